Source: an optimization exercise on an open RTL-to-GDS flow (aim: a short achievable clock period and few clock cycles). Production flows keep margins and buffers that such runs may drop.
Function was checked by simulation only, so behaviour that the tests miss may differ from the original.
Runs are listed by start time; runs that overlapped did not see each other's results, and the first one shown may already differ from the original design.
Not every run is shown, and edits may drop behaviour that the tests do not exercise.
Power figures rest on the tool's default switching activity, not on a simulated workload.

<file path="flow/design.v">
module alu_control
  (
   input [5:0] opcode,
   input [5:0] funct,
   output [3:0] op
   );
    reg [3:0]   opreg;
    assign op = opreg;
    always @ (opcode or funct)
    begin
        case(opcode)
          6'b000000:
            begin
                case(funct)
                6'b100000:
                  opreg = 4'b0001;
                6'b100010:
                  opreg = 4'b0010 ;
                6'b011000:
                  opreg = 4'b0011 ;
                6'b011010:
                  opreg = 4'b0100;
                default:
                  opreg = 4'b0000;
                endcase  
            end
        6'b001000:
          opreg = 4'b0001;
        default:
          opreg = 4'b0000;
        endcase  
    end  
endmodule  
module alu
  (
   input [5:0] opcode,
   input [5:0] funct,
   input [31:0]  busA,
   input [31:0]  busB,
   output [31:0] result,
   output        zero,
   input         clk,
   input         rst
   );
    wire [3:0]   op;
    alu_control alu_control(
                            .opcode(opcode),
                            .funct(funct),
                            .op(op));
    reg [31:0]   result_reg;
    assign result = result_reg;
    assign zero = result == 32'd0;
    always @ (op or busA or busB or rst)
    begin
        if(rst)
        begin
            result_reg <= 32'd0;
        end
        else
        begin
            case(op)
            4'b0001:
              result_reg <= busA + busB;
            4'b0010:
              result_reg <= busA - busB;
            4'b0011:
              result_reg <= busA * busB;
            4'b0100:
              result_reg <= (busB == 32'd0) ? 32'hffffffff : busA / busB;
            default:
              result_reg <= busB;
            endcase  
        end
    end  
endmodule  
module register_file
  (
   input         write_enable,
   input [4:0]   write_register,
   input [31:0]  busW,
   input [4:0]   RS,
   input [4:0]   RT,
   output [31:0] busA,
   output [31:0] busB,
   input         rst,
   input         clk
   );
    integer      i;
    reg [31:0]   registers[31:0];
    reg [31:0]   busA_reg;
    reg [31:0]   busB_reg;
    assign busA = busA_reg;
    assign busB = busB_reg;
    always @ (*)
    begin
        if(rst)
        begin
            busA_reg <= 32'b0;
            busB_reg <= 32'b0;
        end
        else
        begin
            busA_reg <= registers[RS];
            busB_reg <= registers[RT];
        end
    end  
    always@(posedge clk)
    begin
        if(rst)
        begin
            for(i = 0; i < 32; i = i + 1)
              registers[i] <= 32'b0;
        end
        else
        begin
            if(write_enable)
            begin
                if (write_register != 0)
                  registers[write_register] <= busW;
            end
        end
    end  
endmodule  
module mips
  (
   input         clk,
   input         rst,
   output [31:0] imem_addr,
   input [31:0]  imem_data,
   output        wb_en,
   output [4:0]  wb_reg,
   output [31:0] wb_data
   );
    reg [31:0] pc;
    wire        jmp;
    wire [31:0] jmp_adr;
    wire [31:0] busA;
    wire [31:0] busB;
    wire [31:0] instruction = rst ? 32'b0 : imem_data;
    wire [5:0]  opcode = instruction[31:26];
    wire [4:0]  RS = instruction[25:21];
    wire [4:0]  RT = instruction[20:16];
    wire [4:0]  RD = instruction[15:11];
    wire [31:0]  immediate = { {16{instruction[15]}}, instruction[15:0]};
    wire [5:0]  funct = instruction[5:0];
    wire [25:0]  jump_target = instruction[25:0];
    assign jmp_adr = (opcode == 6'b000010) ? {6'b0, jump_target} : 32'b0;
    assign jmp = (opcode == 6'b000010) ? 1'b1 : 1'b0;
    wire        alu_zero;
    wire [31:0] alu_out;
    always@(posedge clk)
    begin
        if(rst)
        begin
            pc <= 32'd0;
        end
        else
        begin
            case(opcode)
            6'b000010:
              pc <= jmp_adr;
            6'b000100:
                if(alu_zero)
                  pc <= pc + 32'd4 + (32'd4 * immediate);
                else
                  pc <= pc + 32'd4;
            default:
              pc <= pc + 32'd4;
            endcase
        end
    end  
    assign imem_addr = pc;
    wire [31:0] alu_busB = (
        ((opcode == 6'b001000 ) ? 1 : 
         (opcode == 6'b001111 ) ? 1 : 
         0)) ? immediate : busB;
    wire [5:0]  alu_opcode = (opcode == 6'b000100) ? 6'b000000 : opcode;
    wire [5:0]  alu_funct = (opcode == 6'b000100) ? 6'b100010 : funct;
    alu alu(
            .opcode(alu_opcode),
            .funct(alu_funct),
            .busA(busA),
            .busB(alu_busB),
            .result(alu_out),
            .zero(alu_zero),
            .clk(clk),
            .rst(rst));
    wire r_type_write = (
        ((opcode == 6'b000000 ) ? 1 : 
         0)) &&
                        (funct == 6'b100000 || funct == 6'b100010 ||
                         funct == 6'b011000 || funct == 6'b011010);
    wire reg_write_enable = ((opcode == 6'b001111) ? 1'b1 :
                             (opcode == 6'b001000) ? 1'b1 :
                             r_type_write);
    wire [4:0] reg_write_register = (
        ((opcode == 6'b001000 ) ? 1 : 
         (opcode == 6'b001111 ) ? 1 : 
         (opcode == 6'b000100 ) ? 1 : 
         0)) ? RT : RD;
    wire [31:0] reg_write_data = alu_out;
    register_file reg_file(
                           .write_enable(reg_write_enable),
                           .write_register(reg_write_register),
                           .busW(reg_write_data),
                           .RS(RS),
                           .RT(RT),
                           .busA(busA),
                           .busB(busB),
                           .rst(rst),
                           .clk(clk));
    assign wb_en = reg_write_enable && (reg_write_register != 5'd0) && !rst;
    assign wb_reg = reg_write_register;
    assign wb_data = reg_write_data;
endmodule  
</file>
<file path="flow/run.sh">
#!/bin/bash
# synth_recipe.tcl (not shown) runs the flow's synth.tcl, then flattens the netlist and writes it again
# the make line also repeats each setting of config.mk as NAME=value (left out here)
make -C /OpenROAD-flow-scripts/flow DESIGN_CONFIG=/design/flow/config.mk WORK_HOME=/design/flow/orfs CLKGATE_MAP_FILE= SYNTH_SCRIPT=/design/flow/synth_recipe.tcl finish
</file>
<file path="flow/config.mk">
export PLATFORM = sky130hd
export DESIGN_NAME = mips
export DESIGN_NICKNAME = mips
export VERILOG_FILES = /design/flow/design.v
export SDC_FILE = /design/flow/constraint.sdc
export NUM_CORES = 4
export LEC_CHECK = 0
export CAP_MARGIN = 20
export CORE_MARGIN = 2
export CORE_UTILIZATION = 40
export SETUP_SLACK_MARGIN = 3
export SLEW_MARGIN = 20
</file>
<file path="flow/constraint.sdc">
create_clock -name core_clock -period 160.0 [get_ports {clk}]
set_input_delay 32.0000 -clock core_clock [delete_from_list [all_inputs] [get_ports {clk}]]
set_output_delay 32.0000 -clock core_clock [all_outputs]
set_load 0.01 [all_outputs]
</file>
==> metrics.yaml, run 1 <==
setup_path:
  rrSetupSlack_ns: 70.52
  slowest_delay_ns: 0.62
  cp_data_arrival_time_ns: 119.74
  crit_buf_inv: 32
  path_common_cell: "o21a_1"
  crit_path_max_fanout: 85
  worstSetupEndpointType: "output pin"
  critPathSlowestCell: "or4_4"
  crit_path_start_kind: "primary input"
  cp_top_family: "compound AO/OA/AOI/OAI gates"
  worstSetupPathType: "in2out"
  required_ns: 128.00
floorplanning:
  die_area_um2: 261000
  initial_utilization_pct: 40.1
  boundaryPins: 104
  die_x_um: 511
  core_um2: 256000
  die_y_um: 511
  rows: 186
cts:
  clkLatencyLatePin_ns: 0.78
  root_buffer: "clkbuf_16"
  clockBufferDepth: 3
  clk_pin_slew_ns: 0.06
  clock_sinks: 1056
  htreeDepth: 3
  numCtsBuffers: 110
  cts_tree: "built"
final_layout:
  reg_top3: "reg_file.registers: 1024 flops, pc: 32 flops"
  largest_reg_flops: 1024
  synthToLayoutAreaGrowth_pct: 10.1
  nFillCells: 24700
  final_core_util_pct: 44.2
  final_nets: 12200
  regMostFlops: "reg_file.registers"
  post_route_cells_drive_above_1_share_pct: 11.7
drt:
  vias: 97500
  wl_mm: 492
  drcViolationCount: 0
  post_drt_wl_per_cell_um: 33.8
  vias_per_cell: 6.69
  drt_iter0_markers: 14100
  dr.pass1.iters: 6
  ant_nets: 0
logic_synthesis:
  syn_area_per_cell_um2: 9.19
  syn-instance-count: 11200
  synth_warnings: 4
  ys_dominant_reg_cell: "edfxtp_1"
  ys_seq_area_share_pct: 30.5
  async_flop_share_pct: 0
  synth_edf_count: 1024
  synth_cell_types: 107
  netlist_area_um2: 103000
  ys_ff_latch: 1056
global_route:
  grt_pass1_vias: 95300
  antenna_found_initial: 31
  grt_max_degree: 87
  grt_pass1_wl_mm: 688
  grt_usage_pct: 36.3
  grt_overflow_total: 0
run_status:
  status: "finished clean"
flow_run:
  maxCapViolCount: 0
min_path:
  hp-class: "reg2reg"
place:
  dp_hpwl_mm: 328
  io_buffers: 103
  gp_congestion: 0.991
sta:
  fin_tns_setup_ns: 0
  worst_pin_slew_ns: 1.31
  slew_viol_final: 0
  setup_viol: 0
  final-hold-violation-count: 0
  post-route-period-util_pct: 94.8
  period_minus_slack_ns: 151.74
  slew-limit-headroom_pct: 12.0
  fmax_ghz: 0.00659
  rsz0062_at_grt: "no"
  clock_skew_ns: 0.0499
[through the flow]
step | hold WS (ns) | cells | worst slack (ns) | area [um2]
finish | 0.474 | 14600 | 8.26 | 113000
global route | 0.489 | 14600 | 2.85 | 113000
CTS | 0.478 | 14500 | 3.07 | 112000
detailed placement | 0.467 | 14300 | 1.56 | 109000
global placement | 0.461 | 14300 | 2.73 | 109000
floorplan | 0.481 | 11200 | 15.38 | 103000
[area by class of cell]
class,count,area (um2),share of cell area (%)
clock buffers,125,2850,2.52
inverters,570,2150,1.90
multi-input cells,8856,67600,59.7
well taps,3384,4230,3.74
repair buffers,492,4170,3.69
diodes,19,47.5,0.0420
flip-flops and latches,1056,31400,27.7
repair inverters,1,5.00,0.00442
clock inverters,80,712,0.629
[tightest hold or removal path: cells and delay by family, from the launching register on]
family	cells	cell delay, ns
compound gates	1	0.05
simple gates	1	0.06
flops	1	0.32
[placed cells by master, fill, tap and decap left out, drive strengths merged, types with 237 or more instances in the layout]
master	netlist	routed
buf	207	393
nand3	237	237
fa	410	410
nor2	1690	1690
mux4	281	281
inv	562	566
nand2	1225	1225
nor3	255	255
edfxtp	1024	1024
mux2i	261	261
xnor2	317	317
a21oi	566	566
ha	718	718
o21ai	422	422
[repair_timing]
action,in CTS,in global routing
hold buffers,0,0
cloned,1,5
setup buffers,14,27
pin swaps,2,13
gates resized for setup,13,128
endpoints found under the setup margin,1,3
hold endpoints to repair,0,0
[cells by family (layout without fill, tap and decap cells)]
kind of cell	count (synthesis)	count (layout)	share of synthesized area (%)
AO/OA/AOI/OAI	2359	2360	15.4
XOR/XNOR	482	482	4.14
adder cells (fa/ha/maj)	1128	1128	16.7
buffers and inverters	1304	1268	5.12
flip-flops	1056	1056	30.5
multiplexers	651	651	9.89
other	1	51	0.00365
AND/OR/NAND/NOR	4201	4203	18.2
[cells in the mapped netlist, types with 70 or more instances]
master / instances / area [um2]
buf_1: 70 / 263
nand3_1: 237 / 1190
o21ai_0: 396 / 1980
a21o_1: 201 / 1510
a211oi_1: 95 / 713
nand2b_1: 108 / 676
or3_1: 80 / 500
edfxtp_1: 1024 / 30700
nor2_1: 1690 / 6340
ha_1: 718 / 8980
nand4_1: 92 / 576
inv_1: 559 / 2100
mux2i_1: 261 / 2610
o22ai_1: 95 / 594
o21a_1: 187 / 1400
clkbuf_1: 527 / 1980
mux4_2: 281 / 6330
buf_2: 88 / 440
xor2_1: 163 / 1430
xnor2_1: 316 / 2770
nand2_1: 1225 / 4600
nor2b_1: 133 / 832
mux2_2: 108 / 1220
a21oi_1: 564 / 2820
a31oi_1: 101 / 632
nor3_1: 252 / 1260
fa_1: 410 / 8210
[layer usage]
| metal | global-route usage (%) | share of wire, % | vias up |
|---|---|---|---|
| li1 | - | - | 40100 |
| met2 | 56.6 | 44 | 7417 |
| met4 | 23.1 | 7.7 | 22 |
| met3 | 10.8 | 13 | 1946 |
| met1 | 43.8 | 35 | 48000 |
| met5 | 0.110 | 0.053 | - |
[worst paths after layout]
| check | from | endpoint | cells after the start |
|---|---|---|---|
| worst max-delay path | rst | wb_data[0] | 379 |
| worst min-delay path | pc[1] | pc[1] | 2 |
| worst max register to register | reg_file.registers[29][21] | pc[5] | 382 |
| worst min register to register | pc[1] | pc[1] | 2 |
Testbench counts, summed over its fixed seeds: cycles 35,634.
Power of run 1 is left out: the tool's default activity adds up to more than one toggle a clock period on the data nets, which glitch-free logic cannot reach.
==> inputs of run 2 (changes only) <==
==> flow/design.v (replaced) <==
module alu
  (
   input [31:0]  busA,
   input [31:0]  busB,
   input [31:0]  imm,
   input         is_lui,
   input         is_addi,
   input [5:0]   funct,
   output [31:0] result
   );
    wire        sub = !is_addi && funct == 6'b100010;
    wire [31:0] opb = is_addi ? imm : busB;
    wire [31:0] sum = busA + (sub ? ~opb : opb) + {31'd0, sub};
    wire [31:0] prod = busA * busB;
    wire        mul = !is_addi && funct == 6'b011000;
    assign result = is_lui ? imm : (mul ? prod : sum);
endmodule  
module div_steps
  #(parameter STEPS = 16)
  (
   input [31:0]  rem_in,
   input [31:0]  quo_in,
   input [31:0]  divisor,
   output [31:0] rem_out,
   output [31:0] quo_out
   );
    reg [31:0] r;
    reg [31:0] q;
    reg [32:0] t;
    integer    i;
    always @(*)
    begin
        r = rem_in;
        q = quo_in;
        for (i = 0; i < STEPS; i = i + 1)
        begin
            t = {r, q[31]} - {1'b0, divisor};
            r = t[32] ? {r[30:0], q[31]} : t[31:0];
            q = {q[30:0], !t[32]};
        end
    end
    assign rem_out = r;
    assign quo_out = q;
endmodule  
module register_file
  (
   input         write_enable,
   input [4:0]   write_register,
   input [31:0]  busW,
   input [4:0]   RS,
   input [4:0]   RT,
   output [31:0] busA,
   output [31:0] busB,
   input         rst,
   input         clk
   );
    integer      i;
    reg [31:0]   registers[31:1];
    assign busA = (RS == 5'd0) ? 32'd0 : registers[RS];
    assign busB = (RT == 5'd0) ? 32'd0 : registers[RT];
    always@(posedge clk)
    begin
        if(rst)
        begin
            for(i = 1; i < 32; i = i + 1)
              registers[i] <= 32'b0;
        end
        else if(write_enable && write_register != 5'd0)
          registers[write_register] <= busW;
    end  
endmodule  
module mips
  (
   input         clk,
   input         rst,
   output [31:0] imem_addr,
   input [31:0]  imem_data,
   output        wb_en,
   output [4:0]  wb_reg,
   output [31:0] wb_data
   );
    reg [31:0]  pc;           
    reg [31:0]  ir;           
    reg         ir_valid;
    assign imem_addr = pc;
    wire        fetch_j = imem_data[31:26] == 6'b000010;
    wire [31:0] pc_plus4 = pc + 32'd4;
    wire [5:0]  opcode = ir[31:26];
    wire [4:0]  RS = ir[25:21];
    wire [4:0]  RT = ir[20:16];
    wire [4:0]  RD = ir[15:11];
    wire [5:0]  funct = ir[5:0];
    wire [31:0] immediate = { {16{ir[15]}}, ir[15:0] };
    wire        is_r    = opcode == 6'b000000;
    wire        is_lui  = opcode == 6'b001111;
    wire        is_addi = opcode == 6'b001000;
    wire        is_beq  = opcode == 6'b000100;
    wire        is_div  = is_r && funct == 6'b011010;
    wire        r_write = is_r && (funct == 6'b100000 || funct == 6'b100010 ||
                                   funct == 6'b011000 || funct == 6'b011010);
    wire        writes  = ir_valid && (is_lui || is_addi || r_write);
    wire [4:0]  dest    = is_r ? RD : RT;
    wire [31:0] busA;
    wire [31:0] busB;
    reg         div_busy;
    reg         div_last;
    reg [31:0]  div_rem;
    reg [31:0]  div_quo;
    reg [31:0]  div_divisor;
    wire        div_start = ir_valid && is_div && !div_busy;
    wire [31:0] d0_rem, d0_quo, d1_rem, d1_quo;
    div_steps #(.STEPS(16)) div_first(
                                      .rem_in(32'd0),
                                      .quo_in(busA),
                                      .divisor(busB),
                                      .rem_out(d0_rem),
                                      .quo_out(d0_quo));
    div_steps #(.STEPS(16)) div_next(
                                     .rem_in(div_rem),
                                     .quo_in(div_quo),
                                     .divisor(div_divisor),
                                     .rem_out(d1_rem),
                                     .quo_out(d1_quo));
    wire        stall = div_start || (div_busy && !div_last);
    wire [31:0] alu_out;
    alu alu(
            .busA(busA),
            .busB(busB),
            .imm(immediate),
            .is_lui(is_lui),
            .is_addi(is_addi),
            .funct(funct),
            .result(alu_out));
    wire [31:0] result = is_div ? d1_quo : alu_out;
    wire        do_write = writes && !stall;
    wire        beq_taken = ir_valid && is_beq && busA == busB;
    wire [31:0] beq_target = pc + {immediate[29:0], 2'b00};
    register_file reg_file(
                           .write_enable(do_write),
                           .write_register(dest),
                           .busW(result),
                           .RS(RS),
                           .RT(RT),
                           .busA(busA),
                           .busB(busB),
                           .rst(rst),
                           .clk(clk));
    always @(posedge clk)
    begin
        if (rst)
        begin
            div_busy <= 1'b0;
            div_last <= 1'b0;
        end
        else if (div_start)
        begin
            div_busy <= 1'b1;
            div_last <= 1'b1;
        end
        else if (div_busy && div_last)
        begin
            div_busy <= 1'b0;
            div_last <= 1'b0;
        end
    end
    always @(posedge clk)
    begin
        if (div_start)
        begin
            div_rem <= d0_rem;
            div_quo <= d0_quo;
            div_divisor <= busB;
        end
    end
    always @(posedge clk)
    begin
        if (rst)
        begin
            pc <= 32'd0;
            ir_valid <= 1'b0;
        end
        else if (beq_taken)
        begin
            pc <= beq_target;
            ir_valid <= 1'b0;
        end
        else if (!stall)
        begin
            pc <= fetch_j ? {6'b0, imem_data[25:0]} : pc_plus4;
            ir_valid <= 1'b1;
        end
    end
    always @(posedge clk)
    begin
        if (!stall)
          ir <= imem_data;
    end
    reg         wb_en_r;
    reg [4:0]   wb_reg_r;
    reg [31:0]  wb_data_r;
    always @(posedge clk)
    begin
        if (rst)
          wb_en_r <= 1'b0;
        else
          wb_en_r <= do_write && dest != 5'd0;
        wb_reg_r <= dest;
        wb_data_r <= result;
    end
    assign wb_en = wb_en_r;
    assign wb_reg = wb_reg_r;
    assign wb_data = wb_data_r;
endmodule  
==> run 2 against run 1 <==
Fmax up 68%. Area after synthesis up 28%. Highest routed layer unchanged. Cell area up 27%. Still clean on timing, DRC and antenna. Largest cell class unchanged. Clock-buffer cell count up 64. Critical path depth up 22. Core utilization down 0.34 points. Wire length down 8.7%. Flip-flop and latch count up 178. Die area up 28%. Sequential share of layout area down 2.5 points. First-iteration DRC count down 16%.
==> metrics.yaml, run 2 <==
logic_synthesis:
  synth.top_cells.by_count: "nor2_1 (2,113), nand2_1 (1,366), inv_1 (1,279)"
  yosysTopAreaCell: "edfxtp_1"
  async_flop_share_pct: 0
  synth_xor_area_share_pct: 5.45
  netlist_area_um2: 132000
  yosys.area.top_type_share_pct: 26.2
  synth.most_common_cell: "nor2_1"
  synth_compound_area_share_pct: 13.8
  synth_top_family_by_area: "adder cells"
  ys_ff_latch: 1234
  synth_cell_types: 106
  synth-adder-area-share_pct: 18.2
  synth_edf_count: 1152
  synth_mux_area_share_pct: 14.3
  ys_dominant_reg_cell: "edfxtp_1"
  synth_area_leaders: "edfxtp_1 (26%), ha_1 (11%), mux4_2 (10%)"
  syn-instance-count: 14300
  syn_area_per_cell_um2: 9.24
  synth_warnings: 3
  ys_seq_area_share_pct: 27.5
  yosys.area_share.simple_pct: 15.1
setup_path:
  crit_path_start_kind: "register"
  path_common_cell: "o21ai_0"
  rr_startpoint: "div_divisor[0]"
  crit_path_end: "reg_file.registers[0][0]"
  worstSetupEndpointType: "register"
  required_ns: 160.49
  rrSetupSlack_ns: 69.48
  r2r-end: "reg_file.registers[0][0]"
  slowest_delay_ns: 0.82
  cp_data_arrival_time_ns: 91.01
  ff2ff_path_depth: 401
  crit_path_max_fanout: 55
  critPathSlowestCell: "edfxtp_1"
  worstSetupStartpoint: "div_divisor[0]"
  worstSetupPathType: "reg2reg"
global_route:
  grt_pass1_wl_mm: 668
  grt_max_degree: 108
  grt_overflow_total: 0
  grt_usage_pct: 26.4
  grt_pass1_vias: 104000
  antenna_found_initial: 16
sta:
  final-hold-violation-count: 0
  fin_ws_ns: 69.48
  slew_viol_final: 0
  clock_skew_ns: 0.111
  fmax_ghz: 0.0110
  worst_pin_slew_ns: 1.16
  post-route-period-util_pct: 56.6
  setup_viol: 0
  rsz0062_at_grt: "no"
  fin_tns_setup_ns: 0
  slew-limit-headroom_pct: 20.7
  period_minus_slack_ns: 90.52
cts:
  numCtsBuffers: 142
  clockBufferDepth: 4
  root_buffer: "clkbuf_16"
  hold_buffers: 0
  htreeDepth: 4
  cts_tree: "built"
  cts_setup_buffers: 0
  clock_sinks: 1234
  post_cts_resize_count: 0
  clkLatencyLatePin_ns: 0.84
  clk_pin_slew_ns: 0.06
min_path:
  hp-class: "reg2reg"
final_layout:
  design_area_um2: 144000
  mostFrequentLayoutCells: "nor2_1 (2,092), nand2_1 (1,349), inv_1 (1,270), ha_1 (1,208), edfxtp_1 (1,152)"
  regMostFlops: "reg_file.registers"
  synthToLayoutAreaGrowth_pct: 8.85
  largest_reg_flops: 1024
  post_route_cells_drive_above_1_share_pct: 11.9
  final_common_cell: "nor2_1"
  final_nets: 15900
drt:
  ant_nets: 0
  drcViolationCount: 0
  vias: 110000
  vias_per_cell: 5.88
  wl_mm: 450
  dr.pass1.iters: 6
  drt_iter0_markers: 11800
  post_drt_wl_per_cell_um: 24.1
place:
  placedInstanceArea_um2: 139000
  place_ws_ns: 70.61
  gp_congestion: 0.938
  dp_hpwl_mm: 313
  io_buffers: 103
floorplanning:
  boundaryPins: 104
  die_y_um: 578
  die_x_um: 578
  initial_utilization_pct: 40.2
  core_um2: 328000
  rows: 210
  die_area_um2: 334000
run_status:
  status: "finished clean"
flow_run:
  maxCapViolCount: 0
## run 2: cell count changes after synthesis, sizes merged, moves of 83 or more
cell and change:
o21ai +404, xnor2 +275, mux4 +329, nand2 +143
a21boi +218, nor2 +426, inv +726, edfxtp +128
o21a -83, mux2i -170, ha +490, a21oi +265
mux2 +268
## run 2: critical path, delay by kind of cell, from the launching register on
| kind | cells | cell delay [ns] |
|---|---|---|
| XOR/XNOR | 5 | 0.82 |
| buffers and inverters | 17 | 6.31 |
| multiplexers | 4 | 1.28 |
| flip-flops | 1 | 0.82 |
| AND/OR/NAND/NOR | 57 | 8.47 |
| adder cells (fa/ha/maj) | 17 | 6.11 |
| AO/OA/AOI/OAI | 301 | 65.84 |
## run 2: how the worst min path moves through the flow
stage | start | end | slack, ns | cells past startpoint
after detailed placement | pc[1] | pc[1] | 0.49 | 2
final | ir[25] | register | 0.49 | 2
after global routing | ir[21] | register | 0.53 | 2
after floorplan | ir[25] | register | 0.43 | 2
after global placement | ir[21] | register | 0.48 | 2
after CTS | pc[0] | pc[0] | 0.50 | 2
## run 2: area by class of cell
| type | instances | area (um2) |
|---|---|---|
| antenna | 1 | 2.50 |
| clock buffer | 189 | 3890 |
| clock inverter | 56 | 445 |
| fill | 31500 | 184000 |
| inverter | 1290 | 4840 |
| multi-input combinational | 11200 | 89200 |
| sequential | 1234 | 36300 |
| tap | 4346 | 5440 |
| timing repair buffer | 414 | 3420 |
## run 2: logic make-up (layout without fill, tap and decap cells)
logic type / after synthesis / count (layout)
and+or+nand+nor: 4646 / 4646
DFF: 1234 / 1234
AOI/OAI and AO/OA: 2917 / 2917
buffers and inverters: 1934 / 1949
other: 1 / 48
adders and majority gates: 1649 / 1649
muxes: 1078 / 1078
xor gates and xnor gates: 818 / 818
## run 2: metrics by stage
stage / utilization (%) / cells / hold WS (ns)
CTS: 43.8 / 18700 / 0.498
global route: 43.8 / 18700 / 0.529
floorplan: - / 14300 / 0.432
finish: 43.8 / 18700 / 0.490
global placement: 42.5 / 18400 / 0.477
detailed placement: 42.5 / 18400 / 0.489
## run 2: per-layer routing
layer	global-route usage, %	routed length (um)	vias up	part of all wire, %
met1	35.7	185000	53100	41
li1	-	-	50700	-
met3	5.68	46700	973	10
met4	11.3	22500	6	5.0
met5	0.156	109	-	0.024
met2	40.9	195000	5159	43
Testbench counts for the RTL of run 2, summed over its fixed seeds: cycles 38,344.
Power of run 2 is left out for the same reason.
==> inputs of run 3 (changes only) <==
--- a/flow/design.v
+++ b/flow/design.v
@@ -16,30 +16,148 @@
     assign result = is_lui ? imm : (mul ? prod : sum);
 endmodule  
-module div_steps
-  #(parameter STEPS = 16)
+module ks_sub
+  #(parameter W = 32)
+  (
+   input [W-1:0]  a,
+   input [W-1:0]  b,
+   output [W-1:0] diff,
+   output         ge
+   );
+    reg [W-1:0]  g, p, gk, pk;
+    integer      i, k;
+    always @(*)
+    begin
+        g = a & ~b;
+        p = a ^ ~b;
+        gk = g;
+        pk = p;
+        gk[0] = g[0] | p[0];
+        for (k = 1; k < W; k = k * 2)
+          for (i = W - 1; i >= k; i = i - 1)
+          begin
+              gk[i] = gk[i] | (pk[i] & gk[i - k]);
+              pk[i] = pk[i] & pk[i - k];
+          end
+    end
+    assign diff = p ^ {gk[W-2:0], 1'b1};
+    assign ge = gk[W-1];
+endmodule  
+module div_step4
+  #(parameter W = 34)
+  (
+   input [W-1:0]  x,
+   input [W-1:0]  d1,
+   input [W-1:0]  d2,
+   input [W-1:0]  d3,
+   input          z1,
+   input          z2,
+   input          z3,
+   output [W-1:0] r,
+   output [1:0]   q
+   );
+    wire [W-1:0] s1, s2, s3;
+    wire         g1, g2, g3;
+    ks_sub #(.W(W)) k1(.a(x), .b(d1), .diff(s1), .ge(g1));
+    ks_sub #(.W(W)) k2(.a(x), .b(d2), .diff(s2), .ge(g2));
+    ks_sub #(.W(W)) k3(.a(x), .b(d3), .diff(s3), .ge(g3));
+    wire         f1 = z1 & g1;
+    wire         f2 = z2 & g2;
+    wire         f3 = z3 & g3;
+    assign q = {f2, f3 | (f1 & !f2)};
+    assign r = f3 ? s3 : f2 ? s2 : f1 ? s1 : x;
+endmodule  
+module div_first
+  #(parameter N = 9)
+  (
+   input [31:0]    dividend,
+   input [31:0]    divisor,
+   input [33:0]    divisor3,    
+   output [31:0]   rem_out,     
+   output [2*N-1:0] quo_out     
+   );
+    wire [33:0] d1 = {2'b0, divisor};
+    wire [33:0] d2 = {1'b0, divisor, 1'b0};
+    wire [31:0] r [0:N];
+    assign r[0] = 32'd0;
+    genvar      j;
+    generate
+        for (j = 0; j < N; j = j + 1)
+        begin : step
+            localparam W = 2 * j + 2;
+            wire [W-1:0] ro;
+            wire [W-1:0] x;
+            wire         z1, z2, z3;
+            if (j == 0)
+              assign x = dividend[31:30];
+            else
+              assign x = {r[j][W-3:0], dividend[31-2*j:30-2*j]};
+            if (W < 34)
+            begin
+                assign z1 = d1[33:W] == 0;
+                assign z2 = d2[33:W] == 0;
+                assign z3 = divisor3[33:W] == 0;
+            end
+            else
+            begin
+                assign z1 = 1'b1;
+                assign z2 = 1'b1;
+                assign z3 = 1'b1;
+            end
+            div_step4 #(.W(W)) s(
+                                 .x(x),
+                                 .d1(d1[W-1:0]),
+                                 .d2(d2[W-1:0]),
+                                 .d3(divisor3[W-1:0]),
+                                 .z1(z1),
+                                 .z2(z2),
+                                 .z3(z3),
+                                 .r(ro),
+                                 .q(quo_out[2*N-1-2*j:2*N-2-2*j]));
+            if (W < 32)
+              assign r[j+1] = {{(32-W){1'b0}}, ro};
+            else
+              assign r[j+1] = ro[31:0];
+        end
+    endgenerate
+    assign rem_out = r[N];
+endmodule  
+module div_next
+  #(parameter N = 7)
   (
    input [31:0]  rem_in,
    input [31:0]  quo_in,
    input [31:0]  divisor,
+   input [33:0]  divisor3,
    output [31:0] rem_out,
    output [31:0] quo_out
    );
-    reg [31:0] r;
-    reg [31:0] q;
-    reg [32:0] t;
-    integer    i;
-    always @(*)
-    begin
-        r = rem_in;
-        q = quo_in;
-        for (i = 0; i < STEPS; i = i + 1)
-        begin
-            t = {r, q[31]} - {1'b0, divisor};
-            r = t[32] ? {r[30:0], q[31]} : t[31:0];
-            q = {q[30:0], !t[32]};
-        end
-    end
-    assign rem_out = r;
-    assign quo_out = q;
+    wire [33:0] d1 = {2'b0, divisor};
+    wire [33:0] d2 = {1'b0, divisor, 1'b0};
+    wire [31:0] r [0:N];
+    wire [31:0] q [0:N];
+    assign r[0] = rem_in;
+    assign q[0] = quo_in;
+    genvar      j;
+    generate
+        for (j = 0; j < N; j = j + 1)
+        begin : step
+            wire [1:0]  qd;
+            wire [33:0] ro;
+            div_step4 #(.W(34)) s(
+                                  .x({r[j], q[j][31:30]}),
+                                  .d1(d1),
+                                  .d2(d2),
+                                  .d3(divisor3),
+                                  .z1(1'b1),
+                                  .z2(1'b1),
+                                  .z3(1'b1),
+                                  .r(ro),
+                                  .q(qd));
+            assign r[j+1] = ro[31:0];
+            assign q[j+1] = {q[j][29:0], qd};
+        end
+    endgenerate
+    assign rem_out = r[N];
+    assign quo_out = q[N];
 endmodule  
 module register_file
@@ -55,16 +173,18 @@
    input         clk
    );
-    integer      i;
     reg [31:0]   registers[31:1];
-    assign busA = (RS == 5'd0) ? 32'd0 : registers[RS];
-    assign busB = (RT == 5'd0) ? 32'd0 : registers[RT];
+    reg [31:1]   written;
+    assign busA = (RS == 5'd0 || !written[RS]) ? 32'd0 : registers[RS];
+    assign busB = (RT == 5'd0 || !written[RT]) ? 32'd0 : registers[RT];
     always@(posedge clk)
     begin
         if(rst)
-        begin
-            for(i = 1; i < 32; i = i + 1)
-              registers[i] <= 32'b0;
-        end
+          written <= 31'd0;
         else if(write_enable && write_register != 5'd0)
+          written[write_register] <= 1'b1;
+    end
+    always@(posedge clk)
+    begin
+        if(write_enable && write_register != 5'd0)
           registers[write_register] <= busW;
     end  
@@ -108,18 +228,24 @@
     reg [31:0]  div_quo;
     reg [31:0]  div_divisor;
+    reg [33:0]  div_divisor3;
     wire        div_start = ir_valid && is_div && !div_busy;
     wire [31:0] d0_rem, d0_quo, d1_rem, d1_quo;
-    div_steps #(.STEPS(16)) div_first(
-                                      .rem_in(32'd0),
-                                      .quo_in(busA),
-                                      .divisor(busB),
-                                      .rem_out(d0_rem),
-                                      .quo_out(d0_quo));
-    div_steps #(.STEPS(16)) div_next(
-                                     .rem_in(div_rem),
-                                     .quo_in(div_quo),
-                                     .divisor(div_divisor),
-                                     .rem_out(d1_rem),
-                                     .quo_out(d1_quo));
+    localparam DIV_FIRST = 9;
+    wire [2*DIV_FIRST-1:0] d0_q;
+    wire [33:0] divisor3 = {2'b0, busB} + {1'b0, busB, 1'b0};
+    div_first #(.N(DIV_FIRST)) div_first(
+                                         .dividend(busA),
+                                         .divisor(busB),
+                                         .divisor3(divisor3),
+                                         .rem_out(d0_rem),
+                                         .quo_out(d0_q));
+    assign d0_quo = {busA[31-2*DIV_FIRST:0], d0_q};
+    div_next #(.N(16-DIV_FIRST)) div_next(
+                                          .rem_in(div_rem),
+                                          .quo_in(div_quo),
+                                          .divisor(div_divisor),
+                                          .divisor3(div_divisor3),
+                                          .rem_out(d1_rem),
+                                          .quo_out(d1_quo));
     wire        stall = div_start || (div_busy && !div_last);
     wire [31:0] alu_out;
@@ -171,4 +297,5 @@
             div_quo <= d0_quo;
             div_divisor <= busB;
+            div_divisor3 <= divisor3;
         end
     end
==> flow/flow/run.sh (new file) <==
#!/bin/bash
# The standard layout, with repair_timing aiming for a setup slack of
# REPAIR_MARGIN ns instead of the flow's few ns, so that the resizer works on
# the paths the achieved period depends on. The SDC is the design's.
set -euo pipefail
REPAIR_MARGIN=126
bash standard.sh SETUP_SLACK_MARGIN=$REPAIR_MARGIN finish > standard_make.log 2>&1
==> flow/standard.sh (new file) <==
#!/bin/bash
# synth_recipe.tcl (not shown) runs the flow's synth.tcl, then flattens the netlist and writes it again
# the make line also repeats each setting of config.mk as NAME=value (left out here)
make -C /OpenROAD-flow-scripts/flow DESIGN_CONFIG=/design/flow/config.mk WORK_HOME=/design/flow/orfs CLKGATE_MAP_FILE= SYNTH_SCRIPT=/design/flow/synth_recipe.tcl "${@:-finish}"
--- a/flow/config.mk
+++ b/flow/config.mk
@@ -9,4 +9,3 @@
 export CORE_MARGIN = 2
 export CORE_UTILIZATION = 40
-export SETUP_SLACK_MARGIN = 3
 export SLEW_MARGIN = 20
removed: flow/run.sh
==> run 3 against run 2 <==
Still clean. Area after synthesis shrank 7.3%. Non-clock buffer count grew 33. Cell count shrank 12%. Clock-buffer cell count shrank 42. Setup slack gained 57 ns. Register-to-register slack gained 59 ns. Cell area shrank 6.2%. Sequential share of layout area grew 1.8 points. Hold slack gained 0.011 ns.
==> metrics.yaml, run 3 <==
run_status:
  status: "finished clean"
logic_synthesis:
  synth.most_common_cell: "ha_1"
  synth_xor_area_share_pct: 5.30
  synth.top_cells.by_count: "ha_1 (1,194), edfxtp_1 (1,139), nand2_1 (1,132)"
  synth_warnings: 14
  synth_area_leaders: "edfxtp_1 (28%), ha_1 (12%), mux4_2 (10%)"
  ys_seq_area_share_pct: 29.8
  yosys.area_share.simple_pct: 11.8
  synth_top_family_by_area: "adder cells"
  synth_edf_count: 1139
  async_flop_share_pct: 0
  netlist_area_um2: 122000
  yosys.area.top_type_share_pct: 28.0
  ys_dominant_reg_cell: "edfxtp_1"
  synth-adder-area-share_pct: 19.5
  ys_ff_latch: 1252
  yosysTopAreaCell: "edfxtp_1"
  syn-instance-count: 12100
  synth_compound_area_share_pct: 16.6
  synth_cell_types: 127
  syn_area_per_cell_um2: 10.1
  synth_mux_area_share_pct: 12.3
sta:
  fmax_ghz: 0.0295
  slew-limit-headroom_pct: 25.9
  fin_ws_ns: 126.09
  rsz0062_at_grt: "no"
  final-hold-violation-count: 0
  worst_pin_slew_ns: 1.10
  clock_skew_ns: 0.133
  period_minus_slack_ns: 33.91
  fin_tns_setup_ns: 0
  slew_viol_final: 0
  post-route-period-util_pct: 21.2
  setup_viol: 0
cts:
  clkLatencyLatePin_ns: 0.82
  cts_tree: "built"
  clockBufferDepth: 3
  clock_sinks: 1252
  clk_pin_slew_ns: 0.06
  numCtsBuffers: 118
  htreeDepth: 3
  hold_buffers: 0
  root_buffer: "clkbuf_16"
place:
  placedInstanceArea_um2: 130000
  io_buffers: 103
  place_ws_ns: 124.98
  dp_hpwl_mm: 307
  gp_congestion: 0.961
flow_run:
  maxCapViolCount: 0
setup_path:
  rrSetupSlack_ns: 128.22
  worstSetupPathType: "reg2out"
  worstSetupStartpoint: "pc[16]"
  worstSetupEndpointType: "output pin"
  cp_top_family: "buffers and inverters"
  required_ns: 128.00
  cp_data_arrival_time_ns: 1.91
  crit_path_max_fanout: 8
  rr_startpoint: "div_divisor[0]"
  crit_path_start_kind: "register"
  critPathSlowestCell: "clkdlybuf4s50_1"
  r2r-end: "reg_file.registers[23][0]"
  worstPathCellList: "clkdlybuf4s50_1"
  crit_buf_inv: 1
  slowest_delay_ns: 0.64
  cp_num_cells: 1
  crit_path_end: "imem_addr[16]"
  ff2ff_path_depth: 126
global_route:
  grt_pass1_wl_mm: 632
  grt_overflow_total: 0
  grt_pass1_vias: 96200
  antenna_found_initial: 10
  grt_usage_pct: 27.2
  grt_max_degree: 103
final_layout:
  design_area_um2: 135000
  final_common_cell: "ha_1"
  largest_reg_flops: 992
  post_route_cells_drive_above_1_share_pct: 11.7
  reg_top3: "reg_file.registers: 992 flops, div_divisor3: 33 flops"
  final_nets: 14000
  synthToLayoutAreaGrowth_pct: 10.2
  mostFrequentLayoutCells: "ha_1 (1,193), edfxtp_1 (1,139), nand2_1 (1,129), inv_1 (995), nor2_1 (773)"
  regMostFlops: "reg_file.registers"
floorplanning:
  core_um2: 304000
  die_x_um: 557
  die_area_um2: 310000
  rows: 202
  die_y_um: 557
  initial_utilization_pct: 40.3
  boundaryPins: 104
drt:
  dr.pass1.iters: 6
  drcViolationCount: 0
  wl_mm: 430
  vias_per_cell: 6.05
  drt_iter0_markers: 10900
  post_drt_wl_per_cell_um: 26.1
  vias: 99600
  ant_nets: 0
min_path:
  min_from: "pc[0]"
  hp-class: "reg2reg"
-- run 3: worst min path at each step --
stage	depth (start not counted)	slack, ns	endpoint
after floorplan	2	0.45	reg_file.written[10]
after global placement	2	0.48	reg_file.written[16]
after detailed placement	2	0.48	reg_file.written[14]
after CTS	2	0.50	reg_file.written[5]
after global routing	2	0.52	reg_file.written[14]
final	2	0.50	pc[0]
-- run 3: cells by family after synthesis --
kind of cell               Yosys count
DFF                               1252
adders and majority gates         1637
other                                1
and+or+nand+nor                   3123
xor gates and xnor gates           740
buffers and inverters             1455
muxes                              810
AOI/OAI and AO/OA                 3129
-- run 3: final cells by class --
type,count,area [um2]
sequential,1252,36500
clock inverter,79,1130
inverter,1008,3810
multi-input combinational,9457,81200
fill,28900,169000
antenna,2,5.00
tap,4080,5100
clock buffer,147,3180
timing repair buffer,447,3780
-- run 3: tightest hold or removal path, stage by stage (launching register included) --
cell,delay (ns)
dfxtp_1,0.32
mux2i_1,0.06
nor2_1,0.08
-- run 3: stage by stage --
stage               instances  hold WS, ns  util (%)
floorplan               12200        0.448         -
global placement        16200        0.479      42.8
detailed placement      16200        0.483      42.8
CTS                     16400        0.500      44.2
global route            16500        0.521      44.4
finish                  16500        0.501      44.4
-- run 3: timing repair --
action,CTS,global route
pin swaps,1,4
resized for setup,7,88
buffers inserted,4,20
endpoints found under the setup margin,20,84
cloned,0,1
-- run 3: routing by layer --
layer	vias up	part of all wire, %	track usage (%)
li1	45100	-	-
met1	49200	41	36.5
met2	4452	46	44.2
met3	830	8.3	4.03
met4	4	4.6	10.3
met5	-	0.0054	0
Testbench counts for the RTL of run 3, summed over its fixed seeds: cycles 38,344.
Power of run 3 is left out for the same reason.
==> inputs of run 4 (changes only) <==
--- a/flow/design.v
+++ b/flow/design.v
@@ -166,8 +166,15 @@
    input [4:0]   write_register,
    input [31:0]  busW,
+   input         write_enable2,
+   input [4:0]   write_register2,
+   input [31:0]  busW2,
    input [4:0]   RS,
    input [4:0]   RT,
+   input [4:0]   RC,
+   input [4:0]   RD,
    output [31:0] busA,
    output [31:0] busB,
+   output [31:0] busC,
+   output [31:0] busD,
    input         rst,
    input         clk
@@ -177,17 +184,56 @@
     assign busA = (RS == 5'd0 || !written[RS]) ? 32'd0 : registers[RS];
     assign busB = (RT == 5'd0 || !written[RT]) ? 32'd0 : registers[RT];
+    assign busC = (RC == 5'd0 || !written[RC]) ? 32'd0 : registers[RC];
+    assign busD = (RD == 5'd0 || !written[RD]) ? 32'd0 : registers[RD];
     always@(posedge clk)
     begin
         if(rst)
           written <= 31'd0;
-        else if(write_enable && write_register != 5'd0)
-          written[write_register] <= 1'b1;
+        else
+        begin
+            if(write_enable2 && write_register2 != 5'd0)
+              written[write_register2] <= 1'b1;
+            if(write_enable && write_register != 5'd0)
+              written[write_register] <= 1'b1;
+        end
     end
     always@(posedge clk)
     begin
+        if(write_enable2 && write_register2 != 5'd0)
+          registers[write_register2] <= busW2;
         if(write_enable && write_register != 5'd0)
           registers[write_register] <= busW;
     end  
 endmodule  
+module fetch_next
+  (
+   input [31:0]  word,
+   input         early_taken,    
+   input [31:0]  early_target,
+   input [31:0]  pc_plus4,
+   input [31:0]  pc_plus8,
+   input [31:0]  pc_plus12,
+   input [31:0]  pc_plus16,
+   output [31:0] next_pc,
+   output        taken           
+   );
+    wire        is_j = word[31:26] == 6'b000010;
+    wire        ubeq = word[31:26] == 6'b000100 && word[15:2] == 14'd0 &&
+                       word[25:21] == word[20:16];
+    reg [31:0]  ubeq_target;
+    always @(*)
+    begin
+        case (word[1:0])
+          2'd0: ubeq_target = pc_plus4;
+          2'd1: ubeq_target = pc_plus8;
+          2'd2: ubeq_target = pc_plus12;
+          default: ubeq_target = pc_plus16;
+        endcase
+    end
+    assign next_pc = early_taken ? early_target :
+                     is_j ? {6'b0, word[25:0]} :
+                     ubeq ? ubeq_target : pc_plus4;
+    assign taken = early_taken || ubeq;
+endmodule  
 module mips
   (
@@ -204,6 +250,10 @@
     reg         ir_valid;
     assign imem_addr = pc;
-    wire        fetch_j = imem_data[31:26] == 6'b000010;
     wire [31:0] pc_plus4 = pc + 32'd4;
+    wire [31:0] pc_plus8 = pc + 32'd8;
+    wire [31:0] pc_plus12 = pc + 32'd12;
+    wire [31:0] pc_plus16 = pc + 32'd16;
+    wire [31:0] fetch_next_pc;
+    wire        fetch_taken;
     wire [5:0]  opcode = ir[31:26];
     wire [4:0]  RS = ir[25:21];
@@ -223,11 +273,44 @@
     wire [31:0] busA;
     wire [31:0] busB;
-    reg         div_busy;
-    reg         div_last;
+    wire [31:0] busC;
+    wire [31:0] busD;
+    localparam BT_N = 4;
+    reg [BT_N-1:0] bt_valid;
+    reg [31:0]     bt_tag [0:BT_N-1];
+    reg [4:0]      bt_rs [0:BT_N-1];
+    reg [4:0]      bt_rt [0:BT_N-1];
+    reg [31:0]     bt_target [0:BT_N-1];
+    reg [1:0]      bt_next;
+    reg            bt_hit;
+    reg [4:0]      bt_hit_rs;
+    reg [4:0]      bt_hit_rt;
+    reg [31:0]     bt_hit_target;
+    integer        n;
+    always @(*)
+    begin
+        bt_hit = 1'b0;
+        bt_hit_rs = 5'd0;
+        bt_hit_rt = 5'd0;
+        bt_hit_target = 32'd0;
+        for (n = 0; n < BT_N; n = n + 1)
+          if (bt_valid[n] && bt_tag[n] == pc)
+          begin
+              bt_hit = 1'b1;
+              bt_hit_rs = bt_hit_rs | bt_rs[n];
+              bt_hit_rt = bt_hit_rt | bt_rt[n];
+              bt_hit_target = bt_hit_target | bt_target[n];
+          end
+    end
+    reg         ir_hit;       
+    reg         ir_taken;     
+    reg         div_busy;     
+    reg [4:0]   div_dest;
     reg [31:0]  div_rem;
     reg [31:0]  div_quo;
     reg [31:0]  div_divisor;
     reg [33:0]  div_divisor3;
-    wire        div_start = ir_valid && is_div && !div_busy;
+    reg         pend_valid;
+    reg [4:0]   pend_reg;
+    reg [31:0]  pend_data;
     wire [31:0] d0_rem, d0_quo, d1_rem, d1_quo;
     localparam DIV_FIRST = 9;
@@ -248,5 +331,7 @@
                                           .rem_out(d1_rem),
                                           .quo_out(d1_quo));
-    wire        stall = div_start || (div_busy && !div_last);
+    wire        stall = ir_valid && div_busy &&
+                        (pend_valid || is_div || RS == div_dest || RT == div_dest);
+    wire        div_start = ir_valid && is_div && !stall;
     wire [31:0] alu_out;
     alu alu(
@@ -258,16 +343,41 @@
             .funct(funct),
             .result(alu_out));
-    wire [31:0] result = is_div ? d1_quo : alu_out;
-    wire        do_write = writes && !stall;
-    wire        beq_taken = ir_valid && is_beq && busA == busB;
+    wire [31:0] result = alu_out;
+    wire        do_write = writes && !is_div && !stall;
+    wire        div_write = div_busy && div_dest != 5'd0;
+    wire        beq_taken = ir_valid && is_beq && !ir_taken && !stall &&
+                            ir[15:0] != 16'd0 && busA == busB;
     wire [31:0] beq_target = pc + {immediate[29:0], 2'b00};
+    wire        e_fwd = do_write && dest != 5'd0;
+    wire [31:0] early_a = (e_fwd && dest == bt_hit_rs) ? alu_out : busC;
+    wire [31:0] early_b = (e_fwd && dest == bt_hit_rt) ? alu_out : busD;
+    wire        early_taken = bt_hit && !(ir_valid && is_div) &&
+                              !(div_busy && (bt_hit_rs == div_dest || bt_hit_rt == div_dest)) &&
+                              early_a == early_b;
+    fetch_next fetch_next(
+                          .word(imem_data),
+                          .early_taken(early_taken),
+                          .early_target(bt_hit_target),
+                          .pc_plus4(pc_plus4),
+                          .pc_plus8(pc_plus8),
+                          .pc_plus12(pc_plus12),
+                          .pc_plus16(pc_plus16),
+                          .next_pc(fetch_next_pc),
+                          .taken(fetch_taken));
     register_file reg_file(
                            .write_enable(do_write),
                            .write_register(dest),
                            .busW(result),
+                           .write_enable2(div_busy),
+                           .write_register2(div_dest),
+                           .busW2(d1_quo),
                            .RS(RS),
                            .RT(RT),
+                           .RC(bt_hit_rs),
+                           .RD(bt_hit_rt),
                            .busA(busA),
                            .busB(busB),
+                           .busC(busC),
+                           .busD(busD),
                            .rst(rst),
                            .clk(clk));
@@ -275,18 +385,7 @@
     begin
         if (rst)
-        begin
-            div_busy <= 1'b0;
-            div_last <= 1'b0;
-        end
-        else if (div_start)
-        begin
-            div_busy <= 1'b1;
-            div_last <= 1'b1;
-        end
-        else if (div_busy && div_last)
-        begin
-            div_busy <= 1'b0;
-            div_last <= 1'b0;
-        end
+          div_busy <= 1'b0;
+        else
+          div_busy <= div_start;
     end
     always @(posedge clk)
@@ -298,4 +397,5 @@
             div_divisor <= busB;
             div_divisor3 <= divisor3;
+            div_dest <= RD;
         end
     end
@@ -314,5 +414,5 @@
         else if (!stall)
         begin
-            pc <= fetch_j ? {6'b0, imem_data[25:0]} : pc_plus4;
+            pc <= fetch_next_pc;
             ir_valid <= 1'b1;
         end
@@ -321,17 +421,76 @@
     begin
         if (!stall)
-          ir <= imem_data;
+        begin
+            ir <= imem_data;
+            ir_hit <= bt_hit;
+            ir_taken <= fetch_taken;
+        end
+    end
+    wire [31:0] pc_minus4 = pc - 32'd4;
+    always @(posedge clk)
+    begin
+        if (rst)
+        begin
+            bt_valid <= {BT_N{1'b0}};
+            bt_next <= 2'd0;
+        end
+        else if (ir_valid && is_beq && !ir_hit && !ir_taken && !stall)
+        begin
+            bt_valid[bt_next] <= 1'b1;
+            bt_next <= bt_next + 2'd1;
+        end
+    end
+    always @(posedge clk)
+    begin
+        if (ir_valid && is_beq && !ir_hit && !ir_taken && !stall)
+        begin
+            bt_tag[bt_next] <= pc_minus4;
+            bt_rs[bt_next] <= RS;
+            bt_rt[bt_next] <= RT;
+            bt_target[bt_next] <= beq_target;
+        end
     end
     reg         wb_en_r;
     reg [4:0]   wb_reg_r;
     reg [31:0]  wb_data_r;
+    wire        e_show = do_write && dest != 5'd0;
     always @(posedge clk)
     begin
         if (rst)
-          wb_en_r <= 1'b0;
+        begin
+            wb_en_r <= 1'b0;
+            pend_valid <= 1'b0;
+        end
+        else
+        begin
+            wb_en_r <= pend_valid || div_write || e_show;
+            pend_valid <= (pend_valid && (div_write || e_show)) ||
+                          (div_write && e_show);
+        end
+        if (pend_valid)
+        begin
+            wb_reg_r <= pend_reg;
+            wb_data_r <= pend_data;
+        end
+        else if (div_write)
+        begin
+            wb_reg_r <= div_dest;
+            wb_data_r <= d1_quo;
+        end
+        else
+        begin
+            wb_reg_r <= dest;
+            wb_data_r <= result;
+        end
+        if (div_write && (pend_valid || e_show) && !(pend_valid && e_show))
+        begin
+            pend_reg <= pend_valid ? div_dest : dest;
+            pend_data <= pend_valid ? d1_quo : result;
+        end
         else
-          wb_en_r <= do_write && dest != 5'd0;
-        wb_reg_r <= dest;
-        wb_data_r <= result;
+        begin
+            pend_reg <= dest;
+            pend_data <= result;
+        end
     end
     assign wb_en = wb_en_r;
--- a/flow/flow/run.sh
+++ b/flow/flow/run.sh
@@ -4,4 +4,4 @@
 # the paths the achieved period depends on. The SDC is the design's.
 set -euo pipefail
-REPAIR_MARGIN=126
+REPAIR_MARGIN=127
 bash standard.sh SETUP_SLACK_MARGIN=$REPAIR_MARGIN finish > standard_make.log 2>&1
--- a/flow/config.mk
+++ b/flow/config.mk
@@ -10,2 +10,3 @@
 export CORE_UTILIZATION = 40
 export SLEW_MARGIN = 20
+export SYNTH_HIERARCHICAL = 1
==> run 4 against run 3 <==
Setup slack gained 0.33 ns. Critical path depth rose by 1. Area after synthesis increased by 56%. Synthesized cell count increased by 61%. Hold slack worse by 0.0064 ns. Clock skew shrank 0.026 ns.
==> metrics.yaml, run 4 <==
sta:
  fin_tns_setup_ns: 0
  worst_pin_slew_ns: 1.33
  fin_ws_ns: 126.41
  setup_viol: 0
  final-hold-violation-count: 0
  slew_viol_final: 0
  period_minus_slack_ns: 33.59
  rsz0062_at_grt: "yes"
  post-route-period-util_pct: 21.0
  clock_skew_ns: 0.107
  fmax_ghz: 0.0298
  slew-limit-headroom_pct: 10.2
power:
  peakVddDrop_v: 0.0000227
  leakage_uw: 0.0808
  powerDensity_nw_per_um2: 13.5
drt:
  post_drt_wl_per_cell_um: 30.5
  vias: 166000
  vias_per_cell: 6.50
  route.met2.wl_mm: 320
  drt_iter0_markers: 24400
  route.met3.wl_mm: 107
  wl_met1_mm: 304
  drcViolationCount: 0
  dr.pass1.iters: 6
  ant_nets: 0
  wl_mm: 779
  top_layer: "met5"
place:
  dp_cells: 25100
  dp_hpwl_mm: 523
  io_buffers: 103
  place_ws_ns: 125.33
  gp_congestion: 0.950
  placedInstanceArea_um2: 198000
logic_synthesis:
  netlist_area_um2: 191000
  syn_area_per_cell_um2: 9.73
  synth_warnings: 21
  syn-instance-count: 19600
setup_path:
  worstSetupPathType: "reg2out"
  required_ns: 128.00
  cp_data_arrival_time_ns: 1.59
  worstSetupEndpointType: "output pin"
  crit_path_max_fanout: 2
  crit_path_start_kind: "register"
cts:
  clock_sinks: 1595
  cts_tree: "built"
  clk_pin_slew_ns: 0.07
  htreeDepth: 4
  clockBufferDepth: 4
  numCtsBuffers: 186
  hold_buffers: 0
  clkLatencyLatePin_ns: 0.97
  root_buffer: "clkbuf_16"
final_layout:
  nFillCells: 45800
  final_core_util_pct: 43.2
  final_nets: 20900
  register_area_um2: 46500
  multiInputGateArea_um2: 132000
  design_area_um2: 205000
  largest_reg_flops: 992
  post_route_cells_drive_above_1_share_pct: 21.8
  synthToLayoutAreaGrowth_pct: 7.55
  final_common_cell: "inv_1"
  regMostFlops: "reg_file.registers"
  final_cell_count_no_fill: 25600
  reg_top3: "reg_file.registers: 992 flops, bt_target: 126 flops, bt_tag: 122 flops"
  mostFrequentLayoutCells: "inv_1 (1,862), edfxtp_1 (1,448), nand2_1 (1,332), ha_1 (1,237), a21oi_1 (1,082)"
floorplanning:
  rows: 253
  die_x_um: 695
  boundaryPins: 104
  die_y_um: 695
  die_area_um2: 483000
  core_um2: 475000
  initial_utilization_pct: 40.2
min_path:
  hp-class: "reg2reg"
global_route:
  grt_pass1_vias: 156000
  grt_max_degree: 105
  grt_pass1_wl_mm: 1110
  antenna_found_initial: 75
  grt_overflow_total: 0
  grt_usage_pct: 31.3
run_status:
  status: "finished clean"
flow_run:
  maxCapViolCount: 0
## run 4: layout make-up
cell class,count,share of cell area (%)
inverters,1896,3.49
multi-input cells,14800,64.3
diodes,20,0.0244
clock inverters,105,0.455
clock buffers,232,2.43
flip-flops and latches,1595,22.7
repair buffers,680,2.81
well taps,6247,3.81
## run 4: power breakdown
group          internal (uW)  switching, uW  total, uW
Sequential               486           2.11        488
Combinational            744           1100       1840
Clock                    239            197        437
## run 4: critical path, cell delays in order, from the launching register on
cell,delay (ns)
dfxtp_4,0.35
buf_12,0.13
buf_6,0.12
## run 4: path summary, 6_finish.rpt
| kind | slack, ns | depth (start not counted) | from | to |
|---|---|---|---|---|
| worst max-delay path | 126.41 | 2 | pc[12] | imem_addr[12] |
| worst min-delay path | 0.49 | 2 | bt_valid[3] | bt_valid[3] |
| worst max register to register | 129.22 | 103 | ir[16] | div_rem[0] |
| worst min register to register | 0.49 | 2 | bt_valid[3] | bt_valid[3] |
## run 4: metal layers
metal  GRT usage [%]  vias to the layer above
met3            10.1                     2323
met2            45.1                    11100
met5               0                        -
met4            15.9                       42
met1            41.8                    81600
li1                -                    71000
## run 4: metrics by stage
step | hold WS [ns] | total power [uW]
2_1_floorplan | 0.406 | 1930
3_5_place_dp | 0.475 | 2300
6_report | 0.495 | 2770
5_1_grt | 0.554 | 2960
3_3_place_gp | 0.460 | 2280
4_1_cts | 0.489 | 2740
## run 4: what timing repair did
| item | CTS | global route |
|---|---|---|
| buffers inserted | 33 | 11 |
| pin swaps | 20 | 30 |
| gates cloned | 7 | 2 |
| endpoints found under the hold margin | 0 | 0 |
| endpoints found under the setup margin | 134 | 133 |
| resized for setup | 514 | 146 |
Testbench counts for the RTL of run 4, summed over its fixed seeds: cycles 36,596.
==> inputs of run 5 (changes only) <==
--- a/flow/design.v
+++ b/flow/design.v
@@ -177,4 +177,5 @@
    output [31:0] busC,
    output [31:0] busD,
+   output [31:0] written_next,
    input         rst,
    input         clk
@@ -182,4 +183,7 @@
     reg [31:0]   registers[31:1];
     reg [31:1]   written;
+    assign written_next = {written, 1'b0} |
+                          ((write_enable && write_register != 5'd0) ? (32'd1 << write_register) : 32'd0) |
+                          ((write_enable2 && write_register2 != 5'd0) ? (32'd1 << write_register2) : 32'd0);
     assign busA = (RS == 5'd0 || !written[RS]) ? 32'd0 : registers[RS];
     assign busB = (RT == 5'd0 || !written[RT]) ? 32'd0 : registers[RT];
@@ -211,4 +215,5 @@
    input         early_taken,    
    input [31:0]  early_target,
+   input [31:0]  written,        
    input [31:0]  pc_plus4,
    input [31:0]  pc_plus8,
@@ -220,5 +225,6 @@
     wire        is_j = word[31:26] == 6'b000010;
     wire        ubeq = word[31:26] == 6'b000100 && word[15:2] == 14'd0 &&
-                       word[25:21] == word[20:16];
+                       (word[25:21] == word[20:16] ||
+                        (!written[word[25:21]] && !written[word[20:16]]));
     reg [31:0]  ubeq_target;
     always @(*)
@@ -254,4 +260,6 @@
     wire [31:0] pc_plus12 = pc + 32'd12;
     wire [31:0] pc_plus16 = pc + 32'd16;
+    wire [31:0] written_next;
+    wire [31:0] written_soon;
     wire [31:0] fetch_next_pc;
     wire        fetch_taken;
@@ -346,4 +354,6 @@
     wire        do_write = writes && !is_div && !stall;
     wire        div_write = div_busy && div_dest != 5'd0;
+    assign written_soon = written_next |
+                          ((ir_valid && is_div && RD != 5'd0) ? (32'd1 << RD) : 32'd0);
     wire        beq_taken = ir_valid && is_beq && !ir_taken && !stall &&
                             ir[15:0] != 16'd0 && busA == busB;
@@ -359,4 +369,5 @@
                           .early_taken(early_taken),
                           .early_target(bt_hit_target),
+                          .written(written_soon),
                           .pc_plus4(pc_plus4),
                           .pc_plus8(pc_plus8),
@@ -380,4 +391,5 @@
                            .busC(busC),
                            .busD(busD),
+                           .written_next(written_next),
                            .rst(rst),
                            .clk(clk));
==> run 5 against run 4 <==
Cell count is 0.18% higher. Non-clock buffer count is 46 lower. First-iteration DRC count is 8.4% lower. Core utilization hardly changed. Hold slack better by 0.0096 ns. Clock-buffer cell count is 2 higher. Setup slack worse by 0.067 ns. Critical path type unchanged. Highest routed layer unchanged.
==> metrics.yaml, run 5 <==
setup_path:
  crit_path_start_kind: "register"
  r2r-end: "div_rem[4]"
  required_ns: 128.00
  rr_startpoint: "ir[16]"
  worstPathCellList: "buf_12 -> buf_6"
  crit_path_end: "imem_addr[24]"
  worstSetupPathType: "reg2out"
  slowest_delay_ns: 0.33
  critPathSlowestCell: "dfxtp_2"
  worstSetupStartpoint: "pc[24]"
  cp_data_arrival_time_ns: 1.65
  worstSetupEndpointType: "output pin"
  rrSetupSlack_ns: 129.62
  crit_path_max_fanout: 2
  ff2ff_path_depth: 102
global_route:
  grt_pass1_wl_mm: 1090
  grt_usage_pct: 30.4
  grt_overflow_total: 0
  grt_max_degree: 112
  antenna_found_initial: 60
  grt_pass1_vias: 156000
sta:
  rsz0062_at_grt: "yes"
  period_minus_slack_ns: 33.65
  post-route-period-util_pct: 21.0
  setup_viol: 0
  fin_tns_setup_ns: 0
  slew_viol_final: 0
  fmax_ghz: 0.0297
  worst_pin_slew_ns: 1.32
  final-hold-violation-count: 0
  clock_skew_ns: 0.207
  slew-limit-headroom_pct: 11.0
  holdWs_ns: 0.504
drt:
  vias_per_cell: 6.41
  drcViolationCount: 0
  ant_nets: 0
  drt_iter0_markers: 22300
  dr.pass1.iters: 9
  vias: 164000
  post_drt_wl_per_cell_um: 29.8
  wl_mm: 762
floorplanning:
  die_x_um: 697
  die_area_um2: 486000
  boundaryPins: 104
  initial_utilization_pct: 40.2
  core_um2: 478000
  die_y_um: 697
  rows: 254
logic_synthesis:
  netlist_area_um2: 192000
  syn_area_per_cell_um2: 9.86
  syn-instance-count: 19500
  synth_warnings: 21
place:
  io_buffers: 103
  dp_hpwl_mm: 516
  dp_cells: 25100
  gp_congestion: 0.974
flow_run:
  maxCapViolCount: 0
final_layout:
  register_area_um2: 46500
  multiInputGateArea_um2: 133000
  final_cell_count_no_fill: 25600
  nFillCells: 45900
  final_nets: 20700
  mostFrequentLayoutCells: "inv_1 (1,855), edfxtp_1 (1,448), nand2_1 (1,335), ha_1 (1,237), mux4_2 (1,071)"
  final_core_util_pct: 43.3
  post_route_cells_drive_above_1_share_pct: 22.4
  largest_reg_flops: 992
  reg_top3: "reg_file.registers: 992 flops, bt_target: 126 flops, bt_tag: 122 flops"
  synthToLayoutAreaGrowth_pct: 7.75
  regMostFlops: "reg_file.registers"
  final_common_cell: "inv_1"
min_path:
  hp-class: "reg2reg"
cts:
  hold_buffers: 0
  clockBufferDepth: 4
  root_buffer: "clkbuf_16"
  clk_pin_slew_ns: 0.07
  cts_tree: "built"
  htreeDepth: 4
  clock_sinks: 1595
  clkLatencyLatePin_ns: 1.07
  numCtsBuffers: 196
run_status:
  status: "finished clean"
## run 5: through the flow
step | setup slack (ns) | area (um2)
6_report | 126.35 | 207000
5_1_grt | 126.33 | 207000
4_1_cts | 126.33 | 206000
3_5_place_dp | 124.22 | 199000
3_3_place_gp | 124.20 | 199000
2_1_floorplan | 125.88 | 193000
## run 5: area by class of cell
type	count	area share, %
clock inverter	127	0.702
tap	6400	3.87
sequential	1595	22.5
timing repair buffer	634	2.70
inverter	1894	3.45
multi-input combinational	14700	64.3
clock buffer	234	2.47
antenna	52	0.0629
## run 5: worst max-delay path, delay by kind of cell, from the launching register on
| kind | cells | cell delay, ns |
|---|---|---|
| buffers and inverters | 2 | 0.24 |
| DFF | 1 | 0.33 |
## run 5: worst min path at each step
stage | from | end | slack, ns | cells after the start
after global routing | bt_valid[3] | bt_valid[3] | 0.57 | 2
after floorplan | pend_data[0] | wb_data_r[0] | 0.41 | 2
after detailed placement | bt_valid[1] | bt_valid[1] | 0.50 | 2
final | bt_valid[1] | bt_valid[1] | 0.50 | 2
after CTS | bt_valid[1] | bt_valid[1] | 0.51 | 2
after global placement | bt_valid[1] | bt_valid[1] | 0.49 | 2
## run 5: metal layers
| layer | wire [um] | vias to the layer above | GRT usage, % | share of wire (%) |
|---|---|---|---|---|
| met5 | 406 | - | 0.0495 | 0.053 |
| met1 | 295000 | 80500 | 40.0 | 39 |
| li1 | - | 70600 | - | - |
| met4 | 54400 | 50 | 17.9 | 7.1 |
| met2 | 309000 | 10800 | 43.6 | 41 |
| met3 | 104000 | 2299 | 9.85 | 14 |
## run 5: timing repair
| item | 4_1_cts | 5_1_grt |
|---|---|---|
| gates resized for setup | 563 | 63 |
| setup buffers | 30 | 8 |
| pin swaps | 41 | 17 |
| setup endpoints to repair | 103 | 123 |
| gates cloned | 11 | 0 |
Testbench counts for the RTL of run 5, summed over its fixed seeds: cycles 36,450.
Power of run 5 is left out: the tool's default activity adds up to more than one toggle a clock period on the data nets, which glitch-free logic cannot reach.
==> inputs of run 6 (changes only) <==
--- a/flow/design.v
+++ b/flow/design.v
@@ -177,5 +177,4 @@
    output [31:0] busC,
    output [31:0] busD,
-   output [31:0] written_next,
    input         rst,
    input         clk
@@ -183,7 +182,4 @@
     reg [31:0]   registers[31:1];
     reg [31:1]   written;
-    assign written_next = {written, 1'b0} |
-                          ((write_enable && write_register != 5'd0) ? (32'd1 << write_register) : 32'd0) |
-                          ((write_enable2 && write_register2 != 5'd0) ? (32'd1 << write_register2) : 32'd0);
     assign busA = (RS == 5'd0 || !written[RS]) ? 32'd0 : registers[RS];
     assign busB = (RT == 5'd0 || !written[RT]) ? 32'd0 : registers[RT];
@@ -215,5 +211,4 @@
    input         early_taken,    
    input [31:0]  early_target,
-   input [31:0]  written,        
    input [31:0]  pc_plus4,
    input [31:0]  pc_plus8,
@@ -225,6 +220,5 @@
     wire        is_j = word[31:26] == 6'b000010;
     wire        ubeq = word[31:26] == 6'b000100 && word[15:2] == 14'd0 &&
-                       (word[25:21] == word[20:16] ||
-                        (!written[word[25:21]] && !written[word[20:16]]));
+                       word[25:21] == word[20:16];
     reg [31:0]  ubeq_target;
     always @(*)
@@ -260,6 +254,4 @@
     wire [31:0] pc_plus12 = pc + 32'd12;
     wire [31:0] pc_plus16 = pc + 32'd16;
-    wire [31:0] written_next;
-    wire [31:0] written_soon;
     wire [31:0] fetch_next_pc;
     wire        fetch_taken;
@@ -354,6 +346,4 @@
     wire        do_write = writes && !is_div && !stall;
     wire        div_write = div_busy && div_dest != 5'd0;
-    assign written_soon = written_next |
-                          ((ir_valid && is_div && RD != 5'd0) ? (32'd1 << RD) : 32'd0);
     wire        beq_taken = ir_valid && is_beq && !ir_taken && !stall &&
                             ir[15:0] != 16'd0 && busA == busB;
@@ -369,5 +359,4 @@
                           .early_taken(early_taken),
                           .early_target(bt_hit_target),
-                          .written(written_soon),
                           .pc_plus4(pc_plus4),
                           .pc_plus8(pc_plus8),
@@ -391,5 +380,4 @@
                            .busC(busC),
                            .busD(busD),
-                           .written_next(written_next),
                            .rst(rst),
                            .clk(clk));
--- a/flow/flow/run.sh
+++ b/flow/flow/run.sh
@@ -4,4 +4,4 @@
 # the paths the achieved period depends on. The SDC is the design's.
 set -euo pipefail
-REPAIR_MARGIN=127
+REPAIR_MARGIN=128
 bash standard.sh SETUP_SLACK_MARGIN=$REPAIR_MARGIN finish > standard_make.log 2>&1
==> run 6 against run 5 <==
Still clean. Global-route usage about the same. Register-to-register slack better by 0.09 ns. Fmax up 0.29%. Die area down 0.63%. Synthesized cell count up 0.71%. Cell area down 0.52%. Core utilization up 0.089 points. Clock-buffer cell count up 12. Flip-flop and latch count unchanged. Setup slack better by 0.097 ns. Critical path type unchanged.
==> metrics.yaml, run 6 <==
run_status:
  status: "finished clean"
sta:
  setup_viol: 0
  worst_pin_slew_ns: 1.31
  clock_skew_ns: 0.118
  rsz0062_at_grt: "yes"
  fin_tns_setup_ns: 0
  period_minus_slack_ns: 33.56
  final-hold-violation-count: 0
  slew_viol_final: 0
  fmax_ghz: 0.0298
  slew-limit-headroom_pct: 12.7
  post-route-period-util_pct: 21.0
  holdWs_ns: 0.562
place:
  dp_hpwl_mm: 500
  io_buffers: 103
  gp_congestion: 0.952
power:
  seqPwrFrac_pct: 17.5
  comb_power_share_pct: 65.3
  p_sw_share_pct: 46.2
  p_total_uw: 2790
  peakVddDrop_v: 0.0000386
  internal_power_uw: 1500
  powerDensity_nw_per_um2: 13.5
  power_switching_uw: 1290
  clkPwrFrac_pct: 17.2
  leakage_uw: 0.0809
setup_path:
  cp_data_arrival_time_ns: 1.56
  slowest_delay_ns: 0.33
  worstSetupStartpoint: "pc[14]"
  worstSetupEndpointType: "output pin"
  crit_path_start_kind: "register"
  worstSetupPathType: "reg2out"
  r2r-end: "div_rem[17]"
  rrSetupSlack_ns: 129.71
  critPathSlowestCell: "dfxtp_2"
  crit_path_max_fanout: 2
  required_ns: 128.00
  ff2ff_path_depth: 107
  worstPathCellList: "buf_12 -> buf_6"
  rr_startpoint: "ir[17]"
final_layout:
  post_route_cells_drive_above_1_share_pct: 21.8
  synthToLayoutAreaGrowth_pct: 7.87
  final_common_cell: "inv_1"
  reg_top3: "reg_file.registers: 992 flops, bt_target: 126 flops, bt_tag: 122 flops"
  mostFrequentLayoutCells: "inv_1 (1,862), edfxtp_1 (1,448), nand2_1 (1,328), ha_1 (1,237), a21oi_1 (1,081)"
  final_nets: 20800
  regMostFlops: "reg_file.registers"
  largest_reg_flops: 992
  nFillCells: 45800
flow_run:
  maxCapViolCount: 0
floorplanning:
  rows: 253
  die_y_um: 695
  die_area_um2: 483000
  core_um2: 475000
  die_x_um: 695
  boundaryPins: 104
  initial_utilization_pct: 40.2
drt:
  wl_mm: 758
  dr.pass1.iters: 9
  wl_met1_mm: 294
  ant_nets: 0
  post_drt_wl_per_cell_um: 29.7
  route.met3.wl_mm: 102
  route.met2.wl_mm: 317
  vias: 165000
  top_layer: "met5"
  drt_iter0_markers: 22200
  drcViolationCount: 0
  vias_per_cell: 6.48
logic_synthesis:
  syn-instance-count: 19600
  syn_area_per_cell_um2: 9.73
  netlist_area_um2: 191000
  synth_warnings: 21
cts:
  numCtsBuffers: 201
  clockBufferDepth: 4
  clk_pin_slew_ns: 0.06
  clkLatencyLatePin_ns: 1.00
  hold_buffers: 0
  cts_tree: "built"
  clock_sinks: 1595
  root_buffer: "clkbuf_16"
  htreeDepth: 4
min_path:
  hp-class: "reg2reg"
  min_to: "bt_valid[2]"
  whs_path_depth: 2
  min_from: "bt_valid[2]"
global_route:
  grt_pass1_wl_mm: 1090
  grt_overflow_total: 0
  antenna_found_initial: 49
  grt_pass1_vias: 157000
  grt_usage_pct: 30.4
  grt_max_degree: 112
==> run 6: final cells by class <==
type / instances / area, um2 / share of cell area [%]
Tap cell: 6247 / 7820 / 3.80
Timing Repair Buffer: 594 / 5230 / 2.54
Sequential cell: 1595 / 46600 / 22.6
Multi-Input combinational cell: 14800 / 132000 / 64.3
Antenna cell: 28 / 70.1 / 0.0340
Clock inverter: 127 / 1370 / 0.664
Clock buffer: 246 / 5350 / 2.60
Inverter: 1896 / 7160 / 3.48
==> run 6: what timing repair did <==
action	4_1_cts	5_1_grt
endpoints found under the setup margin	143	154
pin swaps	52	45
setup buffers	51	15
resized for setup	533	86
cloned	6	0
==> run 6: worst max path at each step <==
stage / end / cells past startpoint / slack, ns
floorplan: pc[20] / 9 / 126.38
global placement: pc[15] / 9 / 125.32
detailed placement: pc[20] / 9 / 125.38
CTS: imem_addr[14] / 2 / 126.39
global route: imem_addr[14] / 2 / 126.42
finish: imem_addr[14] / 2 / 126.44
==> run 6: per-stage QoR <==
step                      cell area, um2  instances  utilization [%]  setup slack (ns)
final                             206000      25500             43.4            126.44
after global routing              206000      25500             43.3            126.42
after CTS                         205000      25500             43.2            126.39
after detailed placement          198000      25000             41.6            125.38
after global placement            198000      25000             41.6            125.32
after floorplan                   192000      19700                -            126.38
==> run 6: routing by layer <==
layer | track usage (%) | vias up
met5 | 0.0900 | -
met4 | 15.2 | 28
met3 | 9.20 | 2269
met1 | 40.3 | 81300
li1 | - | 70800
met2 | 44.8 | 10900
==> run 6: power by group through the flow <==
stage	Sequential [uW]	Combinational (uW)	Clock, uW
final	488	1820	479
after global routing	488	2000	495
after global placement	497	1750	0
after floorplan	497	1430	0
after CTS	488	1790	480
after detailed placement	498	1780	0
==> run 6: worst max-delay path: cells and delay by family (launching register included) <==
family	cells	cell delay, ns
flip-flops	1	0.33
buffers and inverters	2	0.25
Testbench counts for the RTL of run 6, summed over its fixed seeds: cycles 36,596.
==> inputs of run 7 (changes only) <==
--- a/flow/design.v
+++ b/flow/design.v
@@ -177,4 +177,5 @@
    output [31:0] busC,
    output [31:0] busD,
+   output [31:0] written_next,
    input         rst,
    input         clk
@@ -182,4 +183,7 @@
     reg [31:0]   registers[31:1];
     reg [31:1]   written;
+    assign written_next = {written, 1'b0} |
+                          ((write_enable && write_register != 5'd0) ? (32'd1 << write_register) : 32'd0) |
+                          ((write_enable2 && write_register2 != 5'd0) ? (32'd1 << write_register2) : 32'd0);
     assign busA = (RS == 5'd0 || !written[RS]) ? 32'd0 : registers[RS];
     assign busB = (RT == 5'd0 || !written[RT]) ? 32'd0 : registers[RT];
@@ -211,4 +215,5 @@
    input         early_taken,    
    input [31:0]  early_target,
+   input [31:0]  written,        
    input [31:0]  pc_plus4,
    input [31:0]  pc_plus8,
@@ -220,5 +225,6 @@
     wire        is_j = word[31:26] == 6'b000010;
     wire        ubeq = word[31:26] == 6'b000100 && word[15:2] == 14'd0 &&
-                       word[25:21] == word[20:16];
+                       (word[25:21] == word[20:16] ||
+                        (!written[word[25:21]] && !written[word[20:16]]));
     reg [31:0]  ubeq_target;
     always @(*)
@@ -254,4 +260,6 @@
     wire [31:0] pc_plus12 = pc + 32'd12;
     wire [31:0] pc_plus16 = pc + 32'd16;
+    wire [31:0] written_next;
+    wire [31:0] written_soon;
     wire [31:0] fetch_next_pc;
     wire        fetch_taken;
@@ -346,4 +354,6 @@
     wire        do_write = writes && !is_div && !stall;
     wire        div_write = div_busy && div_dest != 5'd0;
+    assign written_soon = written_next |
+                          ((ir_valid && is_div && RD != 5'd0) ? (32'd1 << RD) : 32'd0);
     wire        beq_taken = ir_valid && is_beq && !ir_taken && !stall &&
                             ir[15:0] != 16'd0 && busA == busB;
@@ -359,4 +369,5 @@
                           .early_taken(early_taken),
                           .early_target(bt_hit_target),
+                          .written(written_soon),
                           .pc_plus4(pc_plus4),
                           .pc_plus8(pc_plus8),
@@ -380,4 +391,5 @@
                            .busC(busC),
                            .busD(busD),
+                           .written_next(written_next),
                            .rst(rst),
                            .clk(clk));
==> run 7 against run 6 <==
Hold slack got worse by 0.072 ns. Sequential share of layout area fell by 0.18 points. Flip-flop and latch count did not move. Still clean. Wire length rose by 3.0%. Global-route usage rose by 0.74 points. Area after synthesis rose by 0.63%. Cell area rose by 0.79%. Synthesized cell count fell by 0.70%. Cell count rose by 0.33%. Fmax fell by 0.15%. Clock-buffer cell count fell by 10. Critical path depth did not move.
==> metrics.yaml, run 7 <==
run_status:
  status: "finished clean"
setup_path:
  rr_startpoint: "ir[17]"
  crit_path_max_fanout: 4
  crit_path_start_kind: "register"
  required_ns: 128.00
  worstSetupStartpoint: "pc[26]"
  cp_data_arrival_time_ns: 1.61
  worstSetupEndpointType: "output pin"
  worstSetupPathType: "reg2out"
logic_synthesis:
  syn_area_per_cell_um2: 9.86
  synth_warnings: 21
  syn-instance-count: 19500
  netlist_area_um2: 192000
drt:
  wl_mm: 781
  vias: 166000
  drt_iter0_markers: 24700
  drcViolationCount: 0
  post_drt_wl_per_cell_um: 30.5
  dr.pass1.iters: 7
  vias_per_cell: 6.50
  ant_nets: 0
floorplanning:
  rows: 254
  die_y_um: 697
  die_area_um2: 486000
  die_x_um: 697
  core_um2: 478000
  initial_utilization_pct: 40.2
  boundaryPins: 104
sta:
  slew-limit-headroom_pct: 11.0
  rsz0062_at_grt: "yes"
  final-hold-violation-count: 0
  post-route-period-util_pct: 21.0
  setup_viol: 0
  fin_tns_setup_ns: 0
  period_minus_slack_ns: 33.61
  worst_pin_slew_ns: 1.33
  slew_viol_final: 0
  clock_skew_ns: 0.169
  fmax_ghz: 0.0298
cts:
  clk_pin_slew_ns: 0.06
  clockBufferDepth: 4
  numCtsBuffers: 195
  htreeDepth: 4
  cts_tree: "built"
  root_buffer: "clkbuf_16"
  clock_sinks: 1595
  hold_buffers: 0
  clkLatencyLatePin_ns: 1.03
global_route:
  grt_overflow_total: 0
  grt_pass1_wl_mm: 1110
  grt_usage_pct: 31.1
  grt_max_degree: 124
  antenna_found_initial: 64
  grt_pass1_vias: 156000
final_layout:
  final_common_cell: "inv_1"
  register_area_um2: 46600
  mostFrequentLayoutCells: "inv_1 (1,854), edfxtp_1 (1,448), nand2_1 (1,332), ha_1 (1,237), mux4_2 (1,071)"
  reg_top3: "reg_file.registers: 992 flops, bt_target: 126 flops, bt_tag: 122 flops"
  largest_reg_flops: 992
  synthToLayoutAreaGrowth_pct: 8.04
  regMostFlops: "reg_file.registers"
  multiInputGateArea_um2: 133000
  final_nets: 20700
  nFillCells: 45700
  post_route_cells_drive_above_1_share_pct: 22.7
flow_run:
  maxCapViolCount: 0
place:
  dp_hpwl_mm: 526
  gp_congestion: 0.999
  io_buffers: 103
min_path:
  hp-class: "reg2reg"
  min_from: "bt_valid[2]"
[run 7: routing by layer]
layer	global-route usage (%)	up-vias	wire, um
met5	0.188	-	580
li1	-	70600	-
met4	17.9	46	56500
met1	40.9	81400	299000
met3	10.8	2764	110000
met2	44.3	11600	315000
[run 7: critical path, cell delays in order (launching register included)]
cell and delay (ns):
dfxtp_2 0.33, buf_12 0.13, buf_6 0.11
[run 7: area by class of cell]
type                       instances  area share, %
multi-input combinational      14700           64.2
sequential                      1595           22.5
tap                             6400           3.86
inverter                        1894           3.44
timing repair buffer             649           2.86
clock buffer                     236           2.46
clock inverter                   119          0.710
antenna                           37         0.0446
[run 7: path summary, 6_finish.rpt]
check | endpoint | slack, ns | cells past startpoint
worst min-delay path | bt_valid[2] | 0.49 | 2
worst min register to register | bt_valid[2] | 0.49 | 2
worst max register to register | div_rem[17] | 129.78 | 99
worst max-delay path | imem_addr[26] | 126.39 | 2
[run 7: through the flow]
step,hold WS (ns),utilization [%],worst slack (ns),instance area [um2],instances
6_report,0.490,43.4,126.39,207000,25600
5_1_grt,0.531,43.4,126.39,207000,25600
4_1_cts,0.493,43.3,126.39,207000,25500
3_5_place_dp,0.481,41.6,124.18,199000,25100
3_3_place_gp,0.477,41.6,124.16,199000,25100
2_1_floorplan,0.405,-,125.88,193000,19600
[run 7: repair_timing]
| action | CTS | global route |
|---|---|---|
| endpoints found under the setup margin | 151 | 153 |
| gates cloned | 11 | 0 |
| setup buffers | 45 | 9 |
| resized for setup | 572 | 40 |
| endpoints found under the hold margin | 0 | 0 |
| pin swaps | 58 | 19 |
Testbench counts for the RTL of run 7, summed over its fixed seeds: cycles 36,450.
Power of run 7 is not shown: default switching activity piles up to over one toggle a cycle in this logic, so the estimate is an artifact.

[re-timing with driven ports]
In the flow no input, the clock included, has a driving cell. The finished layouts below were timed again as built, in two steps.
Step 1 assumes that a clkbuf_16 drives the clock port and a buf_2 every other input.
Step 2 adds t to the input delays and takes it off the output delays; t is the mean of the earliest and latest rising clock arrival at the registers after step 1. Input paths then give back, and output paths get back, about the clock's delay inside the block.
Three values: no drivers, after step 1, after step 2; two values: the first two.
| run | shift t [ns] | setup WS [ns] | worst register clock-pin slew, ns |
|---|---|---|---|
| run 1 | 0.827 | 8.262 / 8.215 / 8.215 | 0.07 / 0.07 |
| run 2 | 0.866 | 69.480 / 69.480 / 69.480 | 0.07 / 0.07 |
| run 3 | 0.840 | 126.089 / 126.005 / 125.656 | 0.08 / 0.08 |
| run 4 | 1.067 | 126.414 / 126.267 / 126.026 | 0.07 / 0.07 |
| run 5 | 1.107 | 126.347 / 126.208 / 125.416 | 0.08 / 0.08 |
| run 6 | 1.065 | 126.444 / 126.325 / 125.881 | 0.08 / 0.08 |
| run 7 | 1.080 | 126.393 / 126.261 / 125.416 | 0.07 / 0.07 |
After both steps setup and hold are still met in every run listed. The setup slack of run 7, which loses most, moves by -0.132 ns with the drivers and by -0.977 ns with both steps.
